Source: an optimization exercise on an open RTL-to-GDS flow (aim: small area, a short achievable clock period and few clock cycles). Production flows keep margins and buffers that such runs may drop. RTL that was checked went through simulation tests only; none was proved equivalent to the original. Runs are listed by start time; runs that overlapped did not see each other's results, and the first one shown may already differ from the original design. Not every run is shown, and edits may drop behaviour that the tests do not exercise. Function not checked in runs 2 to 4: the RTL went through the layout flow alone. No activity file was given, so power comes from the tool's default toggle rates.

===== flow/constraint.sdc =====
create_clock -name core_clock -period 6.8 [get_ports {clk}]
set_input_delay 1.3600 -clock core_clock [delete_from_list [all_inputs] [get_ports {clk}]]
set_output_delay 1.3600 -clock core_clock [all_outputs]
set_load 0.01 [all_outputs]

===== flow/design.v =====
`timescale 1ns / 1ps
module ALU(input [31:0]A, B,
			input [2:0]ALUControl,
			output reg [31:0]Y,
			output wire Z);
		assign Z = Y == 32'h00000000;
	always @(*) begin
		case(ALUControl)
			3'b000:
				Y = A + B;
			3'b001:
				Y = A - B;
			3'b010:
				Y = A & B;
			3'b011:
				Y = A | B;
			3'b100:
				Y = A ^ B;
			3'b101:
				Y = ~(A | B);
			3'b110:
				Y = $signed(A) < $signed(B);
			3'b111:
				Y = A < B;
		endcase
	end
endmodule
`timescale 1ns / 1ps
module SignExtend(Sgnzero, A, B);
	input Sgnzero;
	input [15:0]A;
	output [31:0]B;
	assign B = (Sgnzero)?{{16{A[15]}},A}:{16'h0000,A};
endmodule
`timescale 1ns / 1ps
module shifttoleft(A,B);
	input [31:0]A;
	output [31:0]B;
	assign B = {A[29:0], 2'b00};
endmodule
`timescale 1ns / 1ps
module Controller(op, func, zero
						, Mem2reg, Memwrite, PCSrc, ALUOP, ALUSrc, Regdst, Regwrite, Sgnzero, Branch);
	input [5:0]op,func;
	input zero;
	output reg Mem2reg, Memwrite, PCSrc, ALUSrc, Regdst, Regwrite, Sgnzero, Branch;
	output reg [2:0]ALUOP;
	always @(*) begin
		casex({op,zero})
			{6'h00,1'bx}: begin  
				case(func)
					6'd32:  
						ALUOP = 3'b000;
					6'd33:  
						ALUOP = 3'b000;
					6'd34:  
						ALUOP = 3'b001;
					6'd35:  
						ALUOP = 3'b001;
					6'd36:  
						ALUOP = 3'b010;
					6'd38:  
						ALUOP = 3'b100;
					6'd37:  
						ALUOP = 3'b011;
					6'd39:  
						ALUOP = 3'b101;
					6'd42:  
						ALUOP = 3'b110;
					6'd43:  
						ALUOP = 3'b111;
					default:
						ALUOP = 3'b010;
				endcase
				if(|func) begin
					Sgnzero = 1'b0;
					Regdst = 1'b1;
					Regwrite = 1'b1;
					Mem2reg = 1'b0;
					PCSrc = 1'b0;
					ALUSrc = 1'b0;
					Memwrite = 1'b0;
					Branch = 1'b0;
				end else begin   
					Sgnzero = 1'b0;
					Regdst = 1'b0;
					Regwrite = 1'b0;
					Mem2reg = 1'b0;
					PCSrc = 1'b0;
					ALUSrc = 1'b0;
					Memwrite = 1'b0;
					Branch = 1'b0;
				end
			end
			{6'd4,1'b0}: begin  
				Sgnzero = 1'b1;
				Regdst = 1'b0;
				Regwrite = 1'b0;
				Mem2reg = 1'b0;
				PCSrc = 1'b0;
				ALUSrc = 1'b0;
				Memwrite = 1'b0;
				ALUOP = 3'b001;
				Branch = 1'b1;
				end
			{6'd4,1'b1}:  begin  
				Sgnzero = 1'b1;
				Regdst = 1'b0;
				Regwrite = 1'b0;
				Mem2reg = 1'b0;
				PCSrc = 1'b1;
				ALUSrc = 1'b0;
				Memwrite = 1'b0;
				ALUOP = 3'b001;
				Branch = 1'b1;
				end
			{6'd5,1'b1}: begin  
				Sgnzero = 1'b1;
				Regdst = 1'b0;
				Regwrite = 1'b0;
				Mem2reg = 1'b0;
				PCSrc = 1'b0;
				ALUSrc = 1'b0;
				Memwrite = 1'b0;
				ALUOP = 3'b001;
				Branch = 1'b1;
				end
			{6'd5,1'b0}: begin  
				Sgnzero = 1'b1;
				Regdst = 1'b0;
				Regwrite = 1'b0;
				Mem2reg = 1'b0;
				PCSrc = 1'b1;
				ALUSrc = 1'b0;
				Memwrite = 1'b0;
				ALUOP = 3'b001;
				Branch = 1'b1;
				end
			{6'd8,1'bx}: begin  
				Sgnzero = 1'b1;
				Regdst = 1'b0;
				Regwrite = 1'b1;
				Mem2reg = 1'b0;
				PCSrc = 1'b0;
				ALUSrc = 1'b1;
				Memwrite = 1'b0;
				ALUOP = 3'b000;
				Branch = 1'b0;
				end
			{6'd9,1'bx}: begin  
				Sgnzero = 1'b1;
				Regdst = 1'b0;
				Regwrite = 1'b1;
				Mem2reg = 1'b0;
				PCSrc = 1'b0;
				ALUSrc = 1'b1;
				Memwrite = 1'b0;
				ALUOP = 3'b000;
				Branch = 1'b0;
				end
			{6'd12,1'bx}: begin  
				Sgnzero = 1'b0;
				Regdst = 1'b0;
				Regwrite = 1'b1;
				Mem2reg = 1'b0;
				PCSrc = 1'b0;
				ALUSrc = 1'b1;
				Memwrite = 1'b0;
				ALUOP = 3'b010;
				Branch = 1'b0;
				end
			{6'd13,1'bx}: begin  
				Sgnzero = 1'b0;
				Regdst = 1'b0;
				Regwrite = 1'b1;
				Mem2reg = 1'b0;
				PCSrc = 1'b0;
				ALUSrc = 1'b1;
				Memwrite = 1'b0;
				ALUOP = 3'b011;
				Branch = 1'b0;
				end
			{6'd14,1'bx}: begin  
				Sgnzero = 1'b0;
				Regdst = 1'b0;
				Regwrite = 1'b1;
				Mem2reg = 1'b0;
				PCSrc = 1'b0;
				ALUSrc = 1'b1;
				Memwrite = 1'b0;
				ALUOP = 3'b100;
				Branch = 1'b0;
				end
			{6'd10,1'bx}: begin  
				Sgnzero = 1'b1;
				Regdst = 1'b0;
				Regwrite = 1'b1;
				Mem2reg = 1'b0;
				PCSrc = 1'b0;
				ALUSrc = 1'b1;
				Memwrite = 1'b0;
				ALUOP = 3'b110;
				Branch = 1'b0;
				end
			{6'd11,1'bx}: begin  
				Sgnzero = 1'b1;
				Regdst = 1'b0;
				Regwrite = 1'b1;
				Mem2reg = 1'b0;
				PCSrc = 1'b0;
				ALUSrc = 1'b1;
				Memwrite = 1'b0;
				ALUOP = 3'b111;
				Branch = 1'b0;
				end
			{6'd35,1'bx}: begin  
				Sgnzero = 1'b1;
				Regdst = 1'b0;
				Regwrite = 1'b1;
				Mem2reg = 1'b1;
				PCSrc = 1'b0;
				ALUSrc = 1'b1;
				Memwrite = 1'b0;
				ALUOP = 3'b000;
				Branch = 1'b0;
				end
			{6'd43,1'bx}: begin  
				Sgnzero = 1'b1;
				Regdst = 1'b0;
				Regwrite = 1'b0;
				Mem2reg = 1'b0;
				PCSrc = 1'b0;
				ALUSrc = 1'b1;
				Memwrite = 1'b1;
				ALUOP = 3'b000;
				Branch = 1'b0;
				end
			default: begin
				Sgnzero = 1'b0;
				Regdst = 1'b0;
				Regwrite = 1'b0;
				Mem2reg = 1'b0;
				PCSrc = 1'b0;
				ALUSrc = 1'b0;
				Memwrite = 1'b0;
				ALUOP = 3'b000;
				Branch = 1'b0;
				end
			endcase
	end
endmodule
`timescale 1ns / 1ps
module RegisterFile_PipeLine(ReadReg1, ReadReg2, WriteReg, RegWrite, WriteData, clk, ReadData1, ReadData2);
	input [4:0]ReadReg1, ReadReg2, WriteReg;
	input clk, RegWrite;
	input [31:0]WriteData;
	output [31:0]ReadData1, ReadData2;
	reg [31:0]regfile[31:0];
	assign ReadData1 = (ReadReg1 == 5'h00)? 32'h0000: ((RegWrite && (WriteReg == ReadReg1))? WriteData: regfile[ReadReg1]);
	assign ReadData2 = (ReadReg2 == 5'h00)? 32'h0000: ((RegWrite && (WriteReg == ReadReg2))? WriteData: regfile[ReadReg2]);
	always @(posedge clk)
		if(RegWrite) begin
			regfile[WriteReg] <= WriteData;
		end
endmodule
`timescale 1ns / 1ps
module Hazard_Pipeline(stallf, stalld, forwardad, forwardbd, flushe, forwardae, forwardbe, memtorege, regwritee, regwritem, regwritew, branchd, rsd, rtd, rse, rte, writereg, writeregm, memtoregm, writeregw);
	output stallf, stalld, forwardad, forwardbd, flushe;
	output [1:0] forwardae, forwardbe;
	input memtorege, regwritee, regwritem, regwritew, branchd, memtoregm;
	input [4:0] rsd, rtd, rse, rte, writereg, writeregm, writeregw;
	wire [4:0]writerege;
	assign writerege = writereg;
	wire branchstall;
	assign forwardae = ((rse != 5'd0) && regwritem && (writeregm == rse))?2'b10:(((rse != 5'd0) && regwritew && (writeregw == rse))?2'b01:2'b00);
	assign forwardbe = ((rte != 5'd0) && regwritem && (writeregm == rte))?2'b10:(((rte != 5'd0) && regwritew && (writeregw == rte))?2'b01:2'b00);
	assign flushe = ((memtorege && regwritee && ((writerege == rsd) || (writerege == rtd)))?1'b1:1'b0) || (branchstall?1'b1:1'b0);
	assign stalld = ((memtorege && regwritee && ((writerege == rsd) || (writerege == rtd)))?1'b1:1'b0) || (branchstall?1'b1:1'b0);
	assign stallf = ((memtorege && regwritee && ((writerege == rsd) || (writerege == rtd)))?1'b1:1'b0) || (branchstall?1'b1:1'b0);
	assign forwardad = ((rsd != 5'd0) && regwritem && (writeregm == rsd))?1'b1:1'b0;
	assign forwardbd = ((rtd != 5'd0) && regwritem && (writeregm == rtd))?1'b1:1'b0;
	assign branchstall = (branchd && regwritee && ((rsd == writerege) || (rtd == writerege))) || (branchd && regwritem && memtoregm && ((rsd == writeregm) || (rtd == writeregm)));
endmodule
`timescale 1ns / 1ps
module Control_PipLine(clk, reset, op, func, zero, regwrited, memtoregd, memwrited, alusrcd, regdstd, pcsrcd, sgnzero, aluopd, branchd, regwritee, memtorege, memwritee, alusrce, regdste, aluope, regwritem, memtoregm, memwritem, regwritew, memtoregw, flushe);
	output regwrited, memtoregd, memwrited, alusrcd, regdstd, pcsrcd, sgnzero, branchd;
	output [2:0]aluopd;
	output reg regwritee, memtorege, memwritee, alusrce, regdste;
	output reg [2:0]aluope;
	output reg regwritem, memtoregm, memwritem;
	output reg regwritew, memtoregw;
	input [5:0]op,func;
	input clk, reset, zero, flushe;
	Controller control(.op(op), .func(func), .zero(zero), .Mem2reg(memtoregd), .Memwrite(memwrited), .PCSrc(pcsrcd), .ALUOP(aluopd), .ALUSrc(alusrcd), .Regdst(regdstd), .Regwrite(regwrited), .Sgnzero(sgnzero) , .Branch(branchd));
	always @(posedge clk)
	begin
		if(reset)
		begin
			{regwritee, memtorege, memwritee, alusrce, regdste} <= 5'h00;
			{regwritem, memtoregm, memwritem} <= 3'h0;
			{regwritew, memtoregw} <= 2'h0;
			aluope <= 3'h0;
		end
		else
		begin
			if(flushe)
				{regwritee, memtorege, memwritee, alusrce, regdste} <= 5'h00;
			else
				{regwritee, memtorege, memwritee, alusrce, regdste} <= {regwrited, memtoregd, memwrited, alusrcd, regdstd};
			{regwritem, memtoregm, memwritem} <= {regwritee, memtorege, memwritee};
			{regwritew, memtoregw} <= {regwritem, memtoregm};
			aluope <= aluopd;
		end
	end
endmodule
`timescale 1ns / 1ps
module Datapath_PipeLine(reset, clk, pcsrcd, sgnzero, alusrce, regdste, aluope, memwritem, regwritew, memtoregw, stallf, stalld, forwardad, forwardbd, flushe, forwardae, forwardbe, op, func, zero, rsd, rtd, rse, rte, writereg, writeregm, writeregw, resultw, imem_addr, imem_rdata, dmem_addr, dmem_wdata, dmem_we, dmem_rdata);
	output [31:0]imem_addr;
	input [31:0]imem_rdata;
	output [31:0]dmem_addr, dmem_wdata;
	output dmem_we;
	input [31:0]dmem_rdata;
	input clk, reset;
	output wire [31:0]resultw;
	input pcsrcd, sgnzero;
	input alusrce, regdste;
	input [2:0]aluope;
	input memwritem;
	input regwritew, memtoregw;
	output [5:0]op,func;
	output zero;
	assign op = instructiond[31:26];
	assign func = instructiond[5:0];
	input stallf, stalld, forwardad, forwardbd, flushe;
	input [1:0] forwardae, forwardbe;
	output [4:0] rsd, rtd, rse, rte, writereg, writeregm, writeregw;
	reg [4:0]writeregw;
	reg [31:0] PC;
	wire [31:0]instruction;
	wire [31:0] PCPlus4;
	assign PCPlus4 = PC + 32'h04;
	always @(posedge clk)
	begin
		if(reset)
			PC <= 32'h00000000;
		else
		if(!stallf)
			PC <= (pcsrcd)?PCBranch:PCPlus4;
		else
			PC <= PC;
	end
	assign imem_addr = PC;
	assign instruction = imem_rdata;
	reg [31:0]instructiond, PCPlus4d;
	always @(posedge clk)
	begin
		if(reset) begin
			instructiond <= 32'h00000000;
			PCPlus4d <= 32'h00000000;
		end
		else
		if(!stalld && !pcsrcd) begin
			instructiond <= instruction;
			PCPlus4d <= PCPlus4;
		end
		else
			if(stalld)
			begin
				instructiond <= instructiond;
				PCPlus4d <= PCPlus4d;
			end
			else
			if(pcsrcd)
			begin
				instructiond <= 32'h00000000;
				PCPlus4d <= 32'h00000000;
			end
	end
	wire [31:0]d1,d2;
	RegisterFile_PipeLine regfile(.ReadReg1(instructiond[25:21]), .ReadReg2(instructiond[20:16]), .WriteReg(writeregw), .RegWrite(regwritew), .WriteData(resultw), .clk(clk), .ReadData1(d1), .ReadData2(d2));
	wire [31:0]reg1, reg2;
	assign reg1 = (forwardad)?aluoutm:d1;
	assign reg2 = (forwardbd)?aluoutm:d2;
	wire zero;
	assign zero = (reg1 == reg2);
	wire [31:0]extended;
	SignExtend signorzero(.Sgnzero(sgnzero), .A(instructiond[15:0]), .B(extended));
	wire [31:0]shifted;
	shifttoleft sl(.A(extended) ,.B(shifted));
	wire [31:0]PCBranch;
	assign PCBranch = shifted + PCPlus4d;
	assign rsd = instructiond[25:21];
	assign rtd = instructiond[20:16];
	reg [31:0]d1e, d2e, extendede;
	reg [4:0]rse, rte, rde;
	always @(posedge clk)
	begin
		if(flushe) begin
			rse <= 5'h00;
			rte <= 5'h00;
			rde <= 5'h00;
			d1e <= 32'h00000000;
			d2e <= 32'h00000000;
			extendede <= 32'h00000000;
		end
		else begin			
			rse <= rsd;
			rte <= rtd;
			rde <= instructiond[15:11];
			d1e <= d1;
			d2e <= d2;
			extendede <= extended;
		end
	end
	assign writereg = (regdste)?rde:rte;
	wire [31:0]srca, srcb, aluout, writedata;
	assign srca = (forwardae==2'd0)?d1e:((forwardae==2'd1)?resultw:aluoutm);
	assign writedata = (forwardbe==2'd0)?d2e:((forwardbe==2'd1)?resultw:aluoutm);
	assign srcb = (alusrce)?extendede:writedata;
	ALU alu(.A(srca), .B(srcb), .ALUControl(aluope), .Y(aluout), .Z());
	reg [31:0]aluoutm, writedatam; 
	reg [4:0]writeregm;
	always @(posedge clk)
	begin
		aluoutm <= aluout;
		writedatam <= writedata;
		writeregm <= writereg;
	end
	wire [31:0]memout;
	assign dmem_addr = aluoutm;
	assign dmem_wdata = writedatam;
	assign dmem_we = memwritem;
	assign memout = dmem_rdata;
	reg [31:0]memoutw, aluoutw;
	always @(posedge clk)
	begin
		memoutw <= memout;
		aluoutw <= aluoutm;
		writeregw <= writeregm;
	end
	assign resultw = (memtoregw)?memoutw:aluoutw;
endmodule
`timescale 1ns / 1ps
module Main_PipeLine(clk, reset, imem_addr, imem_rdata, dmem_addr, dmem_wdata, dmem_we, dmem_rdata);
	input clk, reset;
	output [31:0]imem_addr;
	input [31:0]imem_rdata;
	output [31:0]dmem_addr, dmem_wdata;
	output dmem_we;
	input [31:0]dmem_rdata;
	wire [31:0]resultw;
	wire regwrited, memtoregd, memwrited, alusrcd, regdstd, pcsrcd, branchd, sgnzero;
	wire [2:0]aluopd;
	wire regwritee, memtorege, memwritee, alusrce, regdste;
	wire [2:0]aluope;
	wire regwritem, memtoregm, memwritem;
	wire regwritew, memtoregw;
	wire [5:0]op,func;
	wire zero;
	wire stallf, stalld, forwardad, forwardbd, flushe;
	wire [1:0] forwardae, forwardbe;
	wire [4:0] rsd, rtd, rse, rte, writereg, writeregm, writeregw;
	Datapath_PipeLine datapath(reset, clk, pcsrcd, sgnzero, alusrce, regdste, aluope, memwritem, regwritew, memtoregw, stallf, stalld, forwardad, forwardbd, flushe, forwardae, forwardbe, op, func, zero, rsd, rtd, rse, rte, writereg, writeregm, writeregw, resultw, imem_addr, imem_rdata, dmem_addr, dmem_wdata, dmem_we, dmem_rdata);
	Control_PipLine controller(clk, reset, op, func, zero, regwrited, memtoregd, memwrited, alusrcd, regdstd, pcsrcd, sgnzero, aluopd, branchd, regwritee, memtorege, memwritee, alusrce, regdste, aluope, regwritem, memtoregm, memwritem, regwritew, memtoregw, flushe);
	Hazard_Pipeline hazard(stallf, stalld, forwardad, forwardbd, flushe, forwardae, forwardbe, memtorege, regwritee, regwritem, regwritew, branchd, rsd, rtd, rse, rte, writereg, writeregm, memtoregm, writeregw);
endmodule

===== flow/config.mk =====
export PLATFORM = sky130hd
export DESIGN_NAME = Main_PipeLine
export DESIGN_NICKNAME = Main_PipeLine
export VERILOG_FILES = /design/flow/design.v
export SDC_FILE = /design/flow/constraint.sdc
export NUM_CORES = 4
export LEC_CHECK = 0
export CAP_MARGIN = 20
export CORE_MARGIN = 2
export CORE_UTILIZATION = 40
export PLACE_DENSITY = 0.6
export SLEW_MARGIN = 20

===== flow/run.sh =====
#!/bin/bash
# synth_recipe.tcl (not shown) runs the flow's synth.tcl, then flattens the netlist and writes it again
# the make line also repeats each setting of config.mk as NAME=value (left out here)
make -C /OpenROAD-flow-scripts/flow DESIGN_CONFIG=/design/flow/config.mk WORK_HOME=/design/flow/orfs CLKGATE_MAP_FILE= SYNTH_SCRIPT=/design/flow/synth_recipe.tcl finish

==> metrics.md, run 1 <==
| Metric | Value |
|---|---|
| Final setup violation count | `0` |
| CP max-delay cell | `and3_2` |
| First-pass GRT wire length | `315000 microns` |
| Clock share of power | `0.349` |
| # resized after CTS | `0` |
| Synth Register Bits | `1373` |
| Most frequent cells in the layout | `edfxtp_1 (1024), mux4_2 (550), dfxtp_1 (338), nand2_1 (290), mux2i_1 (247)` |
| Worst EP arrival | `6960 ps` |
| Crit path capture type | `flop` |
| Area of the multi-input gates | `0.0293 sq mm` |
| CP delay by family, top | `compound AO/OA/AOI/OAI gates` |
| Die H | `420 microns` |
| Synth cell types | `86` |
| Flop pwr share | `0.461` |
| Max cap viols | `0` |
| Die X | `420 microns` |
| Max Root-Sink Buffers | `3` |
| Final WS setup | `485 ps` |
| 1st-pass router iterations | `6` |
| Count of final hold-check violations | `0` |
| Initial drt markers | `5103` |
| Initial Utilization | `0.403` |
| Rows | `152` |
| Sw power | `6870 uW` |
| Final slew viol count | `0` |
| Seq. cell area | `0.0378 sq mm` |
| Antenna violations before repair | `5` |
| Post-synthesis sequential area ratio | `0.546` |
| Peak fanout along the critical path | `16` |
| Root Driver | `clkbuf_16` |
| Routed Antenna Nets | `0` |
| Leak pwr | `0.0259 uW` |
| Post-place setup slack | `469 ps` |
| Int Power | `16600 uW` |
| Placer Congestion | `0.902` |
| Crit path kind | `flop to flop` |
| Setup TNS | `0 ps` |
| Min Tclk post-route | `6310 ps` |
| # fillers | `15000` |
| Slew headroom | `0.252` |
| DRC Markers | `0` |
| Worst hold path type | `flop to flop` |
| Power per cell area | `298 mW/mm^2` |
| Peak supply drop | `0.230 mV` |
| CTS Hold Bufs | `0` |
| CP Launch Type | `flop` |
| Post-synth top flop | `edfxtp_1` |
| Bufs and invs on worst path | `2` |
| Yosys warns | `5` |
| H-tree depth | `4` |
| Detail Placement HPWL | `138000 microns` |
| Post-synthesis async set-or-reset flop share | `0` |
| Pwr Total | `23400 uW` |
| Grt total ovfl | `0` |
| Core Footprint | `0.172 sq mm` |
| Reg2reg setup slack | `490 ps` |
| Req. time, crit path | `7440 ps` |
| Die area | `0.176 sq mm` |
| Total GRT Usage | `0.246` |
| Fraction of layout cells with a size suffix above 1 | `0.210` |
| Most common cell after layout, fill and taps aside | `edfxtp_1` |
| Cell Area, Synth | `0.0692 sq mm` |
| Mapped Cells | `4884` |
| Pin count of the biggest net entering global routing | `155` |
| Max stage delay on crit path | `630 ps` |
| Final wirelength | `219000 microns` |
| # IOs | `163` |
| Vias in the first global route | `44800` |
| Clock transition at path regs | `70 ps` |
| Tcrit/Tclk final | `0.929` |
| EDFF count, synth | `1024` |
| Area growth, synth to finish | `13.8%` |
| Status | `complete, no violations` |
| CTS sink cnt | `1373` |
| CTS tree | `yes` |
| Sw Share | `0.293` |
| PortBufs | `162` |
| RSZ-0062 raised after global routing | `no` |
| Final net count | `5197` |
| Worst slew pin tran | `1120 ps` |
| Wire per inst | `29.5 microns` |
| Critical-path cell list | `inv_1 > a222oi_1 > and3_2 > mux2i_1 > o21a_1 > ha_1 > inv_1 > fa_1 > nor2b_1 > o21ai_0 > a21oi_1 > o21ai_0 > a21oi_1 > o41ai_1 > o21ai_0 > a211oi_1 > o21bai_1 > a21o_1 > a21oi_1 > mux2i_1 > o21ai_0 > o221ai_1` |
| Comb pwr share | `0.190` |
| Clk_skew | `42.8 ps` |
| Vias per cell | `6.12` |
| Critical path's most frequent cell | `o21ai_0` |
| Peak Freq | `158 MHz` |
| Setup Fix Bufs, Post-CTS | `0` |
| Clock latency (worst-skew pair) | `800 ps` |
| Vias | `45400` |
| CTS Buf Count | `147` |
| Syn Area/Cell | `14.2 sq um` |
[cells by family after synthesis]
logic type / after synthesis / share of synthesized area
fa+ha+maj: 129 / 0.0237
xor+xnor: 137 / 0.0173
flops: 1373 / 0.546
simple gates: 966 / 0.0665
mux: 835 / 0.221
compound gates: 929 / 0.0902
buf+inv: 515 / 0.0356
[state kept, by name, indices dropped and copies added, names as in the netlist, 3 cells and up, named ones only]
signal,count
datapath.PCPlus4d,32
datapath.aluoutm,32
datapath.writedatam,32
datapath.rse,5
datapath.PC,32
datapath.memoutw,32
datapath.extendede,14
datapath.regfile.regfile,1024
datapath.aluoutw,32
datapath.rde,4
controller.aluope,3
datapath.d2e,32
datapath.d1e,32
datapath.writeregw,5
datapath.writeregm,5
datapath.rte,5
datapath.instructiond,32
[final cells by class]
cell class              count  share of cell area
flip-flops and latches   1373               0.480
repair buffers            325              0.0416
diodes                      4            0.000127
well taps                2310              0.0367
multi-input cells        2996               0.372
clock buffers             189              0.0509
inverters                 159             0.00759
clock inverters            75              0.0107
[stage by stage]
step | instance area (sq um) | hold WS (ps) | util | cells
after floorplan | 69200 | 329 | - | 4884
after global placement | 73800 | 431 | 0.430 | 7162
after detailed placement | 73800 | 431 | 0.430 | 7162
after CTS | 78600 | 445 | 0.458 | 7426
after global routing | 78700 | 466 | 0.458 | 7427
final | 78700 | 442 | 0.458 | 7431
[metal layers]
| metal | part of all wire | track usage |
|---|---|---|
| met1 | 0.41 | 0.343 |
| met2 | 0.47 | 0.391 |
| met3 | 0.080 | 0.0407 |
| met4 | 0.035 | 0.0857 |
| met5 | 0 | 0 |
[synth_stat cells, types with 100 or more instances]
master	n	area, sq um
nor2_1	224	841
edfxtp_1	1024	30700
dfxtp_1	349	6990
o21ai_0	163	816
mux4_2	550	12400
a22oi_1	126	946
a21oi_1	203	1020
nand2_1	290	1090
inv_1	158	593
o22ai_1	100	626
mux2i_1	247	2470
clkbuf_1	182	683
ha_1	126	1580
[power by group through the flow]
stage               Combinational, uW  Sequential (uW)  Clock (uW)
floorplan                        2690            10700           0
global placement                 4370            11000           0
detailed placement               4410            11000           0
CTS                              4430            10800        8300
global route                     4790            10800        8630
finish                           4460            10800        8180
[worst register-to-register path, delay by kind of cell, from the launching register on]
kind	cells	cell delay [ps]
AO/OA/AOI/OAI	14	3570
adder cells (fa/ha/maj)	2	640
buffers and inverters	2	240
flip-flops	1	520
multiplexers	2	420
AND/OR/NAND/NOR	2	790
[path summary, 6_finish.rpt]
check	from	endpoint	cells after the start
max	datapath.writeregw[2]$_DFF_P_	datapath.aluoutm[24]$_DFF_P_	22
min	controller.memwritee$_SDFF_PP0_	controller.memwritem$_SDFF_PP0_	1
min reg2reg	controller.memwritee$_SDFF_PP0_	controller.memwritem$_SDFF_PP0_	1
max reg2reg	datapath.writeregw[2]$_DFF_P_	datapath.aluoutm[24]$_DFF_P_	22
Testbench counts, summed over its fixed seeds: cycles 41,007.
==> run 2: changes to the inputs <==
==> flow/design.v (replaced) <==
`timescale 1ns / 1ps
module ALU(input [31:0]A, B,
			input sub,
			input [6:0]sel,
			output [31:0]Y,
			output Z);
	wire [31:0]bx = B ^ {32{sub}};
	wire [32:0]s = {1'b0, A} + {1'b0, bx} + {32'h0, sub};
	wire [31:0]x = A ^ B;
	wire [31:0]o = A | B;
	wire lt = (A[31] ^ B[31]) ? A[31] : s[31];
	wire ltu = ~s[32];
	assign Z = (x == 32'h0);
	assign Y = ({32{sel[0]}} & s[31:0]) |
	           ({32{sel[1]}} & (A & B)) |
	           ({32{sel[2]}} & o) |
	           ({32{sel[3]}} & x) |
	           ({32{sel[4]}} & ~o) |
	           {31'h0, (sel[5] & lt) | (sel[6] & ltu)};
endmodule
`timescale 1ns / 1ps
module RegisterFile_PipeLine(ReadReg1, ReadReg2, WriteReg, RegWrite, WriteData, clk, ReadData1, ReadData2);
	input [4:0]ReadReg1, ReadReg2, WriteReg;
	input clk, RegWrite;
	input [31:0]WriteData;
	output reg [31:0]ReadData1, ReadData2;
	reg [31:0]regfile[31:1];
	integer i;
	always @(*) begin
		ReadData1 = 32'h0;
		ReadData2 = 32'h0;
		for (i = 1; i < 32; i = i + 1) begin
			ReadData1 = ReadData1 | ({32{ReadReg1 == i}} & regfile[i]);
			ReadData2 = ReadData2 | ({32{ReadReg2 == i}} & regfile[i]);
		end
	end
	always @(posedge clk)
		if(RegWrite && WriteReg != 5'h00)
			regfile[WriteReg] <= WriteData;
endmodule
`timescale 1ns / 1ps
module Main_PipeLine(clk, reset, imem_addr, imem_rdata, dmem_addr, dmem_wdata, dmem_we, dmem_rdata);
	input clk, reset;
	output [31:0]imem_addr;
	input [31:0]imem_rdata;
	output [31:0]dmem_addr, dmem_wdata;
	output dmem_we;
	input [31:0]dmem_rdata;
	reg [9:0]pc;
	reg [31:0]a_e, b_e;
	reg [15:0]imm_e;
	reg sx_e, alusrc_e, sub_e;
	reg [6:0]sel_e;
	reg [4:0]dest_e;
	reg rw_e, mw_e, mr_e, br_e, bne_e, pt_e;
	reg [9:0]alt_e;
	wire [31:0]srcb = alusrc_e ? {{16{sx_e & imm_e[15]}}, imm_e} : b_e;
	wire [31:0]aluy;
	wire eq;
	ALU alu(.A(a_e), .B(srcb), .sub(sub_e), .sel(sel_e), .Y(aluy), .Z(eq));
	wire [11:0]maddr = a_e[11:0] + imm_e[11:0];
	assign dmem_addr = {20'h0, maddr};
	assign dmem_wdata = b_e;
	assign dmem_we = mw_e;
	wire [31:0]wb = mr_e ? dmem_rdata : aluy;
	wire mis = br_e & (eq ^ bne_e ^ pt_e);
	wire [31:0]ins = imem_rdata;
	wire [5:0]op = ins[31:26];
	wire [4:0]rs = ins[25:21];
	wire [4:0]rt = ins[20:16];
	wire [4:0]rd = ins[15:11];
	wire [5:0]fn = ins[5:0];
	wire rtype = (op == 6'd0);
	wire ialu = (op[5:3] == 3'b001);
	wire lw = (op == 6'd35);
	wire sw = (op == 6'd43);
	wire isbr = (op[5:1] == 5'b00010);
	wire [31:0]rf1, rf2;
	RegisterFile_PipeLine regfile(.ReadReg1(rs), .ReadReg2(rt), .WriteReg(dest_e), .RegWrite(rw_e),
		.WriteData(wb), .clk(clk), .ReadData1(rf1), .ReadData2(rf2));
	wire fa = rw_e && (dest_e == rs);
	wire fb = rw_e && (dest_e == rt);
	wire [31:0]ra = fa ? wb : rf1;
	wire [31:0]rb = fb ? wb : rf2;
	wire rw_d = (rtype && fn != 6'd0) || ialu || lw;
	wire [4:0]dest_d = rtype ? rd : rt;
	wire [6:0]sel_d;
	wire sub_d;
	wire [3:0]code = rtype ? fn[3:0] :
	                 ialu ? (op[2] ? {2'b01, op[1:0]} : (op[1] ? {3'b101, op[0]} : 4'b0000)) : 4'b0000;
	assign sel_d[0] = (code[3:2] == 2'b00);
	assign sel_d[1] = (code == 4'b0100);
	assign sel_d[2] = (code == 4'b0101);
	assign sel_d[3] = (code == 4'b0110);
	assign sel_d[4] = (code == 4'b0111);
	assign sel_d[5] = (code == 4'b1010);
	assign sel_d[6] = (code == 4'b1011);
	assign sub_d = (code[3:1] == 3'b001) || code[3];
	wire sx_d = ~(ialu && op[2]);
	wire [9:0]pc1 = pc + 10'd1;
	wire [9:0]tgt = pc1 + ins[9:0];
	wire same = (rs == rt);
	wire pt_d = isbr && (same ? ~op[0] : ins[15]);
	wire [9:0]npc = mis ? alt_e : (pt_d ? tgt : pc1);
	assign imem_addr = {20'h0, pc, 2'b00};
	always @(posedge clk) begin
		a_e <= ra;
		b_e <= rb;
		imm_e <= ins[15:0];
		sx_e <= sx_d;
		alusrc_e <= ~rtype && ~isbr;
		sub_e <= sub_d;
		sel_e <= sel_d;
		dest_e <= dest_d;
		bne_e <= op[0];
		pt_e <= pt_d;
		alt_e <= pt_d ? pc1 : tgt;
		if (reset) begin
			pc <= 10'h0;
			rw_e <= 1'b0;
			mw_e <= 1'b0;
			mr_e <= 1'b0;
			br_e <= 1'b0;
		end else begin
			pc <= npc;
			rw_e <= ~mis && rw_d && (dest_d != 5'h0);
			mw_e <= ~mis && sw;
			mr_e <= lw;
			br_e <= ~mis && isbr;
		end
	end
endmodule
==> run 2 against run 1 <==
Compared with the run above:
- register-to-register slack improved by 970 ps
- first-iteration DRC count is 120% higher
- clock power decreased by 24%
- critical path depth is 10 lower
- utilization grew 1.2 points
- combinational power decreased by 35%
- sequential power shrank 21%
- count of clock-buffer cells in the layout fell by 58
- design area is 25% lower
- worst setup slack improved by 970 ps
- sequential share of layout area up 6.4 points
- die area is 26% lower
- highest routed layer is now met5
==> metrics.md, run 2 <==
| Metric | Value |
|---|---|
| Status | `complete, no violations` |
| Fraction of layout cells with a size suffix above 1 | `0.119 (-0.0913)` |
| Total GRT Usage | `0.363 (+0.117)` |
| CTS tree | `yes` |
| Syn Area/Cell | `12.7 sq um (-10%)` |
| Crit path kind | `flop to flop` |
| Reg2reg setup slack | `1450 ps (+970 ps)` |
| Clk_skew | `33.3 ps (-9.55 ps)` |
| Placer Congestion | `0.984 (+9.1%)` |
| Final slew viol count | `0 (unchanged)` |
| Rows | `130 (-14%)` |
| Synth cell types | `71 (-17%)` |
| Count leader, synth | `edfxtp_1` |
| Grt total ovfl | `0 (unchanged)` |
| Wire per inst | `41.5 microns (+41%)` |
| Worst slew pin tran | `1330 ps (+206 ps)` |
| Min Tclk post-route | `5350 ps (-966 ps)` |
| Final setup violation count | `0 (unchanged)` |
| Leak pwr | `0.0202 uW (-22%)` |
| Req. time, crit path | `7130 ps (-310 ps)` |
| # resized after CTS | `0 (unchanged)` |
| Detail Placement HPWL | `145000 microns (+5.5%)` |
| 1st-pass router iterations | `17 (+11)` |
| Comb pwr share | `0.163 (-0.027)` |
| Peak fanout along the critical path | `31 (+15)` |
| Power per cell area | `299 mW/mm^2 (+0.44%)` |
| DRC Markers | `0 (unchanged)` |
| Vias | `43500 (-4.3%)` |
| Slew headroom | `0.114 (-0.138)` |
| Final instance area | `0.0592 sq mm (-25%)` |
| Final wirelength | `245000 microns (+12%)` |
| Routed Antenna Nets | `0 (unchanged)` |
| Most common cell after layout, fill and taps aside | `edfxtp_1` |
| Root Driver | `clkbuf_16` |
| Count of final hold-check violations | `0 (unchanged)` |
| Peak supply drop | `0.215 mV (-6.5%)` |
| EDFF count, synth | `992 (-3.1%)` |
| H-tree depth | `3 (-1)` |
| CTS Buf Count | `108 (-27%)` |
| Crit path capture type | `flop` |
| Initial Utilization | `0.404 (+0.00169)` |
| Post-synthesis async set-or-reset flop share | `0 (unchanged)` |
| Cell Area, Synth | `0.0509 sq mm (-26%)` |
| Final net count | `4345 (-16%)` |
| Clock share of power | `0.352 (+0.003)` |
| Die X | `361 microns (-14%)` |
| Max Root-Sink Buffers | `3 (unchanged)` |
| Most frequent cells in the layout | `edfxtp_1 (992), a22oi_1 (902), nand2_1 (277), buf_4 (163), clkdlybuf4s50_1 (120)` |
| Post-synth top flop | `edfxtp_1` |
| Top Registers | `regfile.regfile: 992 flops, a_e: 32 flops, b_e: 32 flops` |
| Max cap viols | `0 (unchanged)` |
| Placed Area | `0.0554 sq mm (-25%)` |
| Post-synthesis sequential area ratio | `0.633 (+0.0870)` |
| Tcrit/Tclk final | `0.787 (-0.142)` |
| Vias in the first global route | `39800 (-11%)` |
| # IOs | `163 (unchanged)` |
| Pwr Total | `17700 uW (-24%)` |
| Sw Share | `0.284 (-0.00890)` |
| Worst EP arrival | `5680 ps (-1280 ps)` |
| Number of flip-flops in the largest register | `992 (-3.1%)` |
| Core Footprint | `0.126 sq mm (-27%)` |
| Initial drt markers | `11200 (+120%)` |
| Die H | `361 microns (-14%)` |
| Worst hold path type | `flop to flop` |
| Die area | `0.130 sq mm (-26%)` |
| Synth top area share | `0.585 (+0.140)` |
| Peak Freq | `187 MHz (+18%)` |
| Clock latency (worst-skew pair) | `760 ps (-40 ps)` |
| Reg with most FFs | `regfile.regfile` |
| Yosys warns | `2 (-3)` |
| Ranking of synthesized cells by area | `edfxtp_1 (59%), a22oi_1 (13%), dfxtp_1 (4.8%), ha_1 (2.9%), nand2_1 (2.0%)` |
| Sw power | `5030 uW (-27%)` |
| Setup Fix Bufs, Post-CTS | `0 (unchanged)` |
| Int Power | `12700 uW (-24%)` |
| Antenna violations before repair | `11 (+6)` |
| Biggest area consumer among synthesized cells | `edfxtp_1` |
| First-pass GRT wire length | `328000 microns (+4.2%)` |
| Synth Register Bits | `1113 (-19%)` |
| PortBufs | `120 (-26%)` |
| Clock transition at path regs | `60 ps (about the same)` |
| RSZ-0062 raised after global routing | `no` |
| Vias per cell | `7.36 (+20%)` |
| WHS | `475 ps (+33.0 ps)` |
| Area growth, synth to finish | `16.2%` |
| Flop pwr share | `0.485 (+0.024)` |
| Mapped Cells | `4007 (-18%)` |
| CTS Hold Bufs | `0 (unchanged)` |
| Setup TNS | `0 ps (unchanged)` |
| Pin count of the biggest net entering global routing | `34 (-78%)` |
| CTS sink cnt | `1113 (-19%)` |
| Most frequent cells after synthesis | `edfxtp_1 (992), a22oi_1 (902), nand2_1 (277)` |
| CP Launch Type | `flop` |
==> run 2: cell count changes after synthesis, moves of 43 or more <==
cell	before	now
a21oi_1	203	71
dfxtp_1	349	121
nor2_1	224	181
a222oi_1	3	67
clkbuf_1	182	243
mux4_2	550	0
a22oi_1	126	902
nand4_1	10	100
and2_1	94	6
mux2i_1	247	61
o22ai_1	100	5
buf_2	72	8
o21ai_0	163	52
==> run 2: worst paths after layout <==
check	end	cells past startpoint	start
hold reg to reg	pc[2]$_SDFF_PP0_	2	alt_e[2]$_DFF_P_
setup reg to reg	regfile.regfile[10][22]$_DFFE_PP_	12	alusrc_e$_DFF_P_
hold / removal	pc[2]$_SDFF_PP0_	2	alt_e[2]$_DFF_P_
setup / recovery	regfile.regfile[10][22]$_DFFE_PP_	12	alusrc_e$_DFF_P_
==> run 2: worst max-delay path, stage by stage, from the launching register on <==
cell and delay [ps]:
dfxtp_2 580, buf_4 430, mux2i_4 380, a21oi_1 140, fa_1 430, nand2b_1 180
a21oi_1 270, o211ai_1 270, o211ai_1 750, a21boi_0 300, mux2i_1 180, o22ai_1 450
inv_1 540
==> run 2: area by class of cell <==
cell class                      instances  area [sq um]
Antenna cell                            6          15.0
Sequential cell                      1113         32200
Tap cell                             1650          2060
Timing Repair Buffer                  303          2850
Fill cell                           11100         66700
Inverter                              117           439
Clock buffer                          131          2880
Clock inverter                         69           718
Multi-Input combinational cell       2517         18000
==> run 2: layer usage <==
layer / wire, microns / track usage
met5: 264 / 0.00629
met4: 18900 / 0.211
met3: 45400 / 0.176
met2: 99600 / 0.519
met1: 80800 / 0.444
==> run 2: power groups by stage <==
stage / Clock, uW / Combinational (uW) / Sequential [uW]
2_1_floorplan: 0 / 1490 / 8650
3_3_place_gp: 0 / 2710 / 8720
3_5_place_dp: 0 / 2730 / 8720
4_1_cts: 6210 / 2740 / 8570
5_1_grt: 6480 / 3030 / 8580
6_report: 6230 / 2900 / 8580
==> run 2: cell families (layout without fill, tap and decap cells) <==
group / Yosys count / count (layout) / synth area share
xor gates and xnor gates: 91 / 91 / 0.0157
DFF: 1113 / 1113 / 0.633
buffers and inverters: 418 / 620 / 0.0343
adders and majority gates: 119 / 119 / 0.0297
and+or+nand+nor: 919 / 919 / 0.0863
AOI/OAI and AO/OA: 1270 / 1270 / 0.186
other: 1 / 48 / 0.0000737
muxes: 76 / 76 / 0.0155
==> run 2: metrics by stage <==
step                      utilization  cells  setup slack [ps]
after global routing            0.470   5900              1020
after CTS                       0.469   5895              1420
after detailed placement        0.440   5695              1560
final                           0.470   5906              1450
after global placement          0.440   5694              1440
after floorplan                     -   4048              1790
==> run 3: changes to the inputs <==
--- a/flow/config.mk
+++ b/flow/config.mk
@@ -8,5 +8,6 @@
 export CAP_MARGIN = 20
 export CORE_MARGIN = 2
-export CORE_UTILIZATION = 40
-export PLACE_DENSITY = 0.6
+export CORE_UTILIZATION = 30
+export PLACE_DENSITY = 0.5
+export SETUP_SLACK_MARGIN = 2.5
 export SLEW_MARGIN = 20
==> run 3 against run 2 <==
Compared with the run above:
- global-route usage shrank 6.8 points
- largest power group unchanged
- synthesized area is the same
- largest cell class unchanged
- count of clock-buffer cells in the layout grew 11
- critical endpoint is now dmem_addr[10]
- still clean
- via count grew 0.19%
- routed wire length grew 8.5%
==> metrics.md, run 3 <==
| Metric | Value |
|---|---|
| Rows | `151 (+16%)` |
| Die X | `416 microns (+15%)` |
| Post-synthesis async set-or-reset flop share | `0 (unchanged)` |
| Clk_skew | `36.5 ps (+3.21 ps)` |
| Worst hold path type | `flop to flop` |
| Count leader, synth | `edfxtp_1` |
| Crit path capture type | `primary output` |
| Min Tclk post-route | `4490 ps (-860 ps)` |
| Max Root-Sink Buffers | `3 (unchanged)` |
| Syn Area/Cell | `12.7 sq um (unchanged)` |
| Worst Hold Launch | `alt_e[2]$_DFF_P_` |
| Worst EP arrival | `3130 ps (-2550 ps)` |
| Most frequent cells after synthesis | `edfxtp_1 (992), a22oi_1 (902), nand2_1 (277)` |
| Final wirelength | `266000 microns (+8.5%)` |
| Synth cell types | `71 (unchanged)` |
| Initial drt markers | `10000 (-10%)` |
| Peak Freq | `223 MHz (+19%)` |
| Pin count of the biggest net entering global routing | `53 (+56%)` |
| Placer Congestion | `0.948 (-3.6%)` |
| Grt total ovfl | `0 (unchanged)` |
| Most frequent cells in the layout | `edfxtp_1 (992), a22oi_1 (902), nand2_1 (274), buf_4 (196), clkbuf_16 (115)` |
| PortBufs | `120 (unchanged)` |
| Die area | `0.173 sq mm (+33%)` |
| Post-synth top flop | `edfxtp_1` |
| Reg2Reg Depth | `13 (+1)` |
| Most common cell after layout, fill and taps aside | `edfxtp_1` |
| H-tree depth | `3 (unchanged)` |
| 1st-pass router iterations | `14 (-3)` |
| Vias per cell | `6.65 (-9.6%)` |
| EDFF count, synth | `992 (unchanged)` |
| Critical R2R Capture | `regfile.regfile[17][19]$_DFFE_PP_` |
| Yosys warns | `2 (unchanged)` |
| Biggest area consumer among synthesized cells | `edfxtp_1` |
| N_diodes | `0 (-6)` |
| Ranking of synthesized cells by area | `edfxtp_1 (59%), a22oi_1 (13%), dfxtp_1 (4.8%), ha_1 (2.9%), nand2_1 (2.0%)` |
| Max cap viols | `0 (unchanged)` |
| Vias | `43600 (+0.19%)` |
| Number of flip-flops in the largest register | `992 (unchanged)` |
| CTS tree | `yes` |
| Hold EP | `pc[2]$_SDFF_PP0_` |
| Clock transition at path regs | `70 ps (about the same)` |
| Detail Placement HPWL | `154000 microns (+5.7%)` |
| Crit path kind | `flop to primary output` |
| Synth top area share | `0.585 (unchanged)` |
| Hold path depth | `2 (unchanged)` |
| Final slew viol count | `0 (unchanged)` |
| Fraction of layout cells with a size suffix above 1 | `0.147 (+0.0288)` |
| CTS Buf Count | `112 (+3.7%)` |
| Leak pwr | `0.0208 uW (+2.9%)` |
| Routed Antenna Nets | `0 (unchanged)` |
| Reg2reg setup slack | `2590 ps (+1140 ps)` |
| # IOs | `163 (unchanged)` |
| Tcrit/Tclk final | `0.660 (-0.126)` |
| Area growth, synth to finish | `20.4%` |
| Antenna violations before repair | `12 (+1)` |
| Die H | `416 microns (+15%)` |
| Wire per inst | `40.6 microns (-2.1%)` |
| Worst slew pin tran | `1330 ps (+6.07 ps)` |
| Final core occ | `0.363 (-0.107)` |
| Count of final hold-check violations | `0 (unchanged)` |
| R2R Path Start | `alusrc_e$_DFF_P_` |
| Power per cell area | `305 mW/mm^2 (+2.0%)` |
| Setup TNS | `0 ps (unchanged)` |
| Root Driver | `clkbuf_16` |
| Peak supply drop | `0.223 mV (+3.7%)` |
| Peak fanout along the critical path | `2 (-94%)` |
| CTS sink cnt | `1113 (unchanged)` |
| Status | `complete, no violations` |
| CP Launch Type | `flop` |
| Cell Area, Synth | `0.0509 sq mm (unchanged)` |
| Clock latency (worst-skew pair) | `780 ps (+20 ps)` |
| Final net count | `4417 (+1.7%)` |
| Vias in the first global route | `40800 (+2.6%)` |
| Initial Utilization | `0.301 (-0.103)` |
| Req. time, crit path | `5440 ps (-1690 ps)` |
| WHS | `475 ps (-0.140 ps)` |
| DRC Markers | `0 (unchanged)` |
| Core Footprint | `0.169 sq mm (+34%)` |
| Mapped Cells | `4007 (unchanged)` |
| Reg with most FFs | `regfile.regfile` |
| Slew headroom | `0.110 (-0.00406)` |
| Final setup violation count | `0 (unchanged)` |
| Post-synthesis sequential area ratio | `0.633 (unchanged)` |
| RSZ-0062 raised after global routing | `yes` |
| Top Registers | `regfile.regfile: 992 flops, a_e: 32 flops, b_e: 32 flops` |
| First-pass GRT wire length | `353000 microns (+7.5%)` |
| Synth Register Bits | `1113 (unchanged)` |
| Total GRT Usage | `0.296 (-0.0678)` |
==> run 3: changes by cell type in the layout (fill, tap and decap cells not counted), moves of 5 or more <==
| cell | delta |
|---|---|
| buf_12 | +22 |
| buf_4 | +33 |
| buf_6 | +7 |
| bufinv_16 | +9 |
| clkbuf_8 | +9 |
| clkdlybuf4s50_1 | -7 |
| clkinvlp_4 | +11 |
| dfxtp_1 | -6 |
| diode_2 | -6 |
| inv_1 | -10 |
| o21ai_0 | -6 |
| o21ai_1 | +5 |
==> run 3: final cells by class <==
cell class | count | area, sq um
tap | 2218 | 2780
sequential | 1113 | 32200
multi-input combinational | 2520 | 18300
timing repair buffer | 360 | 3490
clock buffer | 142 | 3080
fill | 16200 | 108000
timing repair inverter | 8 | 60.1
clock inverter | 70 | 928
inverter | 117 | 468
==> run 3: timing repair <==
action | 4_1_cts | 5_1_grt
gates resized for setup | 83 | 33
gates cloned | 8 | 3
pin swaps | 16 | 22
buffers inserted | 25 | 37
hold buffers | 0 | 0
endpoints found under the setup margin | 563 | 429
==> run 3: how the worst max path moves through the flow <==
| stage | from | endpoint | slack (ps) | cells after the start |
|---|---|---|---|---|
| floorplan | alusrc_e$_DFF_P_ | regfile.regfile[10][15]$_DFFE_PP_ | 2500 | 12 |
| global placement | alusrc_e$_DFF_P_ | regfile.regfile[19][11]$_DFFE_PP_ | 1460 | 11 |
| detailed placement | alusrc_e$_DFF_P_ | regfile.regfile[4][30]$_DFFE_PP_ | 1370 | 13 |
| CTS | a_e[0]$_DFF_P_ | dmem_addr[10] | 2240 | 12 |
| global route | a_e[0]$_DFF_P_ | dmem_addr[10] | 2180 | 12 |
| finish | a_e[0]$_DFF_P_ | dmem_addr[10] | 2310 | 12 |
==> run 3: report_power, final <==
group	total, uW	switching, uW	internal [uW]
registers	8560	151	8410
logic	3330	2340	987
clock network	6840	2860	3970
==> run 3: logic make-up after synthesis <==
family | synth area share
flip-flops | 0.633
adder cells (fa/ha/maj) | 0.0297
XOR/XNOR | 0.0157
multiplexers | 0.0155
AND/OR/NAND/NOR | 0.0863
AO/OA/AOI/OAI | 0.186
other | 0.0000737
buffers and inverters | 0.0343
==> run 3: metrics by stage <==
step	total power (uW)	worst slack [ps]	instances	instance area, sq um
after floorplan	10100	2500	4048	51100
after global placement	11500	1460	6259	56100
after detailed placement	11600	1370	6261	56200
after CTS	18400	2240	6506	60700
after global routing	19100	2180	6548	61300
final	18700	2310	6548	61300
==> run 3: routing by layer <==
metal,vias up,wire length (microns),GRT usage
li1,16500,-,-
met1,21300,91900,0.357
met2,4492,113000,0.445
met3,1279,40900,0.118
met4,24,19900,0.172
met5,-,316,0.00500
==> run 3: worst max-delay path, cell delays in order, from the launching register on <==
cell and delay, ps:
dfxtp_4 400, ha_4 150, inv_2 40, fa_2 350
nor2b_1 120, o21ai_1 90, a21boi_1 200, o21ai_1 100
a21boi_1 200, o21ai_1 110, a211o_1 270, o211ai_1 150
buf_2 200
==> run 4: changes to the inputs <==
--- a/flow/config.mk
+++ b/flow/config.mk
@@ -8,6 +8,6 @@
 export CAP_MARGIN = 20
 export CORE_MARGIN = 2
-export CORE_UTILIZATION = 30
-export PLACE_DENSITY = 0.5
-export SETUP_SLACK_MARGIN = 2.5
+export CORE_UTILIZATION = 40
+export PLACE_DENSITY = 0.6
+export SETUP_SLACK_MARGIN = 3.5
 export SLEW_MARGIN = 20
==> run 4 against run 3 <==
Compared with the run above:
- still clean
- synthesized cell count unchanged
- critical path type unchanged
- power grew 8.1%
- highest routed layer unchanged
- cell count fell by 4.3%
- largest power group unchanged
==> metrics.md, run 4 <==
| Metric | Value |
|---|---|
| Syn Area/Cell | `12.7 sq um (unchanged)` |
| Peak Freq | `230 MHz (+3.2%)` |
| Post-synthesis async set-or-reset flop share | `0 (unchanged)` |
| Bufs and invs on worst path | `2 (unchanged)` |
| PortBufs | `120 (unchanged)` |
| Worst slew pin tran | `1280 ps (-48.5 ps)` |
| Min Tclk post-route | `4350 ps (-140 ps)` |
| Pin count of the biggest net entering global routing | `43 (-19%)` |
| Reg with most FFs | `regfile.regfile` |
| Most frequent cells in the layout | `edfxtp_1 (992), a22oi_1 (901), buf_4 (283), nand2_1 (260), clkbuf_16 (128)` |
| Synth Register Bits | `1113 (unchanged)` |
| Wire per inst | `43.1 microns (+6.2%)` |
| DP Cell Count | `5670 (-9.4%)` |
| CTS sink cnt | `1113 (unchanged)` |
| CP max-delay cell | `dfxtp_4` |
| Final Non-Filler Cells | `6266 (-4.3%)` |
| Reg2Reg Depth | `17 (+4)` |
| Final slew viol count | `0 (unchanged)` |
| CTS Buf Count | `109 (-2.7%)` |
| Top Registers | `regfile.regfile: 992 flops, a_e: 32 flops, b_e: 32 flops` |
| Clock latency (worst-skew pair) | `770 ps (about the same)` |
| First-pass GRT wire length | `353000 microns (about the same)` |
| CTS Hold Bufs | `0 (unchanged)` |
| Vias | `47700 (+9.4%)` |
| Clk_skew | `42.1 ps (+5.57 ps)` |
| Final core occ | `0.521 (+0.158)` |
| Synth cell types | `71 (unchanged)` |
| Die X | `361 microns (-13%)` |
| Peak supply drop | `0.227 mV (+1.9%)` |
| Final wirelength | `270000 microns (+1.6%)` |
| Post-synthesis sequential area ratio | `0.633 (unchanged)` |
| Fraction of layout cells with a size suffix above 1 | `0.243 (+0.0953)` |
| Die H | `361 microns (-13%)` |
| Initial drt markers | `13600 (+36%)` |
| Number of flip-flops in the largest register | `992 (unchanged)` |
| DRC Markers | `0 (unchanged)` |
| R2R Path Start | `alusrc_e$_DFF_P_` |
| CTS tree | `yes` |
| Post-synth top flop | `edfxtp_1` |
| Cell Area, Synth | `0.0509 sq mm (unchanged)` |
| RSZ-0062 raised after global routing | `yes` |
| Vias per cell | `7.61 (+14%)` |
| CP delay by family, top | `compound AO/OA/AOI/OAI gates` |
| Initial Utilization | `0.404 (+0.103)` |
| Count leader, synth | `edfxtp_1` |
| Routed Antenna Nets | `0 (unchanged)` |
| EDFF count, synth | `992 (unchanged)` |
| Worst Hold Launch | `alt_e[2]$_DFF_P_` |
| Setup TNS | `0 ps (unchanged)` |
| Clock transition at path regs | `70 ps (about the same)` |
| Critical-path cell list | `ha_4 > inv_2 > fa_2 > nor2b_2 > o21ai_2 > a21boi_2 > o21ai_2 > a21boi_2 > o21ai_2 > a211o_1 > o211ai_1 > buf_2` |
| Reg2reg setup slack | `2830 ps (+240 ps)` |
| Slew headroom | `0.120 (+0.00998)` |
| Total GRT Usage | `0.394 (+0.0983)` |
| Peak fanout along the critical path | `2 (unchanged)` |
| Tcrit/Tclk final | `0.640 (-0.0206)` |
| Req. time, crit path | `5440 ps (about the same)` |
| Ranking of synthesized cells by area | `edfxtp_1 (59%), a22oi_1 (13%), dfxtp_1 (4.8%), ha_1 (2.9%), nand2_1 (2.0%)` |
| Hold path depth | `2 (unchanged)` |
| Vias in the first global route | `42900 (+5.1%)` |
| Crit path kind | `flop to primary output` |
| Placer Congestion | `0.951 (+0.34%)` |
| Mapped Cells | `4007 (unchanged)` |
| H-tree depth | `3 (unchanged)` |
| Rows | `130 (-14%)` |
| Yosys warns | `2 (unchanged)` |
| Max Root-Sink Buffers | `3 (unchanged)` |
| Antenna violations before repair | `13 (+1)` |
| Crit path capture type | `primary output` |
| Max cap viols | `0 (unchanged)` |
| Hold EP | `pc[2]$_SDFF_PP0_` |
| Area growth, synth to finish | `28.9%` |
| Most common cell after layout, fill and taps aside | `edfxtp_1` |
| Critical path's most frequent cell | `o21ai_2` |
| CP Launch Type | `flop` |
| 1st-pass router iterations | `17 (+3)` |
| Grt total ovfl | `0 (unchanged)` |
| Core Footprint | `0.126 sq mm (-25%)` |
| Final net count | `4690 (+6.2%)` |
| Final setup violation count | `0 (unchanged)` |
| Most Crowded Layer GR | `met2` |
| Count of final hold-check violations | `0 (unchanged)` |
| Detail Placement HPWL | `136000 microns (-11%)` |
| Synth top area share | `0.585 (unchanged)` |
| Routing usage on met2 | `0.528 (+0.0836)` |
| GR Layer Usage met1 | `0.473 (+0.117)` |
| Biggest area consumer among synthesized cells | `edfxtp_1` |
| Status | `complete, no violations` |
| Critical R2R Capture | `regfile.regfile[29][29]$_DFFE_PP_` |
| Power per cell area | `308 mW/mm^2 (+0.95%)` |
| Leak pwr | `0.0229 uW (+9.9%)` |
| Die area | `0.130 sq mm (-25%)` |
| Worst EP arrival | `2990 ps (-140 ps)` |
| # IOs | `163 (unchanged)` |
| M3 GR Usage | `0.226 (+0.108)` |
| Worst hold path type | `flop to flop` |
| Most frequent cells after synthesis | `edfxtp_1 (992), a22oi_1 (902), nand2_1 (277)` |
| Root Driver | `clkbuf_16` |
| Max stage delay on crit path | `410 ps (about the same)` |
run 4: cell counts after synthesis:
Identical to the previous run, type by type.
run 4: worst max path at each step:
stage,cells after the start,from,endpoint
5_1_grt,12,a_e[0]$_DFF_P_,dmem_addr[10]
3_3_place_gp,12,alusrc_e$_DFF_P_,regfile.regfile[29][30]$_DFFE_PP_
6_report,12,a_e[0]$_DFF_P_,dmem_addr[10]
4_1_cts,12,a_e[0]$_DFF_P_,dmem_addr[10]
3_5_place_dp,12,alusrc_e$_DFF_P_,regfile.regfile[29][30]$_DFFE_PP_
2_1_floorplan,13,alusrc_e$_DFF_P_,regfile.regfile[10][19]$_DFFE_PP_
run 4: routing by layer:
layer | up-vias | routed length (microns)
met5 | - | 1230
met3 | 1827 | 55000
li1 | 17100 | -
met1 | 22700 | 86900
met2 | 5975 | 102000
met4 | 29 | 24700
run 4: repair_timing:
item	4_1_cts	5_1_grt
resized for setup	405	222
cloned	48	23
endpoints found under the setup margin	975	949
setup buffers	242	58
pin swaps	137	96
run 4: through the flow:
stage | total power (uW) | instance area, sq um | hold WS, ps | setup slack, ps
after floorplan | 10200 | 51400 | 437 | 3160
after global placement | 11400 | 55300 | 446 | 1480
final | 20200 | 65600 | 480 | 2450
after detailed placement | 11500 | 55400 | 460 | 1460
after global routing | 20500 | 65600 | 500 | 2380
after CTS | 18800 | 63400 | 475 | 2370
run 4: cell type report:
cell class	instances	area, sq um
Timing Repair inverter	15	136
Inverter	117	532
Multi-Input combinational cell	2549	20400
Fill cell	10400	60300
Tap cell	1650	2060
Clock buffer	141	3020
Sequential cell	1113	32200
Timing Repair Buffer	600	6570
Clock inverter	65	649
Antenna cell	16	40.0
run 4: logic make-up (layout without fill, tap and decap cells):
kind of cell / Yosys count / count (layout) / synth area share
flops: 1113 / 1113 / 0.633
xor+xnor: 91 / 91 / 0.0157
fa+ha+maj: 119 / 119 / 0.0297
mux: 76 / 76 / 0.0155
other cells: 1 / 58 / 0.0000737
compound gates: 1270 / 1289 / 0.186
simple gates: 919 / 932 / 0.0863
buf+inv: 418 / 938 / 0.0343
run 4: worst reg2reg max path: cells and delay by family (launching register included):
family	cells	cell delay, ps
AOI/OAI and AO/OA	4	840
DFF	1	390
and+or+nand+nor	3	660
buffers and inverters	6	810
muxes	2	580
xor gates and xnor gates	1	100
adders and majority gates	1	350
run 4: power by group:
group | switching (uW) | leakage (uW) | total, uW | internal (uW)
logic | 3130 | 0.0112 | 5340 | 2220
clock network | 2810 | 0.00179 | 6300 | 3490
registers | 190 | 0.00995 | 8590 | 8400
total | 6120 | 0.0229 | 20200 | 14100
==> run 5: changes to the inputs <==
--- a/flow/design.v
+++ b/flow/design.v
@@ -1,21 +1,49 @@
 `timescale 1ns / 1ps
-module ALU(input [31:0]A, B,
+module ALU(input [31:0]A, Bx,
 			input sub,
 			input [6:0]sel,
 			output [31:0]Y,
 			output Z);
-	wire [31:0]bx = B ^ {32{sub}};
-	wire [32:0]s = {1'b0, A} + {1'b0, bx} + {32'h0, sub};
-	wire [31:0]x = A ^ B;
-	wire [31:0]o = A | B;
-	wire lt = (A[31] ^ B[31]) ? A[31] : s[31];
-	wire ltu = ~s[32];
+	wire [31:0]s;
+	wire co;
+	PrefixAdd #(32, 5) add(.A(A), .B(Bx), .CI(sub), .S(s), .CO(co));
+	wire [31:0]x = A ^ Bx;
+	wire [31:0]o = A | Bx;
+	wire lt = (A[31] ^ ~Bx[31]) ? A[31] : s[31];
+	wire ltu = ~co;
 	assign Z = (x == 32'h0);
-	assign Y = ({32{sel[0]}} & s[31:0]) |
-	           ({32{sel[1]}} & (A & B)) |
+	assign Y = ({32{sel[0]}} & s) |
+	           ({32{sel[1]}} & (A & Bx)) |
 	           ({32{sel[2]}} & o) |
 	           ({32{sel[3]}} & x) |
 	           ({32{sel[4]}} & ~o) |
 	           {31'h0, (sel[5] & lt) | (sel[6] & ltu)};
+endmodule
+`timescale 1ns / 1ps
+module PrefixAdd #(parameter N = 32, parameter L = 5) (input [N-1:0]A, B, input CI, output [N-1:0]S, output CO);
+	wire [N-1:0]g0 = A & B;
+	wire [N-1:0]p0 = A ^ B;
+	genvar k, i;
+	generate
+		for (k = 0; k <= L; k = k + 1) begin : lvl
+			wire [N-1:0]g, p;
+			if (k == 0) begin : first
+				assign g = {g0[N-1:1], g0[0] | (p0[0] & CI)};
+				assign p = p0;
+			end else begin : next
+				for (i = 0; i < N; i = i + 1) begin : bt
+					if ((i >> (k-1)) & 1) begin : cmb
+						assign g[i] = lvl[k-1].g[i] | (lvl[k-1].p[i] & lvl[k-1].g[((i>>(k-1))<<(k-1))-1]);
+						assign p[i] = lvl[k-1].p[i] & lvl[k-1].p[((i>>(k-1))<<(k-1))-1];
+					end else begin : pas
+						assign g[i] = lvl[k-1].g[i];
+						assign p[i] = lvl[k-1].p[i];
+					end
+				end
+			end
+		end
+	endgenerate
+	assign S = p0 ^ {lvl[L].g[N-2:0], CI};
+	assign CO = lvl[L].g[N-1];
 endmodule
 `timescale 1ns / 1ps
@@ -49,16 +77,14 @@
 	reg [9:0]pc;
 	reg [31:0]a_e, b_e;
-	reg [15:0]imm_e;
-	reg sx_e, alusrc_e, sub_e;
+	reg sub_e;
 	reg [6:0]sel_e;
 	reg [4:0]dest_e;
 	reg rw_e, mw_e, mr_e, br_e, bne_e, pt_e;
 	reg [9:0]alt_e;
-	wire [31:0]srcb = alusrc_e ? {{16{sx_e & imm_e[15]}}, imm_e} : b_e;
+	reg [9:0]maddr_e;
 	wire [31:0]aluy;
 	wire eq;
-	ALU alu(.A(a_e), .B(srcb), .sub(sub_e), .sel(sel_e), .Y(aluy), .Z(eq));
-	wire [11:0]maddr = a_e[11:0] + imm_e[11:0];
-	assign dmem_addr = {20'h0, maddr};
+	ALU alu(.A(a_e), .Bx(b_e), .sub(sub_e), .sel(sel_e), .Y(aluy), .Z(eq));
+	assign dmem_addr = {20'h0, maddr_e, 2'b00};
 	assign dmem_wdata = b_e;
 	assign dmem_we = mw_e;
@@ -83,4 +109,8 @@
 	wire [31:0]ra = fa ? wb : rf1;
 	wire [31:0]rb = fb ? wb : rf2;
+	wire [11:0]maddr_d;
+	wire maddr_co;
+	PrefixAdd #(12, 4) agu(.A(rf1[11:0]), .B(ins[11:0]), .CI(1'b0), .S(maddr_d), .CO(maddr_co));
+	wire stall = (lw || sw) && fa && ~mis;
 	wire rw_d = (rtype && fn != 6'd0) || ialu || lw;
 	wire [4:0]dest_d = rtype ? rd : rt;
@@ -98,16 +128,16 @@
 	assign sub_d = (code[3:1] == 3'b001) || code[3];
 	wire sx_d = ~(ialu && op[2]);
+	wire alusrc_d = ~rtype && ~isbr && ~sw;
+	wire [31:0]imm_d = {{16{sx_d & ins[15]}}, ins[15:0]};
+	wire [31:0]bx_d = (alusrc_d ? imm_d : rb) ^ {32{sub_d}};
 	wire [9:0]pc1 = pc + 10'd1;
 	wire [9:0]tgt = pc1 + ins[9:0];
 	wire same = (rs == rt);
-	wire pt_d = isbr && (same ? ~op[0] : ins[15]);
-	wire [9:0]npc = mis ? alt_e : (pt_d ? tgt : pc1);
+	wire pt_d = isbr && (same ? ~op[0] : (op[0] | ins[15]));
+	wire [9:0]npc = mis ? alt_e : (stall ? pc : (pt_d ? tgt : pc1));
 	assign imem_addr = {20'h0, pc, 2'b00};
 	always @(posedge clk) begin
 		a_e <= ra;
-		b_e <= rb;
-		imm_e <= ins[15:0];
-		sx_e <= sx_d;
-		alusrc_e <= ~rtype && ~isbr;
+		b_e <= bx_d;
 		sub_e <= sub_d;
 		sel_e <= sel_d;
@@ -116,4 +146,5 @@
 		pt_e <= pt_d;
 		alt_e <= pt_d ? pc1 : tgt;
+		maddr_e <= maddr_d[11:2];
 		if (reset) begin
 			pc <= 10'h0;
@@ -124,6 +155,6 @@
 		end else begin
 			pc <= npc;
-			rw_e <= ~mis && rw_d && (dest_d != 5'h0);
-			mw_e <= ~mis && sw;
+			rw_e <= ~mis && ~stall && rw_d && (dest_d != 5'h0);
+			mw_e <= ~mis && ~stall && sw;
 			mr_e <= lw;
 			br_e <= ~mis && isbr;
--- a/flow/config.mk
+++ b/flow/config.mk
@@ -8,6 +8,6 @@
 export CAP_MARGIN = 20
 export CORE_MARGIN = 2
-export CORE_UTILIZATION = 40
-export PLACE_DENSITY = 0.6
-export SETUP_SLACK_MARGIN = 3.5
+export CORE_UTILIZATION = 30
+export PLACE_DENSITY = 0.5
+export SETUP_SLACK_MARGIN = 2.5
 export SLEW_MARGIN = 20
==> run 5 against run 4 <==
Compared with the run above:
- design area decreased by 5.7%
- cell count rose by 5.5%
- register-to-register slack lost 190 ps
- critical endpoint is now maddr_e[6]$_DFF_P_
==> metrics.md, run 5 <==
| Metric | Value |
|---|---|
| Final instance area | `0.0619 sq mm (-5.7%)` |
| Wire per inst | `41.6 microns (-3.5%)` |
| Worst hold path type | `flop to flop` |
| Post-synth top flop | `edfxtp_1` |
| Root Driver | `clkbuf_16` |
| Routed Antenna Nets | `0 (unchanged)` |
| Total GRT Usage | `0.308 (-0.0863)` |
| Biggest area consumer among synthesized cells | `edfxtp_1` |
| Status | `complete, no violations` |
| Power per cell area | `296 mW/mm^2 (-3.9%)` |
| Final net count | `4463 (-4.8%)` |
| Slew headroom | `0.172 (+0.0524)` |
| CP Launch Type | `input pin` |
| Tcrit/Tclk final | `0.637 (-0.00258)` |
| Clock share of power | `0.361 (+0.049)` |
| First-pass GRT wire length | `364000 microns (+3.1%)` |
| Fraction of layout cells with a size suffix above 1 | `0.181 (-0.0612)` |
| Pin count of the biggest net entering global routing | `56 (+30%)` |
| Worst EP arrival | `4990 ps (+2000 ps)` |
| Synth cell types | `96 (+35%)` |
| Detail Placement HPWL | `170000 microns (+24%)` |
| Int Power | `13100 uW (-7.3%)` |
| Grt total ovfl | `0 (unchanged)` |
| Synth Register Bits | `1105 (-0.72%)` |
| Die area | `0.172 sq mm (+32%)` |
| Worst slew pin tran | `1240 ps (-44.8 ps)` |
| Clock transition at path regs | `60 ps (about the same)` |
| Post-synthesis async set-or-reset flop share | `0 (unchanged)` |
| Vias in the first global route | `41000 (-4.4%)` |
| Initial drt markers | `9424 (-31%)` |
| RSZ-0062 raised after global routing | `yes` |
| Count leader, synth | `edfxtp_1` |
| Max stage delay on crit path | `570 ps (+160 ps)` |
| CTS Hold Bufs | `0 (unchanged)` |
| Cell Area, Synth | `0.0506 sq mm (-0.69%)` |
| Max Root-Sink Buffers | `3 (unchanged)` |
| Clk_skew | `45.5 ps (+3.46 ps)` |
| Synth top area share | `0.589 (+0.00408)` |
| Top Registers | `regfile.regfile: 992 flops, a_e: 32 flops, b_e: 32 flops` |
| Yosys warns | `2 (unchanged)` |
| DRC Markers | `0 (unchanged)` |
| CTS tree | `yes` |
| WHS | `437 ps (-43.0 ps)` |
| Vias per cell | `6.70 (-12%)` |
| Rows | `150 (+15%)` |
| Post-synthesis sequential area ratio | `0.634 (+0.00125)` |
| Most frequent cells in the layout | `edfxtp_1 (992), a22oi_1 (619), buf_4 (320), nand2_1 (290), a22o_1 (122)` |
| CTS Buf Count | `114 (+4.6%)` |
| Max cap viols | `0 (unchanged)` |
| Vias | `44300 (-7.1%)` |
| Critical path's most frequent cell | `buf_6` |
| Die X | `415 microns (+15%)` |
| 1st-pass router iterations | `14 (-3)` |
| Comb pwr share | `0.174 (-0.090)` |
| Req. time, crit path | `7460 ps (+2020 ps)` |
| CTS sink cnt | `1105 (-0.72%)` |
| Critical-path cell list | `clkdlybuf4s15_2 > buf_6 > nand3b_1 > buf_12 > buf_4 > nor2_4 > buf_6 > a222oi_1 > nand3_1 > or3_4 > ha_4 > o21ai_0 > nand2b_1 > o21ai_4 > o21ai_2 > nor2_2 > fa_2 > inv_2` |
| EDFF count, synth | `992 (unchanged)` |
| Reg with most FFs | `regfile.regfile` |
| Placed Area | `0.0562 sq mm (+1.5%)` |
| Clock latency (worst-skew pair) | `800 ps (+30 ps)` |
| Area growth, synth to finish | `22.4%` |
| H-tree depth | `3 (unchanged)` |
| Sw Share | `0.288 (-0.0151)` |
| Die H | `415 microns (+15%)` |
| Final wirelength | `275000 microns (+1.8%)` |
| Initial Utilization | `0.302 (-0.102)` |
| Crit path capture type | `flop` |
| Antenna violations before repair | `17 (+4)` |
| Sw power | `5280 uW (-14%)` |
| CP max-delay cell | `fa_2` |
| Setup TNS | `0 ps (unchanged)` |
| Flop pwr share | `0.465 (+0.041)` |
| Min Tclk post-route | `4330 ps (-17.5 ps)` |
| Peak fanout along the critical path | `9 (+7)` |
| Mapped Cells | `3959 (-1.2%)` |
| PortBufs | `118 (-1.7%)` |
| Syn Area/Cell | `12.8 sq um (+0.51%)` |
| Leak pwr | `0.0212 uW (-7.3%)` |
| # fillers | `15900 (+53%)` |
| Crit path kind | `input pin to flop` |
| Count of final hold-check violations | `0 (unchanged)` |
| Core Footprint | `0.167 sq mm (+33%)` |
| Placer Congestion | `0.977 (+2.7%)` |
| Peak Freq | `231 MHz (+0.40%)` |
| Peak supply drop | `0.207 mV (-8.6%)` |
| Ranking of synthesized cells by area | `edfxtp_1 (59%), a22oi_1 (9.2%), dfxtp_1 (4.5%), a221oi_1 (2.3%), nand2_1 (2.2%)` |
| # IOs | `163 (unchanged)` |
| Final setup violation count | `0 (unchanged)` |
| Final slew viol count | `0 (unchanged)` |
| Most common cell after layout, fill and taps aside | `edfxtp_1` |
| Number of flip-flops in the largest register | `992 (unchanged)` |
| Most frequent cells after synthesis | `edfxtp_1 (992), a22oi_1 (622), nand2_1 (291)` |
## run 5: cell types whose count changed after synthesis, sizes merged, moves of 38 or more
cell / change
a22oi: -280
a22o: +118
mux2i: -38
a221oi: +106
nor3: -46
buf: +66
clkbuf: -60
## run 5: timing repair
action / 4_1_cts / 5_1_grt
gates resized for setup: 44 / 89
buffers inserted: 73 / 73
pin swaps: 25 / 56
setup endpoints to repair: 90 / 59
## run 5: per-layer routing
metal	share of wire	vias up	routed length, microns	global-route usage
met1	0.35	21800	97300	0.376
met2	0.42	4530	115000	0.451
met4	0.074	16	20300	0.180
li1	-	16600	-	-
met5	0.00044	-	120	0
met3	0.16	1277	42800	0.132
## run 5: cell type report
cell class	count	area, sq um	area share
sequential	1105	32100	0.518
multi-input combinational	2483	18300	0.295
timing repair buffer	491	4530	0.0732
clock buffer	140	3010	0.0487
tap	2204	2760	0.0445
clock inverter	73	835	0.0135
inverter	107	404	0.00653
antenna	8	20.0	0.000323
## run 5: power by group through the flow
stage | clock, uW | combinational, uW | sequential, uW
after global routing | 6890 | 3360 | 8540
after floorplan | 0 | 1460 | 8670
after CTS | 6630 | 2940 | 8540
final | 6620 | 3190 | 8540
after global placement | 0 | 2860 | 8690
after detailed placement | 0 | 2880 | 8680
## run 5: critical path, delay by kind of cell
| kind | cells | cell delay (ps) |
|---|---|---|
| buffers and inverters | 6 | 970 |
| adder cells (fa/ha/maj) | 2 | 880 |
| AO/OA/AOI/OAI | 4 | 640 |
| AND/OR/NAND/NOR | 6 | 1120 |
## run 5: worst paths after layout
check                   startpoint  slack [ps]                          endpoint  depth (start not counted)
setup / recovery    imem_rdata[24]        2470                maddr_e[6]$_DFF_P_                         18
hold / removal    alt_e[2]$_DFF_P_         440                pc[2]$_SDFFE_PP0P_                          2
setup reg to reg    b_e[0]$_DFF_P_        2640  regfile.regfile[10][0]$_DFFE_PP_                         16
hold reg to reg   alt_e[2]$_DFF_P_         440                pc[2]$_SDFFE_PP0P_                          2
## run 5: kinds of logic after synthesis
| group | Yosys count | share of synthesized area |
|---|---|---|
| AO/OA/AOI/OAI | 1281 | 0.194 |
| other | 1 | 0.0000742 |
| multiplexers | 48 | 0.0105 |
| buffers and inverters | 414 | 0.0352 |
| XOR/XNOR | 69 | 0.0121 |
| adder cells (fa/ha/maj) | 95 | 0.0251 |
| AND/OR/NAND/NOR | 946 | 0.0893 |
| flip-flops | 1105 | 0.634 |
## run 5: per-stage QoR
| stage | total power, uW | setup slack, ps | utilization | instances |
|---|---|---|---|---|
| after floorplan | 10100 | 2330 | - | 4002 |
| after global placement | 11600 | 843 | 0.335 | 6237 |
| after detailed placement | 11600 | 788 | 0.336 | 6242 |
| after CTS | 18100 | 2390 | 0.363 | 6528 |
| after global routing | 18800 | 2370 | 0.370 | 6608 |
| final | 18400 | 2470 | 0.370 | 6611 |
Testbench counts for the RTL of run 5, summed over its fixed seeds: cycles 35,141.
==> run 6: changes to the inputs <==
==> flow/design.v (replaced) <==
`timescale 1ns / 1ps
module ALU(input [31:0]A, Bx,
			input sub,
			input [6:0]sel,
			output [31:0]Y,
			output Z);
	wire [31:0]s;
	wire co, s0;
	assign {co, s, s0} = {1'b0, A, 1'b1} + {1'b0, Bx, sub};
	wire [31:0]x = A ^ Bx;
	wire [31:0]o = A | Bx;
	wire lt = (A[31] ^ ~Bx[31]) ? A[31] : s[31];
	wire ltu = ~co;
	assign Z = (x == 32'h0);
	assign Y = ({32{sel[0]}} & s) |
	           ({32{sel[1]}} & (A & Bx)) |
	           ({32{sel[2]}} & o) |
	           ({32{sel[3]}} & x) |
	           ({32{sel[4]}} & ~o) |
	           {31'h0, (sel[5] & lt) | (sel[6] & ltu)};
endmodule
`timescale 1ns / 1ps
module RegisterFile_PipeLine(ReadReg1, ReadReg2, WriteReg, RegWrite, WriteData, clk, ReadData1, ReadData2);
	input [4:0]ReadReg1, ReadReg2, WriteReg;
	input clk, RegWrite;
	input [31:0]WriteData;
	output reg [31:0]ReadData1, ReadData2;
	reg [31:0]regfile[31:1];
	integer i;
	always @(*) begin
		ReadData1 = 32'h0;
		ReadData2 = 32'h0;
		for (i = 1; i < 32; i = i + 1) begin
			ReadData1 = ReadData1 | ({32{ReadReg1 == i}} & regfile[i]);
			ReadData2 = ReadData2 | ({32{ReadReg2 == i}} & regfile[i]);
		end
	end
	always @(posedge clk)
		if(RegWrite && WriteReg != 5'h00)
			regfile[WriteReg] <= WriteData;
endmodule
`timescale 1ns / 1ps
module Main_PipeLine(clk, reset, imem_addr, imem_rdata, dmem_addr, dmem_wdata, dmem_we, dmem_rdata);
	input clk, reset;
	output [31:0]imem_addr;
	input [31:0]imem_rdata;
	output [31:0]dmem_addr, dmem_wdata;
	output dmem_we;
	input [31:0]dmem_rdata;
	reg [9:0]pc;
	reg v_d;
	reg [31:0]ins_d;
	reg [9:0]pc_d, alt_d;
	reg pt_d;
	reg [31:0]a_e, b_e;
	reg sub_e;
	reg [6:0]sel_e;
	reg [4:0]dest_e;
	reg rw_e, mw_e, mr_e, br_e, bne_e, pt_e;
	reg [9:0]alt_e;
	reg [9:0]maddr_e;
	wire [31:0]aluy;
	wire eq;
	ALU alu(.A(a_e), .Bx(b_e), .sub(sub_e), .sel(sel_e), .Y(aluy), .Z(eq));
	assign dmem_addr = {20'h0, maddr_e, 2'b00};
	assign dmem_wdata = b_e;
	assign dmem_we = mw_e;
	wire [31:0]wb = aluy | ({32{mr_e}} & dmem_rdata);
	wire mis = br_e & (eq ^ bne_e ^ pt_e);
	wire [5:0]op = ins_d[31:26];
	wire [4:0]rs = ins_d[25:21];
	wire [4:0]rt = ins_d[20:16];
	wire [4:0]rd = ins_d[15:11];
	wire [5:0]fn = ins_d[5:0];
	wire rtype = (op == 6'd0);
	wire ialu = (op[5:3] == 3'b001);
	wire lw = (op == 6'd35);
	wire sw = (op == 6'd43);
	wire isbr = (op[5:1] == 5'b00010);
	wire [31:0]rf1, rf2;
	RegisterFile_PipeLine regfile(.ReadReg1(rs), .ReadReg2(rt), .WriteReg(dest_e), .RegWrite(rw_e),
		.WriteData(wb), .clk(clk), .ReadData1(rf1), .ReadData2(rf2));
	wire fa = rw_e && (dest_e == rs);
	wire fb = rw_e && (dest_e == rt);
	wire [31:0]ra = fa ? wb : rf1;
	wire [31:0]rb = fb ? wb : rf2;
	wire [11:0]maddr_d;
	assign maddr_d = rf1[11:0] + ins_d[11:0];
	wire stall = v_d && (lw || sw) && fa && ~mis;
	wire rw_d = (rtype && fn != 6'd0) || ialu || lw;
	wire [4:0]dest_d = rtype ? rd : rt;
	wire [6:0]sel_d;
	wire [3:0]code = rtype ? fn[3:0] :
	                 ialu ? (op[2] ? {2'b01, op[1:0]} : (op[1] ? {3'b101, op[0]} : 4'b0000)) :
	                 lw ? 4'b1111 : 4'b0000;
	assign sel_d[0] = (code[3:2] == 2'b00);
	assign sel_d[1] = (code == 4'b0100);
	assign sel_d[2] = (code == 4'b0101);
	assign sel_d[3] = (code == 4'b0110);
	assign sel_d[4] = (code == 4'b0111);
	assign sel_d[5] = (code == 4'b1010);
	assign sel_d[6] = (code == 4'b1011);
	wire sub_d = (code[3:1] == 3'b001) || code[3];
	wire sx_d = ~(ialu && op[2]);
	wire alusrc_d = ~rtype && ~isbr && ~sw;
	wire [31:0]imm_d = {{16{sx_d & ins_d[15]}}, ins_d[15:0]};
	wire [31:0]bx_d = (alusrc_d ? imm_d : rb) ^ {32{sub_d}};
	wire [31:0]ins = imem_rdata;
	wire isbr_f = (ins[31:27] == 5'b00010);
	wire [9:0]pc1 = pc + 10'd1;
	wire [9:0]tgt = pc1 + ins[9:0];
	wire pt_f = isbr_f && ((ins[25:21] == ins[20:16]) ? ~ins[26] : (ins[26] | ins[15]));
	wire [9:0]npc = mis ? alt_e : (stall ? pc_d : (pt_f ? tgt : pc1));
	assign imem_addr = {20'h0, pc, 2'b00};
	always @(posedge clk) begin
		ins_d <= ins;
		pc_d <= pc;
		pt_d <= pt_f;
		alt_d <= pt_f ? pc1 : tgt;
		a_e <= ra;
		b_e <= bx_d;
		sub_e <= sub_d;
		sel_e <= sel_d;
		dest_e <= dest_d;
		bne_e <= op[0];
		pt_e <= pt_d;
		alt_e <= alt_d;
		maddr_e <= maddr_d[11:2];
		if (reset) begin
			pc <= 10'h0;
			v_d <= 1'b0;
			rw_e <= 1'b0;
			mw_e <= 1'b0;
			mr_e <= 1'b0;
			br_e <= 1'b0;
		end else begin
			pc <= npc;
			v_d <= ~mis && ~stall;
			rw_e <= v_d && ~mis && ~stall && rw_d && (dest_d != 5'h0);
			mw_e <= v_d && ~mis && ~stall && sw;
			mr_e <= lw;
			br_e <= v_d && ~mis && isbr;
		end
	end
endmodule
--- a/flow/config.mk
+++ b/flow/config.mk
@@ -10,4 +10,5 @@
 export CORE_UTILIZATION = 30
 export PLACE_DENSITY = 0.5
-export SETUP_SLACK_MARGIN = 2.5
+export SETUP_SLACK_MARGIN = 3.0
 export SLEW_MARGIN = 20
+export TNS_END_PERCENT = 5
==> run 6 against run 5 <==
Compared with the run above:
- still clean
- sequential share of layout area increased by 0.96 points
- utilization fell by 0.33 points
- sequential power grew 3.7%
- routed wire length decreased by 1.6%
- global-route usage shrank 0.88 points
- count of clock-buffer cells in the layout is 19 higher
- clock power up 11%
- sequential cell count rose by 54
- clock skew decreased by 2.5 ps
- critical path type is now flop to flop
- critical endpoint is now b_e[14]$_DFF_P_
- highest routed layer unchanged
==> metrics.md, run 6 <==
| Metric | Value |
|---|---|
| Routed Antenna Nets | `0 (unchanged)` |
| Met3 Routed Length | `43600 microns (+1.8%)` |
| Peak supply drop | `0.269 mV (+30%)` |
| Worst EP arrival | `4730 ps (-260 ps)` |
| CTS tree | `yes` |
| Synth cell types | `83 (-14%)` |
| Most frequent cells after synthesis | `edfxtp_1 (992), a22oi_1 (797), nand2_1 (290)` |
| H-tree depth | `4 (+1)` |
| Antenna violations before repair | `19 (+2)` |
| Peak Freq | `245 MHz (+6.2%)` |
| Synth Register Bits | `1159 (+4.9%)` |
| Critical Path End | `b_e[14]$_DFF_P_` |
| First-pass GRT wire length | `359000 microns (-1.4%)` |
| Yosys warns | `2 (unchanged)` |
| Post-synthesis async set-or-reset flop share | `0 (unchanged)` |
| Post-synthesis sequential area ratio | `0.641 (+0.00729)` |
| Ranking of synthesized cells by area | `edfxtp_1 (58%), a22oi_1 (12%), dfxtp_1 (6.5%), nand2_1 (2.1%), ha_1 (2.0%)` |
| Final net count | `4482 (+0.43%)` |
| Reg with most FFs | `regfile.regfile` |
| Root Driver | `clkbuf_16` |
| RSZ-0062 raised after global routing | `yes` |
| Clk_skew | `43.1 ps (-2.47 ps)` |
| Total GRT Usage | `0.299 (-0.00878)` |
| Reg2Reg Depth | `10 (-6)` |
| CTS Buf Count | `133 (+17%)` |
| R2R Path Start | `ins_d[18]$_DFF_P_` |
| Syn Area/Cell | `12.9 sq um (+0.65%)` |
| Synth top area share | `0.576 (-0.0127)` |
| DRC Markers | `0 (unchanged)` |
| Final WS setup | `2720 ps (+252 ps)` |
| Vias per cell | `6.57 (-1.9%)` |
| Count of final hold-check violations | `0 (unchanged)` |
| # fillers | `16400 (+2.9%)` |
| Crit path depth | `10 (-8)` |
| Top layer in use | `met5` |
| Core Footprint | `0.171 sq mm (+2.5%)` |
| EDFF count, synth | `992 (unchanged)` |
| CP Launch Type | `flop` |
| Critical R2R Capture | `b_e[14]$_DFF_P_` |
| Max Root-Sink Buffers | `3 (unchanged)` |
| Final slew viol count | `0 (unchanged)` |
| Number of flip-flops in the largest register | `992 (unchanged)` |
| Post-synth top flop | `edfxtp_1` |
| Wire per inst | `40.1 microns (-3.6%)` |
| Biggest area consumer among synthesized cells | `edfxtp_1` |
| Max stage delay on crit path | `680 ps (+110 ps)` |
| Mapped Cells | `4020 (+1.5%)` |
| Rows | `152 (+1.3%)` |
| CTS Hold Bufs | `0 (unchanged)` |
| Setup TNS | `0 ps (unchanged)` |
| Area growth, synth to finish | `21.7%` |
| Hold path depth | `0 (-2)` |
| Power per cell area | `309 mW/mm^2 (+4.3%)` |
| Most common cell after layout, fill and taps aside | `edfxtp_1` |
| Bufs and invs on worst path | `1 (-5)` |
| Wire length on met1 | `96600 microns (-0.72%)` |
| Crit path kind | `flop to flop` |
| Met2 routed WL | `111000 microns (-3.4%)` |
| Setup crit start | `ins_d[18]$_DFF_P_` |
| # IOs | `163 (unchanged)` |
| CP max-delay cell | `dfxtp_1` |
| Die X | `419 microns (+1.1%)` |
| Worst hold path type | `flop to flop` |
| Grt total ovfl | `0 (unchanged)` |
| CP delay by family, top | `simple AND/OR/NAND/NOR gates` |
| Cell Area, Synth | `0.0517 sq mm (+2.2%)` |
| Min Tclk post-route | `4080 ps (-252 ps)` |
| Reg2reg setup slack | `2720 ps (+80 ps)` |
| Initial drt markers | `10200 (+7.8%)` |
| Pin count of the biggest net entering global routing | `42 (-25%)` |
| Vias in the first global route | `41100 (+0.28%)` |
| Final setup violation count | `0 (unchanged)` |
| CTS sink cnt | `1159 (+4.9%)` |
| Most frequent cells in the layout | `edfxtp_1 (992), a22oi_1 (796), buf_4 (296), nand2_1 (286), dfxtp_1 (147)` |
| Critical-path cell list | `nand2_2 > nor2_4 > buf_6 > a22oi_1 > nand3_1 > a21oi_1 > nand3_1 > o21ai_0 > a21oi_1 > xor2_1` |
| Clock transition at path regs | `60 ps (about the same)` |
| Detail Placement HPWL | `157000 microns (-7.3%)` |
| 1st-pass router iterations | `9 (-5)` |
| Initial Utilization | `0.302 (-0.000806)` |
| Peak fanout along the critical path | `24 (+15)` |
| Vias | `44400 (+0.19%)` |
| Final instance area | `0.0629 sq mm (+1.6%)` |
| Status | `complete, no violations` |
| Placer Congestion | `0.959 (-1.9%)` |
| Count leader, synth | `edfxtp_1` |
| Clock latency (worst-skew pair) | `790 ps (about the same)` |
| PortBufs | `118 (unchanged)` |
| Tcrit/Tclk final | `0.600 (-0.0371)` |
| Leak pwr | `0.0216 uW (+1.8%)` |
| Final wirelength | `271000 microns (-1.6%)` |
| Post-place setup slack | `1850 ps (+1060 ps)` |
| Fraction of layout cells with a size suffix above 1 | `0.175 (-0.00673)` |
| Req. time, crit path | `7450 ps (about the same)` |
| Placed Area | `0.0566 sq mm (+0.79%)` |
| Slew headroom | `0.100 (-0.0721)` |
| WHS | `323 ps (-114 ps)` |
| Die area | `0.176 sq mm (+2.2%)` |
| Worst slew pin tran | `1340 ps (+101 ps)` |
| Crit path capture type | `flop` |
| Max cap viols | `0 (unchanged)` |
| Die H | `419 microns (+1.1%)` |
## run 6: worst min path at each step
| stage | startpoint | endpoint | slack, ps |
|---|---|---|---|
| after floorplan | alt_d[0]$_DFF_P_ | alt_e[0]$_DFF_P_ | 310 |
| after global placement | alt_d[0]$_DFF_P_ | alt_e[0]$_DFF_P_ | 310 |
| after detailed placement | alt_d[8]$_DFF_P_ | alt_e[8]$_DFF_P_ | 310 |
| after CTS | alt_d[8]$_DFF_P_ | alt_e[8]$_DFF_P_ | 320 |
| after global routing | alt_d[8]$_DFF_P_ | alt_e[8]$_DFF_P_ | 330 |
| final | alt_d[8]$_DFF_P_ | alt_e[8]$_DFF_P_ | 320 |
## run 6: cell families after synthesis
family	share of synthesized area
compound gates	0.189
flops	0.641
simple gates	0.0848
buf+inv	0.0365
xor+xnor	0.0151
fa+ha+maj	0.0215
mux	0.0122
other cells	0.0000726
## run 6: power breakdown
| part | internal, uW | total [uW] | leakage, uW | switching (uW) |
|---|---|---|---|---|
| logic | 901 | 3230 | 0.00913 | 2330 |
| registers | 8750 | 8860 | 0.0103 | 116 |
| clock network | 4280 | 7340 | 0.00215 | 3070 |
| total | 13900 | 19400 | 0.0216 | 5510 |
## run 6: final cells by class
class                      count  area, sq um  area share
sequential                  1159        33200       0.527
tap                         2310         2890      0.0460
timing repair buffer         447         3980      0.0632
clock inverter                78          807      0.0128
clock buffer                 159         3590      0.0571
inverter                     103          387     0.00615
multi-input combinational   2485        18000       0.287
antenna                        9         22.5    0.000358
## run 6: per-stage QoR
| step | std cells | utilization | power (uW) |
|---|---|---|---|
| 6_report | 6750 | 0.367 | 19400 |
| 4_1_cts | 6716 | 0.364 | 19200 |
| 5_1_grt | 6741 | 0.367 | 19900 |
| 3_5_place_dp | 6358 | 0.330 | 11900 |
| 2_1_floorplan | 4063 | - | 10500 |
| 3_3_place_gp | 6356 | 0.330 | 11900 |
## run 6: per-layer routing
metal	track usage	vias up
li1	-	16700
met3	0.129	1174
met5	0	-
met1	0.375	21800
met2	0.429	4628
met4	0.166	16
## run 6: timing repair
action / in CTS / in global routing
gates cloned: 2 / 0
endpoints found under the setup margin: 143 / 167
pin swaps: 41 / 31
buffers inserted: 119 / 22
resized for setup: 53 / 79
## run 6: worst reg2reg max path, cell delays in order (launching register included)
cell and delay [ps]:
dfxtp_1 680, nand2_2 430, nor2_4 570, buf_6 490
a22oi_1 180, nand3_1 130, a21oi_1 70, nand3_1 480
o21ai_0 190, a21oi_1 450, xor2_1 300
Testbench counts for the RTL of run 6, summed over its fixed seeds: cycles 36,150.
==> run 7: changes to the inputs <==
--- a/flow/design.v
+++ b/flow/design.v
@@ -6,6 +6,12 @@
 			output Z);
 	wire [31:0]s;
-	wire co, s0;
-	assign {co, s, s0} = {1'b0, A, 1'b1} + {1'b0, Bx, sub};
+	wire co, s0, c16, hs0, hs1;
+	wire [15:0]h0, h1;
+	wire co0, co1;
+	assign {c16, s[15:0], s0} = {1'b0, A[15:0], 1'b1} + {1'b0, Bx[15:0], sub};
+	assign {co0, h0} = {1'b0, A[31:16]} + {1'b0, Bx[31:16]};
+	assign {co1, h1, hs1} = {1'b0, A[31:16], 1'b1} + {1'b0, Bx[31:16], 1'b1};
+	assign s[31:16] = c16 ? h1 : h0;
+	assign co = c16 ? co1 : co0;
 	wire [31:0]x = A ^ Bx;
 	wire [31:0]o = A | Bx;
@@ -21,6 +27,8 @@
 endmodule
 `timescale 1ns / 1ps
-module RegisterFile_PipeLine(ReadReg1, ReadReg2, WriteReg, RegWrite, WriteData, clk, ReadData1, ReadData2);
-	input [4:0]ReadReg1, ReadReg2, WriteReg;
+module RegisterFile_PipeLine(ReadHi1, ReadLo1, ReadHi2, ReadLo2, WriteReg, RegWrite, WriteData, clk, ReadData1, ReadData2);
+	input [3:0]ReadHi1, ReadHi2;
+	input [7:0]ReadLo1, ReadLo2;
+	input [4:0]WriteReg;
 	input clk, RegWrite;
 	input [31:0]WriteData;
@@ -32,6 +40,6 @@
 		ReadData2 = 32'h0;
 		for (i = 1; i < 32; i = i + 1) begin
-			ReadData1 = ReadData1 | ({32{ReadReg1 == i}} & regfile[i]);
-			ReadData2 = ReadData2 | ({32{ReadReg2 == i}} & regfile[i]);
+			ReadData1 = ReadData1 | ({32{ReadHi1[i / 8] & ReadLo1[i % 8]}} & regfile[i]);
+			ReadData2 = ReadData2 | ({32{ReadHi2[i / 8] & ReadLo2[i % 8]}} & regfile[i]);
 		end
 	end
@@ -53,4 +61,6 @@
 	reg [9:0]pc_d, alt_d;
 	reg pt_d;
+	reg [3:0]rshi_d, rthi_d;
+	reg [7:0]rslo_d, rtlo_d;
 	reg [31:0]a_e, b_e;
 	reg sub_e;
@@ -79,5 +89,5 @@
 	wire isbr = (op[5:1] == 5'b00010);
 	wire [31:0]rf1, rf2;
-	RegisterFile_PipeLine regfile(.ReadReg1(rs), .ReadReg2(rt), .WriteReg(dest_e), .RegWrite(rw_e),
+	RegisterFile_PipeLine regfile(.ReadHi1(rshi_d), .ReadLo1(rslo_d), .ReadHi2(rthi_d), .ReadLo2(rtlo_d), .WriteReg(dest_e), .RegWrite(rw_e),
 		.WriteData(wb), .clk(clk), .ReadData1(rf1), .ReadData2(rf2));
 	wire fa = rw_e && (dest_e == rs);
@@ -115,4 +125,8 @@
 	always @(posedge clk) begin
 		ins_d <= ins;
+		rshi_d <= 4'b0001 << ins[25:24];
+		rslo_d <= 8'b00000001 << ins[23:21];
+		rthi_d <= 4'b0001 << ins[20:19];
+		rtlo_d <= 8'b00000001 << ins[18:16];
 		pc_d <= pc;
 		pt_d <= pt_f;
--- a/flow/config.mk
+++ b/flow/config.mk
@@ -10,5 +10,5 @@
 export CORE_UTILIZATION = 30
 export PLACE_DENSITY = 0.5
-export SETUP_SLACK_MARGIN = 3.0
+export SETUP_SLACK_MARGIN = 3.5
 export SLEW_MARGIN = 20
 export TNS_END_PERCENT = 5
==> run 7 against run 6 <==
Compared with the run above:
- power grew 1.4%
- largest cell class unchanged
- critical path depth grew 4
- worst setup slack gained 420 ps
- register-to-register slack gained 420 ps
- clock power grew 0.5%
- critical endpoint is now maddr_e[9]$_DFF_P_
- combinational power grew 4%
- design area is essentially flat
- die area grew 0.47%
- utilization shrank 0.060 points
==> metrics.md, run 7 <==
| Metric | Value |
|---|---|
| Fraction of layout cells with a size suffix above 1 | `0.178 (+0.00305)` |
| Synth cell types | `78 (-6.0%)` |
| 1st-pass router iterations | `14 (+5)` |
| Min Tclk post-route | `3660 ps (-419 ps)` |
| Routed Antenna Nets | `0 (unchanged)` |
| Peak Freq | `273 MHz (+11%)` |
| Post-synthesis sequential area ratio | `0.647 (+0.00623)` |
| PortBufs | `118 (unchanged)` |
| Clock latency (worst-skew pair) | `800 ps (about the same)` |
| Pin count of the biggest net entering global routing | `44 (+4.8%)` |
| Worst Hold Launch | `alt_d[1]$_DFF_P_` |
| Total GRT Usage | `0.297 (-0.00144)` |
| M3 GR Usage | `0.135 (+0.00568)` |
| CTS tree | `yes` |
| Routing usage on met2 | `0.423 (-0.00594)` |
| Worst hold path type | `flop to flop` |
| Antenna violations before repair | `23 (+4)` |
| Most frequent cells after synthesis | `edfxtp_1 (992), a22oi_1 (461), clkbuf_1 (237)` |
| Crit path capture type | `flop` |
| Hold path depth | `0 (unchanged)` |
| Max cap viols | `0 (unchanged)` |
| Final setup violation count | `0 (unchanged)` |
| Root Driver | `clkbuf_16` |
| Slew headroom | `0.211 (+0.111)` |
| Count of final hold-check violations | `0 (unchanged)` |
| Ranking of synthesized cells by area | `edfxtp_1 (57%), dfxtp_1 (7.4%), a22oi_1 (6.7%), a22o_1 (3.9%), a221oi_1 (3.8%)` |
| Setup TNS | `0 ps (unchanged)` |
| Initial Utilization | `0.302 (+0.000760)` |
| Cell Area, Synth | `0.0519 sq mm (+0.47%)` |
| Clock transition at path regs | `60 ps (about the same)` |
| Vias | `44400 (+0.18%)` |
| Post-synth top flop | `edfxtp_1` |
| Final wirelength | `273000 microns (+0.93%)` |
| EDFF count, synth | `992 (unchanged)` |
| Synth top area share | `0.574 (-0.00272)` |
| Final net count | `4265 (-4.8%)` |
| Reg2reg setup slack | `3140 ps (+420 ps)` |
| Power per cell area | `313 mW/mm^2 (+1.3%)` |
| Max Root-Sink Buffers | `3 (unchanged)` |
| Area growth, synth to finish | `21.2%` |
| Worst slew pin tran | `1170 ps (-166 ps)` |
| Rows | `152 (unchanged)` |
| CTS sink cnt | `1183 (+2.1%)` |
| H-tree depth | `4 (unchanged)` |
| Vias per cell | `6.80 (+3.5%)` |
| Biggest area consumer among synthesized cells | `edfxtp_1` |
| Core Footprint | `0.172 sq mm (+0.22%)` |
| Initial drt markers | `10000 (-1.3%)` |
| Status | `complete, no violations` |
| Vias in the first global route | `41100 (-0.10%)` |
| Worst EP arrival | `4310 ps (-420 ps)` |
| Yosys warns | `2 (unchanged)` |
| Detail Placement HPWL | `150000 microns (-4.6%)` |
| Post-synthesis async set-or-reset flop share | `0 (unchanged)` |
| Most common cell after layout, fill and taps aside | `edfxtp_1` |
| Synth Register Bits | `1183 (+2.1%)` |
| Most frequent cells in the layout | `edfxtp_1 (992), a22oi_1 (459), a22o_1 (233), buf_4 (224), a221oi_1 (218)` |
| Reg2Reg Depth | `14 (+4)` |
| Syn Area/Cell | `13.5 sq um (+4.7%)` |
| R2R Path Start | `rshi_d[3]$_SDFF_PN0_` |
| Grt total ovfl | `0 (unchanged)` |
| Placer Congestion | `0.936 (-2.3%)` |
| Mapped Cells | `3857 (-4.1%)` |
| Count leader, synth | `edfxtp_1` |
| Leak pwr | `0.0211 uW (-2.3%)` |
| Peak supply drop | `0.236 mV (-12%)` |
| # IOs | `163 (unchanged)` |
| Wire per inst | `41.8 microns (+4.3%)` |
| Reg with most FFs | `regfile.regfile` |
| CTS Buf Count | `132 (-0.75%)` |
| DRC Markers | `0 (unchanged)` |
| RSZ-0062 raised after global routing | `yes` |
| Peak fanout along the critical path | `12 (-50%)` |
| GR Layer Usage met1 | `0.364 (-0.0113)` |
| First-pass GRT wire length | `358000 microns (-0.29%)` |
| CP Launch Type | `flop` |
| Critical R2R Capture | `maddr_e[9]$_DFF_P_` |
| Most Crowded Layer GR | `met2` |
| Pwr Total | `19700 uW (+1.4%)` |
| Crit path kind | `flop to flop` |
| Clk_skew | `44.7 ps (+1.67 ps)` |
| Req. time, crit path | `7450 ps (about the same)` |
| Tcrit/Tclk final | `0.538 (-0.0616)` |
| Die H | `420 microns (+0.23%)` |
| Die X | `420 microns (+0.23%)` |
| Final slew viol count | `0 (unchanged)` |
| Die area | `0.176 sq mm (+0.47%)` |
| Hold EP | `alt_e[1]$_DFF_P_` |
| WHS | `325 ps (+1.91 ps)` |
| Number of flip-flops in the largest register | `992 (unchanged)` |
[run 7: cell count changes after synthesis, sizes merged, moves of 68 or more]
cell    change
a22oi     -335
a22o      +182
nand2     -180
a221oi    +175
nor2       -98
nand4      +81
clkbuf     +78
and2       +68
[run 7: timing repair]
item	CTS	global route
buffers inserted	102	18
hold buffers	0	0
setup endpoints to repair	662	686
resized for setup	207	66
gates cloned	12	6
hold endpoints to repair	0	0
pin swaps	57	23
[run 7: worst max path at each step]
stage	start	endpoint	slack (ps)
3_3_place_gp	b_e[0]$_DFF_P_	regfile.regfile[15][28]$_DFFE_PP_	2270
2_1_floorplan	b_e[0]$_DFF_P_	b_e[23]$_DFF_P_	2340
5_1_grt	rshi_d[1]$_SDFF_PP0_	maddr_e[9]$_DFF_P_	3150
3_5_place_dp	b_e[0]$_DFF_P_	regfile.regfile[15][28]$_DFFE_PP_	2230
6_report	rshi_d[3]$_SDFF_PN0_	maddr_e[9]$_DFF_P_	3140
4_1_cts	b_e[0]$_DFF_P_	a_e[11]$_DFF_P_	3190
[run 7: cell type report]
class	instances	area, sq um
fillers	16300	109000
flip-flops and latches	1183	33700
multi-input cells	2295	17800
repair buffers	403	3810
clock buffers	161	3550
well taps	2310	2890
clock inverters	82	850
inverters	93	363
repair inverters	3	22.5
diodes	3	7.51
[run 7: metal layers]
layer | vias to the layer above | share of wire | wire, microns
met5 | - | 0.0011 | 308
met4 | 20 | 0.081 | 22100
met3 | 1397 | 0.17 | 46800
met2 | 4864 | 0.40 | 110000
met1 | 21800 | 0.34 | 93600
li1 | 16400 | - | -
[run 7: where the power goes]
group | total (uW) | switching (uW) | leakage (uW) | internal (uW)
combinational | 3370 | 2370 | 0.00844 | 1000
clock | 7380 | 3100 | 0.00214 | 4280
sequential | 8950 | 116 | 0.0105 | 8840
[run 7: kinds of logic (layout without fill, tap and decap cells)]
kind of cell    count (synthesis)  in the layout  share of synthesized area
buf+inv                       431            742                     0.0345
compound gates               1271           1274                      0.194
simple gates                  743            749                     0.0765
other cells                     1             47                  0.0000722
xor+xnor                       79             79                     0.0133
fa+ha+maj                      88             88                     0.0218
flops                        1183           1183                      0.647
mux                            61             61                     0.0124
[run 7: critical path, cell delays in order (launching register included)]
cell      delay (ps)
dfxtp_4          390
buf_4            190
and2_4           170
buf_4            260
a22o_1           280
a221oi_1         370
nand4_1          190
or3_4            500
ha_1             350
nand3_1           80
nand2_1           50
a41o_1           240
nor4_1           230
nor3_1           100
xnor2_1          140
[run 7: metrics by stage]
step	cell area (sq um)	util	instances	setup slack (ps)
floorplan	52100	-	3900	2340
global placement	56200	0.327	6145	2270
detailed placement	56200	0.328	6146	2230
CTS	62400	0.363	6503	3190
global route	62900	0.366	6530	3150
finish	62900	0.366	6533	3140
Testbench counts for the RTL of run 7, summed over its fixed seeds: cycles 36,150.
==> run 8: changes to the inputs <==
--- a/flow/config.mk
+++ b/flow/config.mk
@@ -9,5 +9,7 @@
 export CORE_MARGIN = 2
 export CORE_UTILIZATION = 30
-export PLACE_DENSITY = 0.5
+export CTS_CLUSTER_DIAMETER = 60
+export CTS_CLUSTER_SIZE = 30
+export PLACE_DENSITY = 0.6
 export SETUP_SLACK_MARGIN = 3.5
 export SLEW_MARGIN = 20
==> run 8 against run 7 <==
Compared with the run above:
- combinational power is 4% lower
- count of clock-buffer cells in the layout decreased by 61
- synthesized area is the same
- clock power fell by 17%
==> metrics.md, run 8 <==
| Metric | Value |
|---|---|
| Die H | `420 microns (unchanged)` |
| Max Root-Sink Buffers | `3 (unchanged)` |
| Post-place setup slack | `2320 ps (+92.3 ps)` |
| Final wirelength | `259000 microns (-5.3%)` |
| Clock latency (worst-skew pair) | `760 ps (-40 ps)` |
| Peak Freq | `278 MHz (+1.9%)` |
| CP Launch Type | `flop` |
| Placer Congestion | `0.981 (+4.7%)` |
| Detail Placement HPWL | `144000 microns (-4.0%)` |
| Routed Antenna Nets | `0 (unchanged)` |
| First-pass GRT wire length | `343000 microns (-4.1%)` |
| Pin count of the biggest net entering global routing | `43 (-2.3%)` |
| Compound-Gate Fraction of Synth Area | `0.194 (unchanged)` |
| Synth Register Bits | `1183 (unchanged)` |
| Most frequent cells in the layout | `edfxtp_1 (992), a22oi_1 (458), a22o_1 (233), buf_4 (231), a221oi_1 (219)` |
| Vias in the first global route | `40800 (-0.63%)` |
| Synth cell types | `78 (unchanged)` |
| Final net count | `4226 (-0.91%)` |
| Most frequent cells after synthesis | `edfxtp_1 (992), a22oi_1 (461), clkbuf_1 (237)` |
| Max cap viols | `0 (unchanged)` |
| Initial Utilization | `0.302 (unchanged)` |
| Synth top area share | `0.574 (unchanged)` |
| Adder-cell area share of the yosys netlist | `0.0218 (unchanged)` |
| RSZ-0062 raised after global routing | `yes` |
| EDFF count, synth | `992 (unchanged)` |
| Setup TNS | `0 ps (unchanged)` |
| CTS sink cnt | `1183 (unchanged)` |
| Number of flip-flops in the largest register | `992 (unchanged)` |
| Peak fanout along the critical path | `19 (+7)` |
| # IOs | `163 (unchanged)` |
| Initial drt markers | `10900 (+8.5%)` |
| Min Tclk post-route | `3590 ps (-67.6 ps)` |
| Biggest area consumer among synthesized cells | `edfxtp_1` |
| Ranking of synthesized cells by area | `edfxtp_1 (57%), dfxtp_1 (7.4%), a22oi_1 (6.7%), a22o_1 (3.9%), a221oi_1 (3.8%)` |
| H-tree depth | `3 (-1)` |
| Count of final hold-check violations | `0 (unchanged)` |
| Simple logic cell fraction of the synthesized area | `0.0765 (unchanged)` |
| Clk_skew | `49.5 ps (+4.76 ps)` |
| Post-synth top flop | `edfxtp_1` |
| Tcrit/Tclk final | `0.528 (-0.00995)` |
| Final WS setup | `3210 ps (+67.6 ps)` |
| Root Driver | `clkbuf_16` |
| CTS tree | `yes` |
| PortBufs | `118 (unchanged)` |
| Reg with most FFs | `regfile.regfile` |
| Area growth, synth to finish | `19.4%` |
| Crit path kind | `flop to flop` |
| Core Footprint | `0.172 sq mm (unchanged)` |
| Antenna violations before repair | `28 (+22%)` |
| DRC Markers | `0 (unchanged)` |
| Rows | `152 (unchanged)` |
| Power per cell area | `296 mW/mm^2 (-5.6%)` |
| Vias | `44600 (+0.44%)` |
| Post-synthesis async set-or-reset flop share | `0 (unchanged)` |
| Slew headroom | `0.165 (-0.0466)` |
| Wire per inst | `39.9 microns (-4.6%)` |
| Die area | `0.176 sq mm (unchanged)` |
| Final setup violation count | `0 (unchanged)` |
| Largest family of logic cells by synthesized area | `compound AO/OA/AOI/OAI gates` |
| 1st-pass router iterations | `12 (-2)` |
| Total GRT Usage | `0.281 (-0.0160)` |
| Grt total ovfl | `0 (unchanged)` |
| Req. time, crit path | `7430 ps (-20 ps)` |
| Yosys warns | `2 (unchanged)` |
| Most common cell after layout, fill and taps aside | `edfxtp_1` |
| Count leader, synth | `edfxtp_1` |
| Status | `complete, no violations` |
| Peak supply drop | `0.206 mV (-13%)` |
| Cell Area, Synth | `0.0519 sq mm (unchanged)` |
| Vias per cell | `6.88 (+1.2%)` |
| Mapped Cells | `3857 (unchanged)` |
| Post-synthesis xor/xnor area fraction | `0.0133 (unchanged)` |
| Multiplexer area fraction after synthesis | `0.0124 (unchanged)` |
| Worst EP arrival | `4220 ps (-90 ps)` |
| Fraction of layout cells with a size suffix above 1 | `0.177 (-0.00118)` |
| Worst slew pin tran | `1240 ps (+69.4 ps)` |
| Syn Area/Cell | `13.5 sq um (unchanged)` |
| Post-synthesis sequential area ratio | `0.647 (unchanged)` |
| Worst hold path type | `flop to flop` |
| Final slew viol count | `0 (unchanged)` |
| Die X | `420 microns (unchanged)` |
| Final core occ | `0.361 (-0.00525)` |
| Crit path capture type | `flop` |
| Clock transition at path regs | `90 ps (+30 ps)` |
| Leak pwr | `0.0207 uW (-2.1%)` |
| CTS Buf Count | `93 (-30%)` |
==> run 8: cell types whose count changed in the layout (fill, tap and decap cells not counted), moves of 9 or more <==
cell / previous run / this run
buf_6: 31 / 22
bufinv_16: 14 / 1
clkbuf_1: 22 / 4
clkbuf_16: 139 / 95
clkinv_1: 23 / 2
clkinv_2: 22 / 4
clkinv_8: 2 / 19
diode_2: 3 / 23
inv_12: 0 / 17
==> run 8: stage by stage <==
stage	hold WS (ps)	total power, uW	std cells	instance area, sq um
floorplan	310	10500	3900	52100
CTS	331	18000	6432	61400
detailed placement	315	11800	6138	56200
finish	331	18300	6485	62000
global placement	311	11700	6137	56200
global route	339	18700	6466	62000
==> run 8: area by class of cell <==
class | instances | area (sq um)
Timing Repair inverter | 5 | 35.0
Antenna cell | 23 | 57.6
Tap cell | 2310 | 2890
Clock inverter | 75 | 1080
Clock buffer | 100 | 2410
Sequential cell | 1183 | 33700
Timing Repair Buffer | 399 | 3720
Multi-Input combinational cell | 2297 | 17800
Fill cell | 16300 | 110000
Inverter | 93 | 360
==> run 8: worst max-delay path, stage by stage, from the launching register on <==
cell,delay [ps]
dfxtp_1,420
and2_2,570
buf_4,450
a22o_1,250
a221oi_1,230
nand4_1,140
nor3_1,800
a21oi_1,200
a22oi_2,200
xnor2_1,190
==> run 8: logic make-up after synthesis <==
logic type      count (synthesis)
compound gates               1271
xor+xnor                       79
fa+ha+maj                      88
buf+inv                       431
flops                        1183
mux                            61
other cells                     1
simple gates                  743
==> run 8: worst paths after layout <==
check | start | endpoint | slack [ps] | cells past startpoint
worst min register to register | alt_d[5]$_DFF_P_ | alt_e[5]$_DFF_P_ | 330 | 0
worst min-delay path | alt_d[5]$_DFF_P_ | alt_e[5]$_DFF_P_ | 330 | 0
worst max-delay path | rthi_d[1]$_SDFF_PP0_ | b_e[0]$_DFF_P_ | 3210 | 9
worst max register to register | rthi_d[1]$_SDFF_PP0_ | b_e[0]$_DFF_P_ | 3210 | 9
==> run 8: repair_timing <==
item,in CTS,in global routing
setup buffers,109,23
hold buffers,0,0
endpoints found under the setup margin,642,662
resized for setup,194,92
cloned,10,7
pin swaps,54,26
==> run 8: per-layer routing <==
| layer | routed length [microns] | vias to the layer above | GRT usage |
|---|---|---|---|
| li1 | - | 16300 | - |
| met1 | 86100 | 21500 | 0.334 |
| met2 | 103000 | 5216 | 0.404 |
| met3 | 45100 | 1625 | 0.133 |
| met4 | 23800 | 30 | 0.186 |
| met5 | 354 | - | 0.00583 |
==> run 8: where the power goes <==
part / total (uW) / internal, uW / leakage [uW] / switching [uW]
logic: 3220 / 949 / 0.00847 / 2270
registers: 8940 / 8820 / 0.0105 / 119
clock network: 6160 / 2910 / 0.00167 / 3260
total: 18300 / 12700 / 0.0207 / 5650
==> run 9: changes to the inputs <==
--- a/flow/config.mk
+++ b/flow/config.mk
@@ -11,5 +11,5 @@
 export CTS_CLUSTER_DIAMETER = 60
 export CTS_CLUSTER_SIZE = 30
-export PLACE_DENSITY = 0.6
+export PLACE_DENSITY = 0.65
 export SETUP_SLACK_MARGIN = 3.5
 export SLEW_MARGIN = 20
==> run 9 against run 8 <==
Compared with the run above:
- global-route usage down 1.3 points
- synthesized cell count unchanged
- clock skew up 7.0 ps
- count of clock-buffer cells in the layout down 11
- design area up 0.31%
- sequential share of layout area down 0.16 points
- critical path type unchanged
- largest cell class unchanged
- highest routed layer unchanged
==> metrics.md, run 9 <==
| Metric | Value |
|---|---|
| Placer Congestion | `0.969 (-1.2%)` |
| Slew headroom | `0.181 (+0.0158)` |
| Leak pwr | `0.0207 uW (about the same)` |
| # IOs | `163 (unchanged)` |
| Max Root-Sink Buffers | `3 (unchanged)` |
| Final setup violation count | `0 (unchanged)` |
| Synth cell types | `78 (unchanged)` |
| Sw Share | `0.310 (+0.00198)` |
| Cell Area, Synth | `0.0519 sq mm (unchanged)` |
| Post-synthesis sequential area ratio | `0.647 (unchanged)` |
| Worst EP arrival | `4180 ps (-40 ps)` |
| Fraction of layout cells with a size suffix above 1 | `0.180 (+0.00323)` |
| Final WS setup | `3230 ps (+21.9 ps)` |
| Die area | `0.176 sq mm (unchanged)` |
| Final net count | `4217 (-0.21%)` |
| Syn Area/Cell | `13.5 sq um (unchanged)` |
| Reg2Reg Depth | `14 (+5)` |
| First-pass GRT wire length | `331000 microns (-3.7%)` |
| Detail Placement HPWL | `137000 microns (-5.2%)` |
| Post-place setup slack | `2350 ps (+24.4 ps)` |
| CTS Buf Count | `86 (-7.5%)` |
| Number of flip-flops in the largest register | `992 (unchanged)` |
| Peak fanout along the critical path | `20 (+1)` |
| Most frequent cells after synthesis | `edfxtp_1 (992), a22oi_1 (461), clkbuf_1 (237)` |
| Max cap viols | `0 (unchanged)` |
| Antenna violations before repair | `24 (-14%)` |
| Vias per cell | `6.94 (+0.88%)` |
| Final wirelength | `251000 microns (-2.8%)` |
| Biggest area consumer among synthesized cells | `edfxtp_1` |
| Final slew viol count | `0 (unchanged)` |
| EDFF count, synth | `992 (unchanged)` |
| Crit path capture type | `flop` |
| 1st-pass router iterations | `14 (+2)` |
| Post-synthesis async set-or-reset flop share | `0 (unchanged)` |
| Status | `complete, no violations` |
| Int Power | `12600 uW (-0.24%)` |
| Total GRT Usage | `0.269 (-0.0129)` |
| Clock share of power | `0.326 (-0.010)` |
| Clock transition at path regs | `100 ps (about the same)` |
| Clock latency (worst-skew pair) | `740 ps (-20 ps)` |
| Initial drt markers | `12300 (+13%)` |
| H-tree depth | `3 (unchanged)` |
| Area growth, synth to finish | `19.8%` |
| Req. time, crit path | `7410 ps (-20 ps)` |
| Tcrit/Tclk final | `0.525 (-0.00322)` |
| Hold path depth | `0 (unchanged)` |
| Yosys warns | `2 (unchanged)` |
| Vias in the first global route | `40500 (-0.74%)` |
| DRC Markers | `0 (unchanged)` |
| Worst slew pin tran | `1220 ps (-23.5 ps)` |
| Vias | `44800 (+0.45%)` |
| Count of final hold-check violations | `0 (unchanged)` |
| Reg with most FFs | `regfile.regfile` |
| Synth top area share | `0.574 (unchanged)` |
| Ranking of synthesized cells by area | `edfxtp_1 (57%), dfxtp_1 (7.4%), a22oi_1 (6.7%), a22o_1 (3.9%), a221oi_1 (3.8%)` |
| Power per cell area | `295 mW/mm^2 (-0.26%)` |
| Grt total ovfl | `0 (unchanged)` |
| Die H | `420 microns (unchanged)` |
| CTS tree | `yes` |
| CP Launch Type | `flop` |
| Post-synth top flop | `edfxtp_1` |
| Pin count of the biggest net entering global routing | `43 (unchanged)` |
| Initial Utilization | `0.302 (unchanged)` |
| Most frequent cells in the layout | `edfxtp_1 (992), a22oi_1 (459), a22o_1 (233), buf_4 (223), a221oi_1 (215)` |
| Peak Freq | `280 MHz (+0.61%)` |
| RSZ-0062 raised after global routing | `yes` |
| Wire per inst | `38.9 microns (-2.4%)` |
| Rows | `152 (unchanged)` |
| Crit path kind | `flop to flop` |
| PortBufs | `118 (unchanged)` |
| Die X | `420 microns (unchanged)` |
| Count leader, synth | `edfxtp_1` |
| Worst hold path type | `flop to flop` |
| Peak supply drop | `0.177 mV (-14%)` |
| Comb pwr share | `0.187 (+0.011)` |
| Routed Antenna Nets | `0 (unchanged)` |
| Root Driver | `clkbuf_16` |
| Synth Register Bits | `1183 (unchanged)` |
| Mapped Cells | `3857 (unchanged)` |
| Flop pwr share | `0.487 (about the same)` |
| Clk_skew | `56.5 ps (+7.03 ps)` |
| Sw power | `5690 uW (+0.69%)` |
| Setup TNS | `0 ps (unchanged)` |
| Min Tclk post-route | `3570 ps (-21.9 ps)` |
| Most common cell after layout, fill and taps aside | `edfxtp_1` |
| Core Footprint | `0.172 sq mm (unchanged)` |
| CTS sink cnt | `1183 (unchanged)` |
| CTS Hold Bufs | `0 (unchanged)` |
-- run 9: cell counts after synthesis --
No cell type changed its count.
-- run 9: cells by family after synthesis --
family	after synthesis	synth area share
AO/OA/AOI/OAI	1271	0.194
flip-flops	1183	0.647
AND/OR/NAND/NOR	743	0.0765
buffers and inverters	431	0.0345
adder cells (fa/ha/maj)	88	0.0218
XOR/XNOR	79	0.0133
multiplexers	61	0.0124
other	1	0.0000722
-- run 9: what timing repair did --
item                                    CTS  global route
hold endpoints to repair                  0             0
endpoints found under the setup margin  652           617
gates resized for setup                 144           204
gates cloned                              8            12
pin swaps                                26            62
buffers inserted                         50            80
-- run 9: cell type report --
cell class,count,area [sq um]
clock buffers,89,2180
repair inverters,3,20.0
flip-flops and latches,1183,33700
repair buffers,398,3870
multi-input cells,2298,18000
fillers,16100,110000
inverters,93,360
clock inverters,69,1140
diodes,14,35.0
well taps,2310,2890
-- run 9: per-layer routing --
layer	track usage	vias to the layer above	share of wire
li1	-	16200	-
met1	0.310	21200	0.31
met2	0.384	5535	0.40
met3	0.137	1803	0.19
met4	0.187	30	0.099
met5	0.00111	-	0.0016
-- run 9: final timing paths --
path,from,end,slack [ps]
hold reg to reg,alt_d[6]$_DFF_P_,alt_e[6]$_DFF_P_,330
hold / removal,alt_d[6]$_DFF_P_,alt_e[6]$_DFF_P_,330
setup reg to reg,rshi_d[2]$_SDFF_PN0_,maddr_e[9]$_DFF_P_,3230
setup / recovery,rshi_d[2]$_SDFF_PN0_,maddr_e[9]$_DFF_P_,3230
-- run 9: critical path: stages (launching register included) --
cell,delay [ps]
dfxtp_4,400
buf_6,150
and2_4,180
buf_6,240
a22o_1,220
a221oi_1,320
nand4_1,180
or3_4,510
ha_1,360
nand3_1,100
nand2_1,50
a41o_1,250
nor4_2,250
nor3_2,90
xnor2_1,120
-- run 9: power by group through the flow --
stage	logic, uW	registers, uW	clock network [uW]
after floorplan	1440	9100	0
after detailed placement	2590	9120	0
after global routing	3490	8950	6230
after global placement	2540	9110	0
final	3420	8940	5980
after CTS	2820	8940	5940
-- run 9: metrics by stage --
stage,power (uW),utilization,instance area [sq um],std cells,hold slack (ps)
floorplan,10500,-,52100,3900,310
global placement,11700,0.327,56100,6134,310
detailed placement,11700,0.327,56200,6135,312
CTS,17700,0.353,60600,6351,333
global route,18700,0.362,62200,6444,334
finish,18300,0.362,62200,6457,333
==> run 10: changes to the inputs <==
--- a/flow/design.v
+++ b/flow/design.v
@@ -27,8 +27,6 @@
 endmodule
 `timescale 1ns / 1ps
-module RegisterFile_PipeLine(ReadHi1, ReadLo1, ReadHi2, ReadLo2, WriteReg, RegWrite, WriteData, clk, ReadData1, ReadData2);
-	input [3:0]ReadHi1, ReadHi2;
-	input [7:0]ReadLo1, ReadLo2;
-	input [4:0]WriteReg;
+module RegisterFile_PipeLine(ReadReg1, ReadReg2, WriteReg, RegWrite, WriteData, clk, ReadData1, ReadData2);
+	input [4:0]ReadReg1, ReadReg2, WriteReg;
 	input clk, RegWrite;
 	input [31:0]WriteData;
@@ -40,6 +38,6 @@
 		ReadData2 = 32'h0;
 		for (i = 1; i < 32; i = i + 1) begin
-			ReadData1 = ReadData1 | ({32{ReadHi1[i / 8] & ReadLo1[i % 8]}} & regfile[i]);
-			ReadData2 = ReadData2 | ({32{ReadHi2[i / 8] & ReadLo2[i % 8]}} & regfile[i]);
+			ReadData1 = ReadData1 | ({32{ReadReg1 == i}} & regfile[i]);
+			ReadData2 = ReadData2 | ({32{ReadReg2 == i}} & regfile[i]);
 		end
 	end
@@ -57,10 +55,4 @@
 	input [31:0]dmem_rdata;
 	reg [9:0]pc;
-	reg v_d;
-	reg [31:0]ins_d;
-	reg [9:0]pc_d, alt_d;
-	reg pt_d;
-	reg [3:0]rshi_d, rthi_d;
-	reg [7:0]rslo_d, rtlo_d;
 	reg [31:0]a_e, b_e;
 	reg sub_e;
@@ -78,9 +70,10 @@
 	wire [31:0]wb = aluy | ({32{mr_e}} & dmem_rdata);
 	wire mis = br_e & (eq ^ bne_e ^ pt_e);
-	wire [5:0]op = ins_d[31:26];
-	wire [4:0]rs = ins_d[25:21];
-	wire [4:0]rt = ins_d[20:16];
-	wire [4:0]rd = ins_d[15:11];
-	wire [5:0]fn = ins_d[5:0];
+	wire [31:0]ins = imem_rdata;
+	wire [5:0]op = ins[31:26];
+	wire [4:0]rs = ins[25:21];
+	wire [4:0]rt = ins[20:16];
+	wire [4:0]rd = ins[15:11];
+	wire [5:0]fn = ins[5:0];
 	wire rtype = (op == 6'd0);
 	wire ialu = (op[5:3] == 3'b001);
@@ -89,5 +82,5 @@
 	wire isbr = (op[5:1] == 5'b00010);
 	wire [31:0]rf1, rf2;
-	RegisterFile_PipeLine regfile(.ReadHi1(rshi_d), .ReadLo1(rslo_d), .ReadHi2(rthi_d), .ReadLo2(rtlo_d), .WriteReg(dest_e), .RegWrite(rw_e),
+	RegisterFile_PipeLine regfile(.ReadReg1(rs), .ReadReg2(rt), .WriteReg(dest_e), .RegWrite(rw_e),
 		.WriteData(wb), .clk(clk), .ReadData1(rf1), .ReadData2(rf2));
 	wire fa = rw_e && (dest_e == rs);
@@ -96,9 +89,10 @@
 	wire [31:0]rb = fb ? wb : rf2;
 	wire [11:0]maddr_d;
-	assign maddr_d = rf1[11:0] + ins_d[11:0];
-	wire stall = v_d && (lw || sw) && fa && ~mis;
+	assign maddr_d = rf1[11:0] + ins[11:0];
+	wire stall = (lw || sw) && fa && ~mis;
 	wire rw_d = (rtype && fn != 6'd0) || ialu || lw;
 	wire [4:0]dest_d = rtype ? rd : rt;
 	wire [6:0]sel_d;
+	wire sub_d;
 	wire [3:0]code = rtype ? fn[3:0] :
 	                 ialu ? (op[2] ? {2'b01, op[1:0]} : (op[1] ? {3'b101, op[0]} : 4'b0000)) :
@@ -111,25 +105,16 @@
 	assign sel_d[5] = (code == 4'b1010);
 	assign sel_d[6] = (code == 4'b1011);
-	wire sub_d = (code[3:1] == 3'b001) || code[3];
+	assign sub_d = (code[3:1] == 3'b001) || code[3];
 	wire sx_d = ~(ialu && op[2]);
 	wire alusrc_d = ~rtype && ~isbr && ~sw;
-	wire [31:0]imm_d = {{16{sx_d & ins_d[15]}}, ins_d[15:0]};
+	wire [31:0]imm_d = {{16{sx_d & ins[15]}}, ins[15:0]};
 	wire [31:0]bx_d = (alusrc_d ? imm_d : rb) ^ {32{sub_d}};
-	wire [31:0]ins = imem_rdata;
-	wire isbr_f = (ins[31:27] == 5'b00010);
 	wire [9:0]pc1 = pc + 10'd1;
 	wire [9:0]tgt = pc1 + ins[9:0];
-	wire pt_f = isbr_f && ((ins[25:21] == ins[20:16]) ? ~ins[26] : (ins[26] | ins[15]));
-	wire [9:0]npc = mis ? alt_e : (stall ? pc_d : (pt_f ? tgt : pc1));
+	wire same = (rs == rt);
+	wire pt_d = isbr && (same ? ~op[0] : (op[0] | ins[15]));
+	wire [9:0]npc = mis ? alt_e : (stall ? pc : (pt_d ? tgt : pc1));
 	assign imem_addr = {20'h0, pc, 2'b00};
 	always @(posedge clk) begin
-		ins_d <= ins;
-		rshi_d <= 4'b0001 << ins[25:24];
-		rslo_d <= 8'b00000001 << ins[23:21];
-		rthi_d <= 4'b0001 << ins[20:19];
-		rtlo_d <= 8'b00000001 << ins[18:16];
-		pc_d <= pc;
-		pt_d <= pt_f;
-		alt_d <= pt_f ? pc1 : tgt;
 		a_e <= ra;
 		b_e <= bx_d;
@@ -139,9 +124,8 @@
 		bne_e <= op[0];
 		pt_e <= pt_d;
-		alt_e <= alt_d;
+		alt_e <= pt_d ? pc1 : tgt;
 		maddr_e <= maddr_d[11:2];
 		if (reset) begin
 			pc <= 10'h0;
-			v_d <= 1'b0;
 			rw_e <= 1'b0;
 			mw_e <= 1'b0;
@@ -150,9 +134,8 @@
 		end else begin
 			pc <= npc;
-			v_d <= ~mis && ~stall;
-			rw_e <= v_d && ~mis && ~stall && rw_d && (dest_d != 5'h0);
-			mw_e <= v_d && ~mis && ~stall && sw;
+			rw_e <= ~mis && ~stall && rw_d && (dest_d != 5'h0);
+			mw_e <= ~mis && ~stall && sw;
 			mr_e <= lw;
-			br_e <= v_d && ~mis && isbr;
+			br_e <= ~mis && isbr;
 		end
 	end
--- a/flow/config.mk
+++ b/flow/config.mk
@@ -11,5 +11,5 @@
 export CTS_CLUSTER_DIAMETER = 60
 export CTS_CLUSTER_SIZE = 30
-export PLACE_DENSITY = 0.65
+export PLACE_DENSITY = 0.6
 export SETUP_SLACK_MARGIN = 3.5
 export SLEW_MARGIN = 20
==> run 10 against run 9 <==
Compared with the run above:
- first-iteration DRC count is 15% lower
- non-clock buffer count grew 180
- sequential share of layout area is 3.4 points lower
- clock skew is 20 ps lower
- die area down 2.7%
- global-route usage increased by 2.2 points
- still clean
- critical path type is now input pin to flop
==> metrics.md, run 10 <==
| Metric | Value |
|---|---|
| Status | `complete, no violations` |
| Compound-Gate Fraction of Synth Area | `0.197 (+0.00287)` |
| Top Registers | `regfile.regfile: 992 flops, a_e: 32 flops, b_e: 32 flops` |
| Count of final hold-check violations | `0 (unchanged)` |
| Crit path capture type | `flop` |
| Max Root-Sink Buffers | `3 (unchanged)` |
| Post-synthesis async set-or-reset flop share | `0 (unchanged)` |
| EDFF count, synth | `992 (unchanged)` |
| Area growth, synth to finish | `25.3%` |
| Die X | `414 microns (-1.4%)` |
| DP Cell Count | `6157 (+0.36%)` |
| Bufs and invs on worst path | `3 (+1)` |
| Req. time, crit path | `7450 ps (+40 ps)` |
| Post-synthesis sequential area ratio | `0.635 (-0.0125)` |
| Core Footprint | `0.167 sq mm (-2.6%)` |
| Vias per cell | `6.81 (-2.0%)` |
| Ranking of synthesized cells by area | `edfxtp_1 (59%), a22oi_1 (9.6%), dfxtp_1 (4.5%), a221oi_1 (2.3%), a22o_1 (2.2%)` |
| Reg with most FFs | `regfile.regfile` |
| Power per cell area | `288 mW/mm^2 (-2.4%)` |
| PortBufs | `118 (unchanged)` |
| Final setup violation count | `0 (unchanged)` |
| Setup TNS | `0 ps (unchanged)` |
| CTS Buf Count | `90 (+4.7%)` |
| RSZ-0062 raised after global routing | `yes` |
| Crit path kind | `input pin to flop` |
| Root Driver | `clkbuf_16` |
| Leak pwr | `0.0216 uW (+4.6%)` |
| 1st-pass router iterations | `22 (+8)` |
| Yosys warns | `2 (unchanged)` |
| Final core occ | `0.378 (+0.0161)` |
| Cell Area, Synth | `0.0505 sq mm (-2.8%)` |
| Max stage delay on crit path | `490 ps (-20 ps)` |
| Most common cell after layout, fill and taps aside | `edfxtp_1` |
| Peak Freq | `256 MHz (-8.7%)` |
| CTS sink cnt | `1105 (-6.6%)` |
| Final net count | `4467 (+5.9%)` |
| Grt total ovfl | `0 (unchanged)` |
| Critical path's most frequent cell | `buf_4` |
| Worst slew pin tran | `1180 ps (-38.8 ps)` |
| Tcrit/Tclk final | `0.575 (+0.0500)` |
| Initial Utilization | `0.302 (-0.000440)` |
| Initial drt markers | `10400 (-15%)` |
| Total GRT Usage | `0.291 (+0.0223)` |
| Synth cell types | `85 (+9.0%)` |
| Most frequent cells after synthesis | `edfxtp_1 (992), a22oi_1 (646), nand2_1 (258)` |
| Most frequent cells in the layout | `edfxtp_1 (992), a22oi_1 (638), buf_4 (343), nand2_1 (250), a22o_1 (128)` |
| Syn Area/Cell | `12.9 sq um (-4.1%)` |
| First-pass GRT wire length | `348000 microns (+5.3%)` |
| Die H | `414 microns (-1.4%)` |
| Adder-cell area share of the yosys netlist | `0.0224 (+0.000620)` |
| H-tree depth | `3 (unchanged)` |
| Placer Congestion | `0.996 (+2.8%)` |
| Number of flip-flops in the largest register | `992 (unchanged)` |
| Clock latency (worst-skew pair) | `730 ps (about the same)` |
| Multiplexer area fraction after synthesis | `0.0112 (-0.00123)` |
| Clk_skew | `36.0 ps (-20.5 ps)` |
| CP delay by family, top | `compound AO/OA/AOI/OAI gates` |
| CP max-delay cell | `or3_4` |
| Post-synth top flop | `edfxtp_1` |
| Wire per inst | `39.7 microns (+2.0%)` |
| Count leader, synth | `edfxtp_1` |
| Antenna violations before repair | `14 (-42%)` |
| Peak fanout along the critical path | `7 (-65%)` |
| CTS tree | `yes` |
| Mapped Cells | `3912 (+1.4%)` |
| Rows | `150 (-1.3%)` |
| Max cap viols | `0 (unchanged)` |
| Clock transition at path regs | `90 ps (about the same)` |
| Largest family of logic cells by synthesized area | `compound AO/OA/AOI/OAI gates` |
| Post-synthesis xor/xnor area fraction | `0.0149 (+0.00159)` |
| CP Launch Type | `input pin` |
| Worst EP arrival | `4560 ps (+380 ps)` |
| Fraction of layout cells with a size suffix above 1 | `0.221 (+0.0416)` |
| # IOs | `163 (unchanged)` |
| Slew headroom | `0.206 (+0.0249)` |
| Worst hold path type | `flop to flop` |
| Min Tclk post-route | `3910 ps (+340 ps)` |
| Detail Placement HPWL | `153000 microns (+12%)` |
| Vias | `44900 (+0.26%)` |
| Final WS setup | `2890 ps (-340 ps)` |
| Die area | `0.172 sq mm (-2.7%)` |
| Simple logic cell fraction of the synthesized area | `0.0827 (+0.00612)` |
| Final Non-Filler Cells | `6604 (+2.3%)` |
| Critical-path cell list | `buf_12 > nand2b_4 > buf_4 > buf_4 > nor2_4 > a22o_1 > a221oi_1 > nand3_1 > or3_4 > ha_4 > or3_1 > o31a_1 > a21o_1 > a21oi_2 > xnor2_1` |
| DRC Markers | `0 (unchanged)` |
| Synth top area share | `0.590 (+0.0163)` |
| Routed Antenna Nets | `0 (unchanged)` |
| Vias in the first global route | `41200 (+1.8%)` |
| CTS Hold Bufs | `0 (unchanged)` |
| Final wirelength | `262000 microns (+4.3%)` |
| Pin count of the biggest net entering global routing | `56 (+30%)` |
| Peak supply drop | `0.184 mV (+3.7%)` |
| Post-place setup slack | `1140 ps (-1210 ps)` |
| Final slew viol count | `0 (unchanged)` |
| Synth Register Bits | `1105 (-6.6%)` |
| Biggest area consumer among synthesized cells | `edfxtp_1` |
-- run 10: cell types whose count changed in the layout (fill, tap and decap cells not counted), sizes merged, moves of 26 or more --
| cell | change |
|---|---|
| a21oi | +36 |
| a221oi | -96 |
| a22o | -105 |
| a22oi | +184 |
| and2 | -72 |
| buf | +191 |
| dfxtp | -78 |
| nand2 | +149 |
| nand4 | -63 |
| nor2 | +80 |
| nor4 | +26 |
-- run 10: power by group --
group / switching, uW / internal (uW) / total [uW]
clock network: 3250 / 2960 / 6210
logic: 2390 / 1060 / 3460
registers: 119 / 8420 / 8540
total: 5770 / 12400 / 18200
-- run 10: per-layer routing --
metal  up-vias  GRT usage  share of wire
met1     21600      0.353           0.34
li1      16600          -              -
met2      5155      0.425           0.41
met3      1525      0.123           0.17
met4        10      0.182          0.083
met5         -          0        0.00065
-- run 10: final timing paths --
check | from | endpoint | slack, ps | cells past startpoint
worst min-delay path | alt_e[4]$_DFF_P_ | pc[4]$_SDFFE_PP0P_ | 450 | 2
worst min register to register | alt_e[4]$_DFF_P_ | pc[4]$_SDFFE_PP0P_ | 450 | 2
worst max-delay path | imem_rdata[22] | maddr_e[8]$_DFF_P_ | 2890 | 15
worst max register to register | b_e[0]$_DFF_P_ | regfile.regfile[30][15]$_DFFE_PP_ | 3200 | 10
-- run 10: metrics by stage --
step | hold slack (ps) | power (uW) | instance area (sq um)
2_1_floorplan | 417 | 10200 | 50800
3_3_place_gp | 421 | 11600 | 55500
3_5_place_dp | 426 | 11600 | 55500
4_1_cts | 446 | 17900 | 62000
5_1_grt | 466 | 18600 | 63200
6_report | 447 | 18200 | 63300
-- run 10: cell families after synthesis --
kind of cell	after synthesis
muxes	54
adders and majority gates	88
other	1
and+or+nand+nor	861
DFF	1105
AOI/OAI and AO/OA	1299
xor gates and xnor gates	86
buffers and inverters	418
-- run 10: timing repair --
item                                    CTS  global route
gates cloned                              3             6
hold endpoints to repair                  0             0
endpoints found under the setup margin  473           606
pin swaps                                92            50
setup buffers                           204            55
resized for setup                       225           151
-- run 10: cell type report --
class,count,area (sq um)
clock buffers,98,2400
repair inverters,1,5.00
inverters,100,383
flip-flops and latches,1105,32100
multi-input cells,2437,18600
fillers,15600,104000
repair buffers,578,5740
clock inverters,72,1280
well taps,2204,2760
diodes,9,22.5
-- run 10: tightest hold or removal path, cell delays in order, from the launching register on --
cell and delay, ps:
dfxtp_1 310, nand2_1 50, a21oi_1 50
Testbench counts for the RTL of run 10, summed over its fixed seeds: cycles 35,141.

==> re-timing with driven ports <==
In the flow no input, the clock included, has a driving cell. The finished layouts below were timed again as built, in two steps. Step 1 (the two cells are an assumption about what drives the block):
set clk [get_ports {clk}]
set_driving_cell -lib_cell sky130_fd_sc_hd__clkbuf_16 $clk
set_driving_cell -lib_cell sky130_fd_sc_hd__buf_2 [delete_from_list [all_inputs] $clk]
Step 2 moves the port delays by t, midway between the first and last clock arrival at a register: inputs arrive t later, outputs are due t later. That takes back most of the time a late clock gives input paths. Slacks: no drivers / after step 1 / after step 2; pairs: no drivers / after step 1.
run	shift t [ns]	setup slack, ns	worst register clock-pin slew, ns	pins driven straight from the clock port
run 1	0.871	0.485 / 0.485 / 0.485	0.07 / 0.07	1
run 2	0.822	1.451 / 1.388 / 1.143	0.07 / 0.07	1
run 3	0.849	2.311 / 2.227 / 1.508	0.07 / 0.07	1
run 4	0.834	2.451 / 2.368 / 2.423	0.07 / 0.07	1
run 5	0.859	2.468 / 2.474 / 1.615	0.07 / 0.07	1
run 6	0.853	2.720 / 2.720 / 2.508	0.07 / 0.07	1
run 7	0.861	3.139 / 3.139 / 2.570	0.07 / 0.07	1
run 8	0.835	3.207 / 3.207 / 2.867	0.11 / 0.11	1
run 9	0.790	3.229 / 3.229 / 2.858	0.11 / 0.11	1
run 10	0.790	2.889 / 2.875 / 2.084	0.11 / 0.11	1
After both steps setup and hold are still met in every run listed. For run 5, which loses most, drivers alone change the setup slack by +0.006 ns; drivers and shift together by -0.853 ns.
